This design comes from an exercise in tuning for small area on the open sky130 flow, not from production work. RTL that was checked went through simulation tests only; none was proved equivalent to the original. Order is by start time. A run may have started before the one above it ended, and the first run may already hold edits. Some runs may be left out. An edit can pass the tests and still lose a function that they never use. The RTL of run 1 was laid out without a check of its function.

[flow/design.v]
module encrypt_v3(  input wire [ 80 - 1 : 0 ]   k,
                    input wire [ 64 - 1 : 0 ]   m,
                   output wire [ 64 - 1 : 0 ]   c,
                    input wire                  clk,
                    input wire                  rst,
                    input wire                  in_valid,
                   output wire                  out_valid );
  parameter [ 31 : 0 ] STAGE_MASK = ( 32'd1 << 6 ) | ( 32'd1 << 13 ) | ( 32'd1 << 20 ) | ( 32'd1 << 26 );
  function automatic integer popcount( input [ 31 : 0 ] x );
    integer j;
    begin
      popcount = 0;
      for ( j = 0; j < 32; j = j + 1 ) popcount = popcount + x[ j ];
    end
  endfunction
  localparam integer NS = popcount( STAGE_MASK );
  function automatic [ 3 : 0 ] sb( input [ 3 : 0 ] x );
    case ( x )
      4'h0: sb = 4'hC; 4'h1: sb = 4'h5; 4'h2: sb = 4'h6; 4'h3: sb = 4'hB;
      4'h4: sb = 4'h9; 4'h5: sb = 4'h0; 4'h6: sb = 4'hA; 4'h7: sb = 4'hD;
      4'h8: sb = 4'h3; 4'h9: sb = 4'hE; 4'hA: sb = 4'hF; 4'hB: sb = 4'h8;
      4'hC: sb = 4'h4; 4'hD: sb = 4'h7; 4'hE: sb = 4'h1; default: sb = 4'h2;
    endcase
  endfunction
  function automatic [ 63 : 0 ] rnd( input [ 63 : 0 ] x, input [ 79 : 0 ] kk );
    reg [ 63 : 0 ] t;
    integer j;
    begin
      t = x ^ kk[ 79 : 16 ];
      for ( j = 0; j < 16; j = j + 1 ) t[ 4*j +: 4 ] = sb( t[ 4*j +: 4 ] );
      for ( j = 0; j < 63; j = j + 1 ) rnd[ ( 16 * j ) % 63 ] = t[ j ];
      rnd[ 63 ] = t[ 63 ];
    end
  endfunction
  function automatic [ 79 : 0 ] ks( input [ 79 : 0 ] x, input [ 4 : 0 ] i );
    reg [ 79 : 0 ] t;
    begin
      t = { x[ 18 : 0 ], x[ 79 : 19 ] };
      t[ 79 : 76 ] = sb( t[ 79 : 76 ] );
      t[ 19 : 15 ] = t[ 19 : 15 ] ^ i;
      ks = t;
    end
  endfunction
  wire [ 63 : 0 ] s_w [ 0 : 31 ];
  wire [ 79 : 0 ] k_w [ 0 : 31 ];
  wire [ 63 : 0 ] s_n [ 0 : 31 ];
  wire [ 79 : 0 ] k_n [ 0 : 31 ];
  assign s_n[ 0 ] = m;
  assign k_n[ 0 ] = k;
  genvar r;
  generate
    for ( r = 0; r < 32; r = r + 1 ) begin : rounds
      if ( r > 0 ) begin : logic_r
        assign s_n[ r ] = rnd( s_w[ r-1 ], k_w[ r-1 ] );
        assign k_n[ r ] = ks( k_w[ r-1 ], r );
      end
      if ( STAGE_MASK[ r ] ) begin : stage
        reg [ 63 : 0 ] s_q;
        reg [ 79 : 0 ] k_q;
        always @( posedge clk ) begin
          s_q <= s_n[ r ];
          k_q <= k_n[ r ];
        end
        assign s_w[ r ] = s_q;
        assign k_w[ r ] = k_q;
      end else begin : wire_r
        assign s_w[ r ] = s_n[ r ];
        assign k_w[ r ] = k_n[ r ];
      end
    end
  endgenerate
  assign c = s_w[ 31 ] ^ k_w[ 31 ][ 79 : 16 ];
  reg [ NS - 1 : 0 ] v_q;
  integer vi;
  always @( posedge clk ) begin
    for ( vi = NS - 1; vi > 0; vi = vi - 1 ) v_q[ vi ] <= rst ? 1'b0 : v_q[ vi-1 ];
    v_q[ 0 ] <= rst ? 1'b0 : in_valid;
  end
  assign out_valid = v_q[ NS - 1 ];
endmodule
[flow/run.sh]
#!/bin/bash
# synth_recipe.tcl (not shown) runs the flow's synth.tcl, then flattens the netlist and writes it again
# the make line also repeats each setting of config.mk as NAME=value (left out here)
make -C /OpenROAD-flow-scripts/flow DESIGN_CONFIG=/design/flow/config.mk WORK_HOME=/design/flow/orfs CLKGATE_MAP_FILE= SYNTH_SCRIPT=/design/flow/synth_recipe.tcl finish
[flow/config.mk]
export PLATFORM = sky130hd
export DESIGN_NAME = encrypt_v3
export DESIGN_NICKNAME = encrypt_v3
export VERILOG_FILES = /design/flow/design.v
export SDC_FILE = /design/flow/constraint.sdc
export NUM_CORES = 4
export LEC_CHECK = 0
export ABC_AREA = 1
export ABC_CLOCK_PERIOD_IN_PS = 5000
export CAP_MARGIN = 20
export CORE_MARGIN = 2
export CORE_UTILIZATION = 50
export PLACE_DENSITY = 0.65
export SLEW_MARGIN = 20
[flow/constraint.sdc]
create_clock -name core_clock -period 5.0 [get_ports {clk}]
set_input_delay 1.0000 -clock core_clock [delete_from_list [all_inputs] [get_ports {clk}]]
set_output_delay 1.0000 -clock core_clock [all_outputs]
set_load 0.01 [all_outputs]
==> results.cfg, run 1 <==
[run_status]
status = did not finish
error_line = [ERROR GRT-0116] Global routing finished with congestion. Check the congestion regions in the DRC Viewer.
haltStage = 5_1_grt

[floorplan]
fp.dieH_um = 544
pin_count = 212
core.rowCount = 198
die_w_um = 544
initial_utilization_pct = 50.2

[logic_synthesis]
yosysTopAreaCell = nand2_1
synth_area_per_cell_um2 = 5.87
synth_flop_cell = dfxtp_1
syn_area_mm2 = 0.146
synth-simple-area-share_pct = 42.4
synth_compound_area_share_pct = 10.0
synthTopCellsByArea = nand2_1 26%, ha_1 23%, nand3_1 11%
async_reset_ff_share_pct = 0
synth_xor_area_share_pct = 7.69
synth_top_family_by_area = simple AND/OR/NAND/NOR gates
ys_seq_area_share_pct = 8.19
synth.distinct_cells = 72
synth-adder-area-share_pct = 23.0
yosysTopAreaCellShare_pct = 25.9
synth_edf_count = 0
synth_nets = 27600
synth_seq_cells = 596
synthMuxAreaShare_pct = 0.0137
yosysWarnings = 1
syn_inst = 24800

[global_routing]
grt_usage_pct = 61.1
grt_max_degree = 18
grt_pass1_wl_mm = 1320
grt.overflow.total = 167
first_global_vias = 189000

[cts]
cts_sinks = 596
postCtsHoldBufs = 0
cts-buffers-inserted = 92
cts-root-buf = clkbuf_16
clockBufferDepth = 4
cts_max_level = 3

[placement]
hpwl_mm = 739
portBuffers = 211
place_area_mm2 = 0.209
dp.cells = 34700
finalWeightedCongestion = 1.19
-- worst min-delay path by stage --
stage | startpoint | to | slack, ps
CTS | v_q[2]$_SDFF_PP0_ | v_q[3]$_SDFF_PP0_ | 410
detailed placement | v_q[1]$_SDFF_PP0_ | v_q[2]$_SDFF_PP0_ | 400
global placement | v_q[2]$_SDFF_PP0_ | v_q[3]$_SDFF_PP0_ | 390
floorplan | rounds[6].stage.k_q[22]$_DFF_P_ | rounds[13].stage.k_q[49]$_DFF_P_ | 330
-- logic make-up after synthesis --
group | count (synthesis)
AO/OA/AOI/OAI | 2522
XOR/XNOR | 1089
adder cells (fa/ha/maj) | 2680
buffers and inverters | 3217
flip-flops | 596
multiplexers | 2
AND/OR/NAND/NOR | 14700
-- metal layers --
layer  GRT usage [%]  overflow
met1            65.5         2
met2            83.0        96
met3            34.6         3
met4            58.7        66
met5            1.61         0
-- per-stage QoR --
step | setup TNS, ps | util (%) | setup slack, ps | hold WS (ps)
4_1_cts | -496920 | 74.9 | -2530 | 413
3_5_place_dp | -622420 | 72.0 | -2460 | 397
3_3_place_gp | -590020 | 72.0 | -2420 | 390
2_1_floorplan | -198580 | - | -1710 | 326
-- cells in the mapped netlist (55+ instances only) --
master / instances
a21oi_1: 226
buf_2: 114
buf_4: 69
dfxtp_1: 596
ha_1: 2680
inv_1: 2547
inv_2: 373
nand2_1: 10100
nand2_2: 439
nand3_1: 3284
nand3b_1: 61
nor2_1: 531
o211ai_1: 465
o21ai_0: 1140
o21ai_1: 468
o21ai_2: 55
o31ai_1: 56
or2_1: 94
or2_2: 96
xnor2_1: 134
xor2_1: 760
xor2_2: 153
-- timing repair --
action	4_1_cts
pin swaps	513
gates resized for setup	1429
endpoints found under the setup margin	320
cloned	1
setup buffers	125
==> inputs of run 2 (changes only) <==
==> flow/design.v (replaced) <==
module sbox( output reg [ 3 : 0 ] r,
              input wire [ 3 : 0 ] x );
  always @* begin
    case ( x )
      4'h0: r = 4'hC; 4'h1: r = 4'h5; 4'h2: r = 4'h6; 4'h3: r = 4'hB;
      4'h4: r = 4'h9; 4'h5: r = 4'h0; 4'h6: r = 4'hA; 4'h7: r = 4'hD;
      4'h8: r = 4'h3; 4'h9: r = 4'hE; 4'hA: r = 4'hF; 4'hB: r = 4'h8;
      4'hC: r = 4'h4; 4'hD: r = 4'h7; 4'hE: r = 4'h1; default: r = 4'h2;
    endcase
  end
endmodule
module sbox_d( output reg [ 3 : 0 ] r,
                input wire [ 3 : 0 ] x );
  reg [ 3 : 0 ] t;
  always @* begin
    case ( x ^ 4'h7 )
      4'h0: t = 4'hC; 4'h1: t = 4'h5; 4'h2: t = 4'h6; 4'h3: t = 4'hB;
      4'h4: t = 4'h9; 4'h5: t = 4'h0; 4'h6: t = 4'hA; 4'h7: t = 4'hD;
      4'h8: t = 4'h3; 4'h9: t = 4'hE; 4'hA: t = 4'hF; 4'hB: t = 4'h8;
      4'hC: t = 4'h4; 4'hD: t = 4'h7; 4'hE: t = 4'h1; default: t = 4'h2;
    endcase
    r = t ^ 4'hE;
  end
endmodule
module encrypt_v3(  input wire [ 80 - 1 : 0 ]   k,
                    input wire [ 64 - 1 : 0 ]   m,
                   output wire [ 64 - 1 : 0 ]   c,
                    input wire                  clk,
                    input wire                  rst,
                    input wire                  in_valid,
                   output wire                  out_valid );
  parameter [ 31 : 0 ] STAGE_MASK = 32'h49249248;
  localparam [ 3 : 0 ] SA = 4'h7;   
  localparam [ 3 : 0 ] SB = 4'hE;
  function automatic integer popcount( input [ 31 : 0 ] x );
    integer j;
    begin
      popcount = 0;
      for ( j = 0; j < 32; j = j + 1 ) popcount = popcount + x[ j ];
    end
  endfunction
  function automatic [ 63 : 0 ] perm( input [ 63 : 0 ] x );
    integer j;
    begin
      for ( j = 0; j < 63; j = j + 1 ) perm[ ( 16 * j ) % 63 ] = x[ j ];
      perm[ 63 ] = x[ 63 ];
    end
  endfunction
  localparam integer      NS   = popcount( STAGE_MASK );
  localparam [ 63 : 0 ]   SA16 = { 16{ SA } };
  localparam [ 63 : 0 ]   CP   = perm( { 16{ SB } } );
  wire [ 63 : 0 ] u_w [ 0 : 31 ];
  wire [ 79 : 0 ] k_w [ 0 : 31 ];
  wire [ 63 : 0 ] u_n [ 0 : 31 ];
  wire [ 79 : 0 ] k_n [ 0 : 31 ];
  assign u_n[ 0 ] = m ^ CP;
  assign k_n[ 0 ] = k;
  genvar r, j;
  generate
    for ( r = 0; r < 32; r = r + 1 ) begin : rounds
      if ( r > 0 ) begin : logic_r
        wire [ 63 : 0 ] z = u_w[ r-1 ] ^ k_w[ r-1 ][ 79 : 16 ] ^ CP ^ SA16;
        wire [ 63 : 0 ] y;
        for ( j = 0; j < 16; j = j + 1 ) begin : sb
          sbox_d s( .r( y[ 4*j +: 4 ] ), .x( z[ 4*j +: 4 ] ) );
        end
        assign u_n[ r ] = perm( y );
        wire [ 79 : 0 ] t = { k_w[ r-1 ][ 18 : 0 ], k_w[ r-1 ][ 79 : 19 ] };
        wire [  3 : 0 ] ks;
        sbox sk( .r( ks ), .x( t[ 79 : 76 ] ) );
        assign k_n[ r ] = { ks, t[ 75 : 20 ], t[ 19 : 15 ] ^ r[ 4 : 0 ], t[ 14 : 0 ] };
      end
      if ( STAGE_MASK[ r ] ) begin : stage
        reg [ 63 : 0 ] u_q;
        reg [ 79 : 0 ] k_q;
        always @( posedge clk ) begin
          u_q <= u_n[ r ];
          k_q <= k_n[ r ];
        end
        assign u_w[ r ] = u_q;
        assign k_w[ r ] = k_q;
      end else begin : wire_r
        assign u_w[ r ] = u_n[ r ];
        assign k_w[ r ] = k_n[ r ];
      end
    end
  endgenerate
  assign c = u_w[ 31 ] ^ CP ^ k_w[ 31 ][ 79 : 16 ];
  reg [ NS - 1 : 0 ] v_q;
  integer vi;
  always @( posedge clk ) begin
    for ( vi = NS - 1; vi > 0; vi = vi - 1 ) v_q[ vi ] <= rst ? 1'b0 : v_q[ vi-1 ];
    v_q[ 0 ] <= rst ? 1'b0 : in_valid;
  end
  assign out_valid = v_q[ NS - 1 ];
endmodule
==> flow/flow/run.sh (new file) <==
#!/bin/bash
# Own layout flow: the standard flow (standard.sh, ORFS make) with these
# changes; floorplan, placement, routing and the rest are ORFS's and the standard flow's.
#  1. ABC maps with an area-oriented script (flow/abc_own.script) in place of
#     ORFS's speed script, from a copy of ORFS's scripts folder.
#  2. No half/full adder extraction (ADDER_MAP_FILE empty): it maps the key
#     additions' XORs into slow adder cells.
#  3. After ORFS's synthesis (hierarchical, so each S-box module is mapped on
#     its own), the S-box modules sbox_d and sbox are replaced by the netlists
#     in flow/sbox_cells.v, then the design is flattened as synth_recipe.tcl does.
#  4. The weakest (_0) variants of cells that have a _1 variant of the same
#     area are added to the don't-use list.
#  5. Ports are buffered with buf_2 cells (ORFS's buffer_ports picks a slow
#     delay cell otherwise).
#  6. CTS with config.mk's buffer and clustering settings, without dummy loads.
# Each tool's output goes to flow_make.log and ORFS's logs under orfs/logs.
set -euo pipefail
W=$(pwd)
rm -rf "$W/scripts_own"
cp -r "$FLOW_HOME/scripts" "$W/scripts_own"
cp "$W/flow/abc_own.script" "$W/scripts_own/abc_speed.script"
cp "$W/flow/abc_own.script" "$W/scripts_own/abc_area.script"
# synth_recipe.tcl with the S-box netlists read in right after ORFS's synthesis
awk -v f="$W/flow/sbox_cells.v" '{print} /^source .*synth\.tcl/ {print "read_verilog -overwrite " f; print "hierarchy -check -top encrypt_v3"}' synth_recipe.tcl > synth_own.tcl
grep -q "sbox_cells.v" synth_own.tcl
sed -e "s|^make -C |make SCRIPTS_DIR=$W/scripts_own ADDER_MAP_FILE= -C |" \
    -e "s|SYNTH_SCRIPT=[^ ]*synth_recipe.tcl|SYNTH_SCRIPT=$W/synth_own.tcl|" standard.sh > standard_own.sh
grep -q "SYNTH_SCRIPT=$W/synth_own.tcl" standard_own.sh
# don't-use list: the platform's, plus the _0 cells above; on the make command
# line, since ORFS runs synthesis in a sub-make that drops environment variables
PLAT_DU=$(make -s -C "$FLOW_HOME" DESIGN_CONFIG="$W/config.mk" WORK_HOME="$W/orfs" print-DONT_USE_CELLS | sed -n 's/^DONT_USE_CELLS: *//p')
test -n "$PLAT_DU"
DU="$PLAT_DU sky130_fd_sc_hd__o21ai_0 sky130_fd_sc_hd__a21boi_0 sky130_fd_sc_hd__or2_0 sky130_fd_sc_hd__and2_0 sky130_fd_sc_hd__o311ai_0"
sed -i -e "s|^make SCRIPTS_DIR=|make DONT_USE_CELLS='$DU' SCRIPTS_DIR=|" standard_own.sh
grep -q "sky130_fd_sc_hd__o311ai_0' SCRIPTS_DIR=" standard_own.sh
export BUFFER_PORTS_ARGS="-buffer_cell sky130_fd_sc_hd__buf_2"
export CTS_ARGS="-sink_clustering_enable -repair_clock_nets -buf_list {sky130_fd_sc_hd__clkbuf_16} -sink_clustering_size 24 -sink_clustering_max_diameter 80 -dont_use_dummy_load"
bash standard_own.sh "$@" > "$W/flow_make.log" 2>&1
if [[ $# -eq 0 ]]; then test -f out/final.def; fi
==> flow/flow/abc_own.script (new file) <==
strash
dch -f
amap
topo
==> flow/flow/sbox_cells.v (new file) <==
// S-box netlists in sky130_fd_sc_hd cells, spliced in place of the RTL
// modules of the same name by flow/run.sh (see flow/synth_own.tcl).

module sbox_d(r, x);
  input [3:0] x;
  wire [3:0] x;
  output [3:0] r;
  wire [3:0] r;
  wire _00_;
  wire _01_;
  wire _02_;
  wire _03_;
  wire _04_;
  wire _05_;
  wire _06_;
  wire _07_;
  wire _08_;
  wire _09_;
  wire _10_;
  wire _11_;
  sky130_fd_sc_hd__clkinv_1 _12_ (
    .A(x[3]),
    .Y(_11_)
  );
  sky130_fd_sc_hd__a21oi_1 _13_ (
    .A1(x[0]),
    .A2(_11_),
    .B1(x[1]),
    .Y(_00_)
  );
  sky130_fd_sc_hd__clkinv_1 _14_ (
    .A(x[2]),
    .Y(_01_)
  );
  sky130_fd_sc_hd__nor2_1 _15_ (
    .A(x[0]),
    .B(_11_),
    .Y(_02_)
  );
  sky130_fd_sc_hd__nor2_1 _16_ (
    .A(_01_),
    .B(_02_),
    .Y(_03_)
  );
  sky130_fd_sc_hd__o22ai_1 _17_ (
    .A1(_01_),
    .A2(x[3]),
    .B1(_11_),
    .B2(_03_),
    .Y(_04_)
  );
  sky130_fd_sc_hd__nand2_1 _18_ (
    .A(_00_),
    .B(_04_),
    .Y(_05_)
  );
  sky130_fd_sc_hd__o21ai_1 _19_ (
    .A1(_00_),
    .A2(_04_),
    .B1(_05_),
    .Y(r[2])
  );
  sky130_fd_sc_hd__clkinv_1 _20_ (
    .A(x[1]),
    .Y(_06_)
  );
  sky130_fd_sc_hd__a21oi_1 _21_ (
    .A1(x[0]),
    .A2(_11_),
    .B1(_02_),
    .Y(_07_)
  );
  sky130_fd_sc_hd__a21oi_1 _22_ (
    .A1(x[2]),
    .A2(_06_),
    .B1(_07_),
    .Y(_08_)
  );
  sky130_fd_sc_hd__o22ai_1 _23_ (
    .A1(_06_),
    .A2(x[3]),
    .B1(_03_),
    .B2(_08_),
    .Y(r[1])
  );
  sky130_fd_sc_hd__nor2_1 _24_ (
    .A(x[2]),
    .B(_06_),
    .Y(_09_)
  );
  sky130_fd_sc_hd__nor2_1 _25_ (
    .A(_07_),
    .B(_09_),
    .Y(_10_)
  );
  sky130_fd_sc_hd__a21oi_1 _26_ (
    .A1(_07_),
    .A2(_09_),
    .B1(_10_),
    .Y(r[0])
  );
  sky130_fd_sc_hd__o22ai_1 _27_ (
    .A1(x[2]),
    .A2(_11_),
    .B1(_00_),
    .B2(_08_),
    .Y(r[3])
  );
endmodule

module sbox(r, x);
  input [3:0] x;
  wire [3:0] x;
  output [3:0] r;
  wire [3:0] r;
  wire _00_;
  wire _01_;
  wire _02_;
  wire _03_;
  wire _04_;
  wire _05_;
  wire _06_;
  wire _07_;
  wire _08_;
  wire _09_;
  wire _10_;
  wire _11_;
  wire _12_;
  wire _13_;
  wire _14_;
  sky130_fd_sc_hd__clkinv_1 _15_ (
    .A(x[1]),
    .Y(_14_)
  );
  sky130_fd_sc_hd__clkinv_1 _16_ (
    .A(x[2]),
    .Y(_00_)
  );
  sky130_fd_sc_hd__o22ai_1 _17_ (
    .A1(_14_),
    .A2(x[2]),
    .B1(x[1]),
    .B2(_00_),
    .Y(_01_)
  );
  sky130_fd_sc_hd__nor2_1 _18_ (
    .A(x[1]),
    .B(x[3]),
    .Y(_02_)
  );
  sky130_fd_sc_hd__nand2_1 _19_ (
    .A(x[2]),
    .B(x[3]),
    .Y(_03_)
  );
  sky130_fd_sc_hd__o21ai_1 _20_ (
    .A1(x[0]),
    .A2(_02_),
    .B1(_03_),
    .Y(_04_)
  );
  sky130_fd_sc_hd__nand2_1 _21_ (
    .A(_01_),
    .B(_04_),
    .Y(_05_)
  );
  sky130_fd_sc_hd__o21ai_1 _22_ (
    .A1(_01_),
    .A2(_04_),
    .B1(_05_),
    .Y(r[2])
  );
  sky130_fd_sc_hd__nand2_1 _23_ (
    .A(x[0]),
    .B(x[3]),
    .Y(_06_)
  );
  sky130_fd_sc_hd__nor2_1 _24_ (
    .A(x[0]),
    .B(x[3]),
    .Y(_07_)
  );
  sky130_fd_sc_hd__a21oi_1 _25_ (
    .A1(x[0]),
    .A2(x[3]),
    .B1(_07_),
    .Y(_08_)
  );
  sky130_fd_sc_hd__a21oi_1 _26_ (
    .A1(x[1]),
    .A2(_00_),
    .B1(_08_),
    .Y(_09_)
  );
  sky130_fd_sc_hd__a21oi_1 _27_ (
    .A1(_00_),
    .A2(_06_),
    .B1(_09_),
    .Y(_10_)
  );
  sky130_fd_sc_hd__nor2_1 _28_ (
    .A(_02_),
    .B(_10_),
    .Y(r[1])
  );
  sky130_fd_sc_hd__nor2_1 _29_ (
    .A(x[1]),
    .B(_00_),
    .Y(_11_)
  );
  sky130_fd_sc_hd__nor2_1 _30_ (
    .A(_11_),
    .B(_08_),
    .Y(_12_)
  );
  sky130_fd_sc_hd__a21oi_1 _31_ (
    .A1(_11_),
    .A2(_08_),
    .B1(_12_),
    .Y(r[0])
  );
  sky130_fd_sc_hd__nor2_1 _32_ (
    .A(_14_),
    .B(_07_),
    .Y(_13_)
  );
  sky130_fd_sc_hd__o21a_1 _33_ (
    .A1(_09_),
    .A2(_13_),
    .B1(_03_),
    .X(r[3])
  );
endmodule

==> flow/standard.sh (new file) <==
#!/bin/bash
# synth_recipe.tcl (not shown) runs the flow's synth.tcl, then flattens the netlist and writes it again
# the make line also repeats each setting of config.mk as NAME=value (left out here)
make -C /OpenROAD-flow-scripts/flow DESIGN_CONFIG=/design/flow/config.mk WORK_HOME=/design/flow/orfs CLKGATE_MAP_FILE= SYNTH_SCRIPT=/design/flow/synth_recipe.tcl "${@:-finish}"
==> flow/config.mk (replaced) <==
export PLATFORM = sky130hd
export DESIGN_NAME = encrypt_v3
export DESIGN_NICKNAME = encrypt_v3
export VERILOG_FILES = /design/flow/design.v
export SDC_FILE = /design/flow/constraint.sdc
export NUM_CORES = 4
export LEC_CHECK = 0
export CAP_MARGIN = 20
export CORE_MARGIN = 2
export CORE_UTILIZATION = 40
export CTS_BUF_LIST = sky130_fd_sc_hd__clkbuf_16
export CTS_CLUSTER_DIAMETER = 80
export CTS_CLUSTER_SIZE = 24
export GPL_TIMING_DRIVEN = 0
export PLACE_DENSITY = 0.6
export SETUP_SLACK_MARGIN = 0.1
export SLEW_MARGIN = 20
export SYNTH_HIERARCHICAL = 1
export SYNTH_MINIMUM_KEEP_SIZE = 0
removed: flow/run.sh
==> run 2 against run 1 <==
Now clean on timing, DRC and antenna. Synthesized cell count down 42%. Area after synthesis down 40%.
==> results.cfg, run 2 <==
[critical_path]
arrival_ps = 5200
crit_fanout = 5
worstSetupStartpointType = flip-flop
critPathKind = flip-flop to flip-flop
worstRegToRegCells = 18
worst_ep_required_time_ps = 5540
endpoint_kind = flip-flop

[timing]
tns_ps = 0
worstMarginPinSlew_ps = 910
fmax_ghz = 0.215
worst_clock_skew_ps = 118
holdWs_ps = 322
rsz0062_at_grt = yes
fin_crit_sh_pct = 93.2
slew_viol_final = 0
finalSetupViolations = 0
setup_slack_ps = 341
final-hold-violation-count = 0
slew_headroom_pct = 39.3
period_minus_slack_ps = 4660

[placement]
finalWeightedCongestion = 1.01
portBuffers = 211
hpwl_mm = 317
place_ws_ps = 67.0

[layout]
largest_reg_flops = 800
syn2layout_area_growth_pct = 8.37
layout_commonest_cell = nor2_1
reg_top3 = rounds.stage.k_q x800, rounds.stage.u_q x640, v_q x10
layout_common_cells = 3772 x nor2_1, 3703 x a21oi_1, 1779 x clkinv_1
regMostFlops = rounds.stage.k_q
nets = 14800
layout-drive-gt1-share_pct = 2.24

[cts]
cts_tree = built
postCtsHoldBufs = 0
cts_sinks = 1450
cts_setup_buffers = 0
cts-root-buf = clkbuf_16
post_cts_resized = 0
clockBufferDepth = 3
cts_max_level = 3
cts-buffers-inserted = 104
clk_latency_ps = 800
clk_pin_slew_ps = 90

[global_routing]
antenna_found_initial = 14
grt_max_degree = 25
first_global_vias = 79000
grt_usage_pct = 32.0
grt_pass1_wl_mm = 523
grt.overflow.total = 0

[routing]
viasPerCell = 5.35
wl_mm = 369
vias = 93600
first_pass_iters = 9
wire_per_inst_um = 21.1
ant_nets = 0
drcViolationCount = 0
drt_iter0_drc = 8725

[floorplan]
initial_utilization_pct = 40.2
pin_count = 212
core.rowCount = 171
core_mm2 = 0.217
die_w_um = 471
dieArea_mm2 = 0.222
fp.dieH_um = 471

[flow_run]
maxCapViolations = 0

[logic_synthesis]
yosysWarnings = 9
synth_area_per_cell_um2 = 6.09
syn_inst = 14300
syn_area_mm2 = 0.0871
synth_nets = 14500

[worst_hold_path]
hold_depth = 0
hold_path.class = flip-flop to flip-flop

[run_status]
status = finished clean
## run 2: per-stage QoR
stage / util, % / area [um^2] / instances
2_1_floorplan: - / 87100 / 14300
3_3_place_gp: 42.3 / 91800 / 17400
3_5_place_dp: 42.3 / 91800 / 17400
4_1_cts: 43.5 / 94400 / 17500
5_1_grt: 43.5 / 94400 / 17500
6_report: 43.5 / 94400 / 17500
## run 2: cell type report
class	count	area [um^2]
clock buffer	104	2600
antenna	6	15.0
inverter	1779	6680
sequential	1450	29000
multi-input combinational	11100	51500
tap	2854	3570
timing repair buffer	211	1060
fill	22900	123000
## run 2: layer usage
| layer | global-route usage (%) | vias up | wire length (um) |
|---|---|---|---|
| met5 | 0 | - | 60 |
| met4 | 20.3 | 8 | 28100 |
| met3 | 3.77 | 857 | 21300 |
| met2 | 55.3 | 3202 | 172000 |
| met1 | 37.6 | 38600 | 147000 |
| li1 | - | 50900 | - |
## run 2: final timing paths
| check | slack [ps] | to | start |
|---|---|---|---|
| setup / recovery | 340 | rounds[18].stage.u_q[63]$_DFF_P_ | rounds[15].stage.k_q[67]$_DFF_P_ |
| hold / removal | 320 | rounds[9].stage.k_q[44]$_DFF_P_ | rounds[6].stage.k_q[21]$_DFF_P_ |
| setup reg to reg | 340 | rounds[18].stage.u_q[63]$_DFF_P_ | rounds[15].stage.k_q[67]$_DFF_P_ |
| hold reg to reg | 320 | rounds[9].stage.k_q[44]$_DFF_P_ | rounds[6].stage.k_q[21]$_DFF_P_ |
## run 2: critical path: stages (launching register included)
cell and delay [ps]:
dfxtp_1 530, clkinv_1 220, a21oi_1 310, clkinv_1 210, a21oi_1 260, a21oi_1 90
o22ai_1 200, nor2_1 60, a21oi_1 240, nor2_1 100, a21oi_1 230, a21oi_1 90
o22ai_1 350, nand2_1 90, o21ai_1 170, clkinv_1 200, a21oi_1 290, a21oi_1 90
o22ai_1 680
Power of run 2 is left out: the tool's default activity adds up to more than one toggle a clock period on the data nets, which glitch-free logic cannot reach.
==> inputs of run 3 (changes only) <==
--- a/flow/flow/run.sh
+++ b/flow/flow/run.sh
@@ -10,7 +10,7 @@
 #     in flow/sbox_cells.v, then the design is flattened as synth_recipe.tcl does.
 #  4. The weakest (_0) variants of cells that have a _1 variant of the same
 #     area are added to the don't-use list.
-#  5. Ports are buffered with buf_2 cells (ORFS's buffer_ports picks a slow
+#  5. Ports are buffered with buf_1 cells (ORFS's buffer_ports picks a slow
 #     delay cell otherwise).
 #  6. CTS with config.mk's buffer and clustering settings, without dummy loads.
 # Each tool's output goes to flow_make.log and ORFS's logs under orfs/logs.
@@ -33,7 +33,7 @@
 DU="$PLAT_DU sky130_fd_sc_hd__o21ai_0 sky130_fd_sc_hd__a21boi_0 sky130_fd_sc_hd__or2_0 sky130_fd_sc_hd__and2_0 sky130_fd_sc_hd__o311ai_0"
 sed -i -e "s|^make SCRIPTS_DIR=|make DONT_USE_CELLS='$DU' SCRIPTS_DIR=|" standard_own.sh
 grep -q "sky130_fd_sc_hd__o311ai_0' SCRIPTS_DIR=" standard_own.sh
-export BUFFER_PORTS_ARGS="-buffer_cell sky130_fd_sc_hd__buf_2"
-export CTS_ARGS="-sink_clustering_enable -repair_clock_nets -buf_list {sky130_fd_sc_hd__clkbuf_16} -sink_clustering_size 24 -sink_clustering_max_diameter 80 -dont_use_dummy_load"
+export BUFFER_PORTS_ARGS="-buffer_cell sky130_fd_sc_hd__buf_1"
+export CTS_ARGS="-sink_clustering_enable -repair_clock_nets -buf_list {sky130_fd_sc_hd__clkbuf_16} -sink_clustering_size 30 -sink_clustering_max_diameter 100 -dont_use_dummy_load"
 bash standard_own.sh "$@" > "$W/flow_make.log" 2>&1
 if [[ $# -eq 0 ]]; then test -f out/final.def; fi
--- a/flow/config.mk
+++ b/flow/config.mk
@@ -9,8 +9,8 @@
 export CORE_MARGIN = 2
 export CORE_UTILIZATION = 40
 export CTS_BUF_LIST = sky130_fd_sc_hd__clkbuf_16
-export CTS_CLUSTER_DIAMETER = 80
-export CTS_CLUSTER_SIZE = 24
+export CTS_CLUSTER_DIAMETER = 100
+export CTS_CLUSTER_SIZE = 30
 export GPL_TIMING_DRIVEN = 0
 export PLACE_DENSITY = 0.6
 export SETUP_SLACK_MARGIN = 0.1
==> run 3 against run 2 <==
First-iteration DRC count is 3.1% lower. Sequential cell count stayed put. Maximum frequency is 1.7% lower. Still clean. Utilization is 0.46 points lower. Final cell count is 0.18% lower. Synthesized cell count stayed put. Sequential share of layout area is 0.33 points higher.
==> results.cfg, run 3 <==
[run_status]
status = finished clean

[global_routing]
grt_usage_pct = 31.5
grt_max_degree = 31
antenna_found_initial = 14
grt.overflow.total = 0
grt_pass1_wl_mm = 515
first_global_vias = 78800

[floorplan]
core.rowCount = 171
fp.dieH_um = 471
pin_count = 212
die_w_um = 471
initial_utilization_pct = 40.2
core_mm2 = 0.217
dieArea_mm2 = 0.222

[routing]
ant_nets = 0
drt_iter0_drc = 8456
viasPerCell = 5.35
drcViolationCount = 0
wl_mm = 364
wire_per_inst_um = 20.8
first_pass_iters = 8
vias = 93300

[timing]
tns_ps = 0
fmax_ghz = 0.211
slew_headroom_pct = 35.3
final-hold-violation-count = 0
finalSetupViolations = 0
slew_viol_final = 0
worst_clock_skew_ps = 128
worstMarginPinSlew_ps = 970
rsz0062_at_grt = yes
fin_crit_sh_pct = 94.8
period_minus_slack_ps = 4740

[cts]
clk_latency_ps = 780
cts_sinks = 1450
cts-root-buf = clkbuf_16
cts_max_level = 3
cts_setup_buffers = 0
cts-buffers-inserted = 73
clk_pin_slew_ps = 120
cts_tree = built
clockBufferDepth = 3

[critical_path]
worst_ep_required_time_ps = 5620
endpoint_kind = flip-flop
arrival_ps = 5360
critPathKind = flip-flop to flip-flop
crit_fanout = 7
worstSetupStartpointType = flip-flop

[layout]
syn2layout_area_growth_pct = 7.22
reg_top3 = rounds.stage.k_q x800, rounds.stage.u_q x640, v_q x10
layout_common_cells = 3772 x nor2_1, 3703 x a21oi_1, 1779 x clkinv_1
layout_commonest_cell = nor2_1
multi_input_area_mm2 = 0.0515
largest_reg_flops = 800
seqCellArea_mm2 = 0.0290
regMostFlops = rounds.stage.k_q
nets = 14700
layout-drive-gt1-share_pct = 0.658
n_fill_cell = 22900

[placement]
hpwl_mm = 313
portBuffers = 211
finalWeightedCongestion = 1.00

[logic_synthesis]
synth_area_per_cell_um2 = 6.09
yosysWarnings = 9
syn_inst = 14300
synth_nets = 14500
syn_area_mm2 = 0.0871

[worst_hold_path]
hold_path.class = flip-flop to flip-flop

[flow_run]
maxCapViolations = 0
run 3: what timing repair did:
item	in CTS	in global routing
setup endpoints to repair	0	49
hold buffers	0	0
gates resized for setup	0	23
run 3: layout make-up:
cell class	count	area share, %
repair buffers	211	0.848
well taps	2854	3.82
clock buffers	73	1.96
inverters	1779	7.15
multi-input cells	11100	55.1
flip-flops and latches	1450	31.1
diodes	6	0.0161
run 3: final timing paths:
| check | start | to | slack (ps) | cells past startpoint |
|---|---|---|---|---|
| max | rounds[27].stage.k_q[65]$_DFF_P_ | rounds[30].stage.u_q[28]$_DFF_P_ | 260 | 19 |
| max reg2reg | rounds[27].stage.k_q[65]$_DFF_P_ | rounds[30].stage.u_q[28]$_DFF_P_ | 260 | 19 |
| min | rounds[18].stage.k_q[1]$_DFF_P_ | rounds[21].stage.k_q[24]$_DFF_P_ | 300 | 0 |
| min reg2reg | rounds[18].stage.k_q[1]$_DFF_P_ | rounds[21].stage.k_q[24]$_DFF_P_ | 300 | 0 |
run 3: per-stage QoR:
| stage | utilization, % | hold slack (ps) | cell area [um^2] | worst slack, ps | std cells |
|---|---|---|---|---|---|
| 5_1_grt | 43.1 | 323 | 93400 | 52.3 | 17400 |
| 6_report | 43.1 | 305 | 93400 | 262 | 17500 |
| 4_1_cts | 43.0 | 313 | 93300 | 334 | 17400 |
| 3_3_place_gp | 42.2 | 344 | 91500 | 38.8 | 17400 |
| 3_5_place_dp | 42.2 | 343 | 91500 | 36.9 | 17400 |
| 2_1_floorplan | - | 338 | 87100 | 1370 | 14300 |
run 3: routing by layer:
layer / track usage [%] / vias up / wire, um / part of all wire [%]
li1: - / 50800 / - / -
met1: 36.7 / 38700 / 145000 / 40
met2: 54.3 / 2974 / 170000 / 47
met3: 3.41 / 785 / 20100 / 5.5
met4: 21.1 / 6 / 28900 / 7.9
met5: 0 / - / 41 / 0.011
run 3: worst max-delay path, stage by stage (launching register included):
cell      delay [ps]
dfxtp_1          760
nor2_1           110
a21oi_1          620
clkinv_1         250
nor2_1           190
nor2_1            50
a21oi_1          160
nor2_1            60
a21oi_1          290
nor2_1           110
a21oi_1          230
a21oi_1           90
o22ai_1          240
nor2_1            70
a21oi_1          490
clkinv_1         290
nor2_1           180
a21oi_1           90
a21oi_1          200
o22ai_1          120
Power of run 3 is left out for the same reason.
==> inputs of run 4 (changes only) <==
--- a/flow/flow/run.sh
+++ b/flow/flow/run.sh
@@ -1,7 +1,7 @@
 #!/bin/bash
 # Own layout flow: the standard flow (standard.sh, ORFS make) with these
 # changes; floorplan, placement, routing and the rest are ORFS's and the standard flow's.
-#  1. ABC maps with an area-oriented script (flow/abc_own.script) in place of
+#  1. ABC maps with an area-recovering script (flow/abc_own.script) in place of
 #     ORFS's speed script, from a copy of ORFS's scripts folder.
 #  2. No half/full adder extraction (ADDER_MAP_FILE empty): it maps the key
 #     additions' XORs into slow adder cells.
@@ -10,7 +10,7 @@
 #     in flow/sbox_cells.v, then the design is flattened as synth_recipe.tcl does.
 #  4. The weakest (_0) variants of cells that have a _1 variant of the same
 #     area are added to the don't-use list.
-#  5. Ports are buffered with buf_1 cells (ORFS's buffer_ports picks a slow
+#  5. Ports are buffered with buf_2 cells (ORFS's buffer_ports picks a slow
 #     delay cell otherwise).
 #  6. CTS with config.mk's buffer and clustering settings, without dummy loads.
 # Each tool's output goes to flow_make.log and ORFS's logs under orfs/logs.
@@ -33,7 +33,7 @@
 DU="$PLAT_DU sky130_fd_sc_hd__o21ai_0 sky130_fd_sc_hd__a21boi_0 sky130_fd_sc_hd__or2_0 sky130_fd_sc_hd__and2_0 sky130_fd_sc_hd__o311ai_0"
 sed -i -e "s|^make SCRIPTS_DIR=|make DONT_USE_CELLS='$DU' SCRIPTS_DIR=|" standard_own.sh
 grep -q "sky130_fd_sc_hd__o311ai_0' SCRIPTS_DIR=" standard_own.sh
-export BUFFER_PORTS_ARGS="-buffer_cell sky130_fd_sc_hd__buf_1"
-export CTS_ARGS="-sink_clustering_enable -repair_clock_nets -buf_list {sky130_fd_sc_hd__clkbuf_16} -sink_clustering_size 30 -sink_clustering_max_diameter 100 -dont_use_dummy_load"
+export BUFFER_PORTS_ARGS="-buffer_cell sky130_fd_sc_hd__buf_2"
+export CTS_ARGS="-sink_clustering_enable -repair_clock_nets -buf_list {sky130_fd_sc_hd__clkbuf_16} -sink_clustering_size 24 -sink_clustering_max_diameter 80 -dont_use_dummy_load"
 bash standard_own.sh "$@" > "$W/flow_make.log" 2>&1
 if [[ $# -eq 0 ]]; then test -f out/final.def; fi
==> flow/flow/abc_own.script (replaced) <==
strash
&get -n
&dch -f
&nf -R 1000
&put
topo
--- a/flow/config.mk
+++ b/flow/config.mk
@@ -9,8 +9,8 @@
 export CORE_MARGIN = 2
 export CORE_UTILIZATION = 40
 export CTS_BUF_LIST = sky130_fd_sc_hd__clkbuf_16
-export CTS_CLUSTER_DIAMETER = 100
-export CTS_CLUSTER_SIZE = 30
+export CTS_CLUSTER_DIAMETER = 80
+export CTS_CLUSTER_SIZE = 24
 export GPL_TIMING_DRIVEN = 0
 export PLACE_DENSITY = 0.6
 export SETUP_SLACK_MARGIN = 0.1
==> run 4 against run 3 <==
Utilization is 0.61 points higher. Register-to-register slack lost 70 ps. Die area down 0.66%. Via count decreased by 8.1%. Synthesized cell count down 15%. Highest routed layer unchanged. Worst setup slack worse by 69 ps. Maximum frequency is 1.4% lower. Sequential cell count unchanged. Wire length grew 3.3%. Critical path type unchanged. Clock skew shrank 13 ps.
==> results.cfg, run 4 <==
[critical_path]
endpoint_kind = flip-flop
worst_ep_required_time_ps = 5560
critPathKind = flip-flop to flip-flop
critPathTopFamily = compound AO/OA/AOI/OAI gates
critPathBufInv = 2
timing.rr.end = rounds[6].stage.u_q[37]$_DFF_P_
slowest_delay_ps = 730
crit_fanout = 5
r2r-start = rounds[3].stage.k_q[31]$_DFF_P_
cp_common_cell = a21oi_1
critPathSlowestCell = o21ai_1
r2r_slack_ps = 190
crit_cells = 16
arrival_ps = 5370
worstRegToRegCells = 16
worstSetupStartpointType = flip-flop
path_cells = xor2_1, clkinv_1, nor2_1, a21oi_1, a21oi_1, o22ai_1, xnor2_1, clkinv_1, a21oi_1, a21oi_1, o22ai_1, xor2_1, nor2_1, nor2_1, o22ai_1, o21ai_1

[timing]
rsz0062_at_grt = no
worstMarginPinSlew_ps = 1030
worst_clock_skew_ps = 115
finalSetupViolations = 0
tns_ps = 0
setup_slack_ps = 192
slew_headroom_pct = 31.3
fmax_ghz = 0.208
slew_viol_final = 0
period_minus_slack_ps = 4810
fin_crit_sh_pct = 96.2
final-hold-violation-count = 0

[floorplan]
pin_count = 212
initial_utilization_pct = 40.3
die_w_um = 469
core_mm2 = 0.215
fp.dieH_um = 469
dieArea_mm2 = 0.220
core.rowCount = 170

[cts]
clk_latency_ps = 800
cts_tree = built
cts-root-buf = clkbuf_16
cts_setup_buffers = 0
postCtsHoldBufs = 0
cts-buffers-inserted = 104
cts_max_level = 3
clk_pin_slew_ps = 100
clockBufferDepth = 3
cts_sinks = 1450

[logic_synthesis]
syn_inst = 12100
yosysWarnings = 9
synth_nets = 12300
synth_area_per_cell_um2 = 7.15
syn_area_mm2 = 0.0866

[global_routing]
grt_usage_pct = 32.8
grt_pass1_wl_mm = 520
grt_max_degree = 25
grt.overflow.total = 0
antenna_found_initial = 22
first_global_vias = 77300

[layout]
layout_commonest_cell = nor2_1
syn2layout_area_growth_pct = 8.40
n_fill_cell = 21500
layout_common_cells = 2170 x nor2_1, 2108 x a21oi_1, 1625 x clkinv_1
fin_cells = 15300
largest_reg_flops = 800
reg_top3 = rounds.stage.k_q x800, rounds.stage.u_q x640, v_q x10
layout-drive-gt1-share_pct = 2.58
nets = 12600
regMostFlops = rounds.stage.k_q

[routing]
drt_iter0_drc = 8032
ant_nets = 0
viasPerCell = 5.61
drcViolationCount = 0
vias = 85700
first_pass_iters = 8
wl_mm = 376
wire_per_inst_um = 24.6

[worst_hold_path]
hold_path.startpoint = rounds[21].stage.k_q[11]$_DFF_P_
hold_path.class = flip-flop to flip-flop
whs_endpoint = rounds[24].stage.k_q[34]$_DFF_P_
hold_depth = 0

[placement]
finalWeightedCongestion = 1.02
dp.cells = 15200
portBuffers = 211
hpwl_mm = 319
place_ws_ps = 177

[flow_run]
maxCapViolations = 0

[run_status]
status = finished clean
## run 4: changes by cell type in the layout (fill, tap and decap cells not counted), moves of 154 or more
| cell | delta |
|---|---|
| nor2_1 | -1602 |
| a21oi_1 | -1595 |
| xor2_1 | +1245 |
| xnor2_1 | +799 |
| nand2_1 | -446 |
| o21ai_1 | -442 |
| buf_1 | -211 |
| buf_2 | +211 |
| clkinv_1 | -154 |
## run 4: area by class of cell
| cell class | instances | area [um^2] | area share (%) |
|---|---|---|---|
| well taps | 2838 | 3550 | 3.78 |
| diodes | 9 | 22.5 | 0.0240 |
| flip-flops and latches | 1450 | 29000 | 30.9 |
| repair buffers | 211 | 1060 | 1.13 |
| inverters | 1625 | 6100 | 6.50 |
| clock buffers | 104 | 2600 | 2.77 |
| multi-input cells | 9033 | 51500 | 54.9 |
## run 4: routing by layer
| layer | GRT usage (%) | up-vias | wire [um] |
|---|---|---|---|
| met2 | 56.7 | 3500 | 178000 |
| met1 | 38.1 | 39400 | 147000 |
| met5 | 0 | - | 13 |
| met4 | 21.1 | 2 | 27900 |
| met3 | 4.05 | 837 | 23600 |
| li1 | - | 41900 | - |
## run 4: worst reg2reg max path: cells and delay by family, from the launching register on
| family | cells | cell delay, ps |
|---|---|---|
| compound gates | 8 | 1920 |
| buf+inv | 2 | 480 |
| simple gates | 3 | 410 |
| flops | 1 | 720 |
| xor+xnor | 3 | 1050 |
## run 4: metrics by stage
step                area, um^2  hold slack [ps]  utilization (%)
CTS                      93800              338             43.6
global route             93800              343             43.7
global placement         91200              382             42.4
finish                   93800              347             43.7
floorplan                86600              373                -
detailed placement       91200              384             42.4
## run 4: worst max path at each step
stage,from,end,slack [ps]
global route,rounds[3].stage.k_q[31]$_DFF_P_,rounds[6].stage.u_q[37]$_DFF_P_,110
floorplan,k[79],rounds[3].stage.u_q[63]$_DFF_P_,1360
global placement,k[79],rounds[3].stage.u_q[0]$_DFF_P_,380
detailed placement,rounds[3].stage.k_q[68]$_DFF_P_,rounds[6].stage.u_q[61]$_DFF_P_,180
CTS,rounds[3].stage.k_q[68]$_DFF_P_,rounds[6].stage.u_q[61]$_DFF_P_,130
finish,rounds[3].stage.k_q[31]$_DFF_P_,rounds[6].stage.u_q[37]$_DFF_P_,190
## run 4: timing repair
item	4_1_cts	5_1_grt
endpoints found under the setup margin	0	19
endpoints found under the hold margin	0	0
gates resized for setup	0	5
Power of run 4 is left out for the same reason.
==> inputs of run 5 (changes only) <==
--- a/flow/flow/run.sh
+++ b/flow/flow/run.sh
@@ -10,7 +10,7 @@
 #     in flow/sbox_cells.v, then the design is flattened as synth_recipe.tcl does.
 #  4. The weakest (_0) variants of cells that have a _1 variant of the same
 #     area are added to the don't-use list.
-#  5. Ports are buffered with buf_2 cells (ORFS's buffer_ports picks a slow
+#  5. Ports are buffered with buf_1 cells (ORFS's buffer_ports picks a slow
 #     delay cell otherwise).
 #  6. CTS with config.mk's buffer and clustering settings, without dummy loads.
 # Each tool's output goes to flow_make.log and ORFS's logs under orfs/logs.
@@ -33,7 +33,7 @@
 DU="$PLAT_DU sky130_fd_sc_hd__o21ai_0 sky130_fd_sc_hd__a21boi_0 sky130_fd_sc_hd__or2_0 sky130_fd_sc_hd__and2_0 sky130_fd_sc_hd__o311ai_0"
 sed -i -e "s|^make SCRIPTS_DIR=|make DONT_USE_CELLS='$DU' SCRIPTS_DIR=|" standard_own.sh
 grep -q "sky130_fd_sc_hd__o311ai_0' SCRIPTS_DIR=" standard_own.sh
-export BUFFER_PORTS_ARGS="-buffer_cell sky130_fd_sc_hd__buf_2"
-export CTS_ARGS="-sink_clustering_enable -repair_clock_nets -buf_list {sky130_fd_sc_hd__clkbuf_16} -sink_clustering_size 24 -sink_clustering_max_diameter 80 -dont_use_dummy_load"
+export BUFFER_PORTS_ARGS="-buffer_cell sky130_fd_sc_hd__buf_1"
+export CTS_ARGS="-sink_clustering_enable -repair_clock_nets -buf_list {sky130_fd_sc_hd__clkbuf_16} -sink_clustering_size 30 -sink_clustering_max_diameter 100 -dont_use_dummy_load"
 bash standard_own.sh "$@" > "$W/flow_make.log" 2>&1
 if [[ $# -eq 0 ]]; then test -f out/final.def; fi
--- a/flow/config.mk
+++ b/flow/config.mk
@@ -9,8 +9,8 @@
 export CORE_MARGIN = 2
 export CORE_UTILIZATION = 40
 export CTS_BUF_LIST = sky130_fd_sc_hd__clkbuf_16
-export CTS_CLUSTER_DIAMETER = 80
-export CTS_CLUSTER_SIZE = 24
+export CTS_CLUSTER_DIAMETER = 100
+export CTS_CLUSTER_SIZE = 30
 export GPL_TIMING_DRIVEN = 0
 export PLACE_DENSITY = 0.6
 export SETUP_SLACK_MARGIN = 0.1
==> run 5 against run 4 <==
Worst hold slack gained 8.7 ps. Still clean. Maximum frequency is 1.9% higher. Global-route usage is 1.5 points lower. First-iteration DRC count grew 1.7%. Cell area down 1.1%.
==> results.cfg, run 5 <==
[run_status]
status = finished clean

[logic_synthesis]
synth_area_per_cell_um2 = 7.15
synth_nets = 12300
syn_area_mm2 = 0.0866
yosysWarnings = 9
syn_inst = 12100

[cts]
clk_latency_ps = 770
postCtsHoldBufs = 0
cts-root-buf = clkbuf_16
clockBufferDepth = 3
clk_pin_slew_ps = 100
cts_setup_buffers = 0
cts_tree = built
cts-buffers-inserted = 74
cts_sinks = 1450
cts_max_level = 3

[layout]
layout_common_cells = 2170 x nor2_1, 2108 x a21oi_1, 1625 x clkinv_1
layout_commonest_cell = nor2_1
reg_top3 = rounds.stage.k_q x800, rounds.stage.u_q x640, v_q x10
syn2layout_area_growth_pct = 7.21
postLayoutCoreUtil_pct = 43.2
layout-drive-gt1-share_pct = 0.629
regMostFlops = rounds.stage.k_q
nets = 12500
n_fill_cell = 21700
largest_reg_flops = 800

[timing]
slew_viol_final = 0
worstMarginPinSlew_ps = 1150
finalSetupViolations = 0
period_minus_slack_ps = 4720
final-hold-violation-count = 0
fin_crit_sh_pct = 94.4
slew_headroom_pct = 23.0
rsz0062_at_grt = no
worst_clock_skew_ps = 94.6
tns_ps = 0
fmax_ghz = 0.212
holdWs_ps = 355
setup_slack_ps = 281

[global_routing]
grt_usage_pct = 31.3
grt.overflow.total = 0
grt_pass1_wl_mm = 502
grt_max_degree = 31
first_global_vias = 77600
antenna_found_initial = 19

[floorplan]
core_mm2 = 0.215
pin_count = 212
initial_utilization_pct = 40.3
core.rowCount = 170
dieArea_mm2 = 0.220
fp.dieH_um = 469
die_w_um = 469

[flow_run]
maxCapViolations = 0

[critical_path]
slowest_delay_ps = 900
crit_fanout = 5
endpoint_kind = flip-flop
worstSetupStartpointType = flip-flop
path_cells = xnor2_1, clkinv_1, nor2_1, nor2_1, o22ai_1, nand2_1, o21ai_1, xor2_1, clkinv_1, a21oi_1, o22ai_1, xnor2_1, clkinv_1, nor2_1, a21oi_1, a21oi_1, o22ai_1
critPathKind = flip-flop to flip-flop
arrival_ps = 5310
critPathSlowestCell = xnor2_1
worst_ep_required_time_ps = 5590

[routing]
first_pass_iters = 9
ant_nets = 0
wire_per_inst_um = 23.6
vias = 85600
viasPerCell = 5.62
drcViolationCount = 0
wl_mm = 360
drt_iter0_drc = 8172

[placement]
finalWeightedCongestion = 0.994
place_ws_ps = 117
portBuffers = 211
hpwl_mm = 303

[worst_hold_path]
hold_path.class = flip-flop to flip-flop
[run 5: critical path: cells and delay by family, from the launching register on]
family / cells / cell delay, ps
XOR/XNOR: 3 / 1710
AO/OA/AOI/OAI: 7 / 990
buffers and inverters: 3 / 790
AND/OR/NAND/NOR: 4 / 580
flip-flops: 1 / 520
[run 5: worst paths after layout]
path	to	slack, ps	cells past startpoint	from
min reg2reg	rounds[18].stage.k_q[65]$_DFF_P_	360	0	rounds[15].stage.k_q[42]$_DFF_P_
max	rounds[18].stage.u_q[62]$_DFF_P_	280	17	rounds[15].stage.k_q[71]$_DFF_P_
min	rounds[18].stage.k_q[65]$_DFF_P_	360	0	rounds[15].stage.k_q[42]$_DFF_P_
max reg2reg	rounds[18].stage.u_q[62]$_DFF_P_	280	17	rounds[15].stage.k_q[71]$_DFF_P_
[run 5: metal layers]
metal	global-route usage, %	vias up	part of all wire [%]
met3	3.87	952	6.8
li1	-	41900	-
met2	52.3	3733	45
met1	36.7	39100	39
met5	0	-	0.013
met4	23.1	6	8.7
[run 5: area by class of cell]
type | count | area, um^2 | share of cell area [%]
multi-input combinational | 9033 | 51500 | 55.5
sequential | 1450 | 29000 | 31.3
inverter | 1625 | 6100 | 6.57
tap | 2838 | 3550 | 3.83
clock buffer | 74 | 1850 | 2.00
timing repair buffer | 211 | 792 | 0.853
antenna | 6 | 15.0 | 0.0162
[run 5: stage by stage]
stage               instance area [um^2]  instances
floorplan                          86600      12100
global placement                   90900      15200
detailed placement                 90900      15200
CTS                                92800      15200
global route                       92800      15200
finish                             92800      15200
[run 5: what timing repair did]
action,CTS,global route
hold endpoints to repair,0,0
endpoints found under the setup margin,0,9
gates resized for setup,0,4
Power of run 5 is left out for the same reason.
==> inputs of run 6 (changes only) <==
--- a/flow/design.v
+++ b/flow/design.v
@@ -13,13 +13,13 @@
                 input wire [ 3 : 0 ] x );
   reg [ 3 : 0 ] t;
   always @* begin
-    case ( x ^ 4'h7 )
+    case ( x ^ 4'h5 )
       4'h0: t = 4'hC; 4'h1: t = 4'h5; 4'h2: t = 4'h6; 4'h3: t = 4'hB;
       4'h4: t = 4'h9; 4'h5: t = 4'h0; 4'h6: t = 4'hA; 4'h7: t = 4'hD;
       4'h8: t = 4'h3; 4'h9: t = 4'hE; 4'hA: t = 4'hF; 4'hB: t = 4'h8;
       4'hC: t = 4'h4; 4'hD: t = 4'h7; 4'hE: t = 4'h1; default: t = 4'h2;
     endcase
-    r = t ^ 4'hE;
+    r = t ^ 4'hA;
   end
 endmodule
 module encrypt_v3(  input wire [ 80 - 1 : 0 ]   k,
@@ -30,8 +30,8 @@
                     input wire                  in_valid,
                    output wire                  out_valid );
   parameter [ 31 : 0 ] STAGE_MASK = 32'h49249248;
-  localparam [ 3 : 0 ] SA = 4'h7;   
-  localparam [ 3 : 0 ] SB = 4'hE;
+  localparam [ 3 : 0 ] SA = 4'h5;   
+  localparam [ 3 : 0 ] SB = 4'hA;
   function automatic integer popcount( input [ 31 : 0 ] x );
     integer j;
     begin
--- a/flow/flow/sbox_cells.v
+++ b/flow/flow/sbox_cells.v
@@ -17,93 +17,88 @@
   wire _08_;
   wire _09_;
   wire _10_;
-  wire _11_;
-  sky130_fd_sc_hd__clkinv_1 _12_ (
+  sky130_fd_sc_hd__clkinv_1 _11_ (
     .A(x[3]),
-    .Y(_11_)
-  );
-  sky130_fd_sc_hd__a21oi_1 _13_ (
-    .A1(x[0]),
-    .A2(_11_),
-    .B1(x[1]),
+    .Y(_10_)
+  );
+  sky130_fd_sc_hd__a21boi_1 _12_ (
+    .A1(x[0]),
+    .A2(_10_),
+    .B1_N(x[1]),
     .Y(_00_)
   );
-  sky130_fd_sc_hd__clkinv_1 _14_ (
+  sky130_fd_sc_hd__clkinv_1 _13_ (
     .A(x[2]),
     .Y(_01_)
   );
+  sky130_fd_sc_hd__nor2_1 _14_ (
+    .A(x[0]),
+    .B(_10_),
+    .Y(_02_)
+  );
   sky130_fd_sc_hd__nor2_1 _15_ (
-    .A(x[0]),
-    .B(_11_),
-    .Y(_02_)
-  );
-  sky130_fd_sc_hd__nor2_1 _16_ (
     .A(_01_),
     .B(_02_),
     .Y(_03_)
   );
-  sky130_fd_sc_hd__o22ai_1 _17_ (
+  sky130_fd_sc_hd__o22ai_1 _16_ (
     .A1(_01_),
     .A2(x[3]),
-    .B1(_11_),
+    .B1(_10_),
     .B2(_03_),
     .Y(_04_)
   );
-  sky130_fd_sc_hd__nand2_1 _18_ (
+  sky130_fd_sc_hd__nor2_1 _17_ (
     .A(_00_),
     .B(_04_),
     .Y(_05_)
   );
-  sky130_fd_sc_hd__o21ai_1 _19_ (
+  sky130_fd_sc_hd__a21oi_1 _18_ (
     .A1(_00_),
     .A2(_04_),
     .B1(_05_),
     .Y(r[2])
   );
-  sky130_fd_sc_hd__clkinv_1 _20_ (
-    .A(x[1]),
+  sky130_fd_sc_hd__a21oi_1 _19_ (
+    .A1(x[0]),
+    .A2(_10_),
+    .B1(_02_),
     .Y(_06_)
   );
-  sky130_fd_sc_hd__a21oi_1 _21_ (
-    .A1(x[0]),
-    .A2(_11_),
-    .B1(_02_),
+  sky130_fd_sc_hd__a21oi_1 _20_ (
+    .A1(x[2]),
+    .A2(x[1]),
+    .B1(_06_),
     .Y(_07_)
   );
-  sky130_fd_sc_hd__a21oi_1 _22_ (
-    .A1(x[2]),
-    .A2(_06_),
-    .B1(_07_),
-    .Y(_08_)
-  );
-  sky130_fd_sc_hd__o22ai_1 _23_ (
-    .A1(_06_),
+  sky130_fd_sc_hd__o22ai_1 _21_ (
+    .A1(x[1]),
     .A2(x[3]),
     .B1(_03_),
-    .B2(_08_),
+    .B2(_07_),
     .Y(r[1])
   );
-  sky130_fd_sc_hd__nor2_1 _24_ (
-    .A(x[2]),
-    .B(_06_),
+  sky130_fd_sc_hd__nor2_1 _22_ (
+    .A(x[2]),
+    .B(x[1]),
+    .Y(_08_)
+  );
+  sky130_fd_sc_hd__nor2_1 _23_ (
+    .A(_06_),
+    .B(_08_),
     .Y(_09_)
   );
-  sky130_fd_sc_hd__nor2_1 _25_ (
-    .A(_07_),
-    .B(_09_),
-    .Y(_10_)
-  );
-  sky130_fd_sc_hd__a21oi_1 _26_ (
-    .A1(_07_),
-    .A2(_09_),
-    .B1(_10_),
+  sky130_fd_sc_hd__a21oi_1 _24_ (
+    .A1(_06_),
+    .A2(_08_),
+    .B1(_09_),
     .Y(r[0])
   );
-  sky130_fd_sc_hd__o22ai_1 _27_ (
+  sky130_fd_sc_hd__o22ai_1 _25_ (
     .A1(x[2]),
-    .A2(_11_),
+    .A2(_10_),
     .B1(_00_),
-    .B2(_08_),
+    .B2(_07_),
     .Y(r[3])
   );
 endmodule
==> run 6 against run 5 <==
Maximum frequency grew 1.7%. Cell area down 0.64%. Global-route usage rose by 0.28 points. Sequential cell count unchanged. Highest routed layer unchanged. Register-to-register slack gained 80 ps. Critical path depth rose by 1. Still clean on timing, DRC and antenna. Wire length is 0.57% higher. Clock skew up 23 ps. Die area down 0.71%. Sequential share of layout area up 0.20 points.
==> results.cfg, run 6 <==
[run_status]
status = finished clean

[timing]
fin_crit_sh_pct = 92.8
worstMarginPinSlew_ps = 1050
rsz0062_at_grt = yes
slew_headroom_pct = 30.0
tns_ps = 0
fmax_ghz = 0.216
worst_clock_skew_ps = 117
final-hold-violation-count = 0
slew_viol_final = 0
period_minus_slack_ps = 4640
finalSetupViolations = 0

[routing]
highest_layer = met5
drt_iter0_drc = 8643
m1WireLength_mm = 142
viasPerCell = 5.74
wire_per_inst_um = 24.5
route.met2.wl_mm = 169
first_pass_iters = 7
vias = 84600
wl_mm = 362
ant_nets = 0
drcViolationCount = 0
wl_met3_mm = 23.9

[critical_path]
timing.rr.end = rounds[6].stage.u_q[46]$_DFF_P_
crit_fanout = 5
arrival_ps = 5230
worst_ep_required_time_ps = 5590
r2r_slack_ps = 360
crit_path_end = rounds[6].stage.u_q[46]$_DFF_P_
worstSetupStartpointType = flip-flop
r2r-start = rounds[3].stage.k_q[78]$_DFF_P_
endpoint_kind = flip-flop
critPathKind = flip-flop to flip-flop
worstRegToRegCells = 18
startpoint = rounds[3].stage.k_q[78]$_DFF_P_

[floorplan]
core.rowCount = 170
dieArea_mm2 = 0.219
core_mm2 = 0.214
initial_utilization_pct = 40.1
die_w_um = 468
fp.dieH_um = 468
pin_count = 212

[layout]
reg_top3 = rounds.stage.k_q x800, rounds.stage.u_q x640, v_q x10
largest_reg_flops = 800
n_fill_cell = 21300
seqCellArea_mm2 = 0.0290
layout_common_cells = 2666 x nor2_1, 2107 x a21oi_1, 1517 x o22ai_1
regMostFlops = rounds.stage.k_q
layout_commonest_cell = nor2_1
layout-drive-gt1-share_pct = 0.715
nets = 12000
syn2layout_area_growth_pct = 7.29
multi_input_area_mm2 = 0.0528

[cts]
cts_max_level = 3
clockBufferDepth = 3
cts_sinks = 1450
cts_tree = built
cts_setup_buffers = 0
clk_pin_slew_ps = 110
clk_latency_ps = 780
cts-buffers-inserted = 73
cts-root-buf = clkbuf_16

[flow_run]
maxCapViolations = 0

[global_routing]
grt_usage_pct = 31.5
grt_max_degree = 31
grt_pass1_wl_mm = 502
grt.overflow.total = 0
first_global_vias = 75700
antenna_found_initial = 20

[logic_synthesis]
synth_nets = 11800
syn_inst = 11600
syn_area_mm2 = 0.0859
yosysWarnings = 9
synth_area_per_cell_um2 = 7.40

[placement]
finalWeightedCongestion = 0.967
hpwl_mm = 304
portBuffers = 211

[worst_hold_path]
hold_path.startpoint = rounds[24].stage.k_q[5]$_DFF_P_
hold_path.class = flip-flop to flip-flop
## run 6: layout make-up
class,instances,share of cell area [%]
multi-input combinational,9033,57.2
sequential,1450,31.5
inverter,1129,4.60
tap,2838,3.85
clock buffer,73,1.98
timing repair buffer,211,0.859
antenna,8,0.0217
## run 6: repair_timing
action	4_1_cts	5_1_grt
resized for setup	0	12
hold buffers	0	0
setup endpoints to repair	0	19
## run 6: stage by stage
stage / worst slack (ps) / util [%] / cells / instance area, um^2 / hold slack, ps
after floorplan: 1260 / - / 11600 / 85900 / 373
after global placement: 220 / 42.2 / 14700 / 90300 / 385
after detailed placement: 49.5 / 42.2 / 14700 / 90300 / 389
after CTS: 283 / 43.0 / 14700 / 92100 / 351
after global routing: 74.1 / 43.0 / 14700 / 92200 / 345
final: 361 / 43.0 / 14700 / 92200 / 354
## run 6: worst max-delay path, cell delays in order, from the launching register on
cell and delay [ps]:
dfxtp_1 610, xor2_1 490, clkinv_1 170, nor2_1 180, o22ai_1 110, a21oi_1 270, xor2_1 300, clkinv_1 200
nor2_1 160, a21oi_1 90, a21oi_1 190, o22ai_1 110, xnor2_1 480, clkinv_1 290, nor2_1 180, nor2_1 70
o22ai_1 150, nor2_1 60, a21oi_1 360
## run 6: how the worst min path moves through the flow
stage / to / cells after the start
finish: rounds[27].stage.k_q[28]$_DFF_P_ / 0
global route: rounds[27].stage.k_q[28]$_DFF_P_ / 0
CTS: rounds[27].stage.k_q[28]$_DFF_P_ / 0
detailed placement: rounds[15].stage.k_q[74]$_DFF_P_ / 0
global placement: rounds[9].stage.k_q[63]$_DFF_P_ / 0
floorplan: rounds[12].stage.k_q[23]$_DFF_P_ / 0
## run 6: routing by layer
| layer | vias up | GRT usage, % |
|---|---|---|
| li1 | 40700 | - |
| met1 | 39100 | 37.5 |
| met2 | 3854 | 53.7 |
| met3 | 909 | 3.62 |
| met4 | 2 | 20.7 |
| met5 | - | 0 |
Power of run 6 is left out for the same reason.
==> inputs of run 7 (changes only) <==
--- a/flow/design.v
+++ b/flow/design.v
@@ -13,13 +13,13 @@
                 input wire [ 3 : 0 ] x );
   reg [ 3 : 0 ] t;
   always @* begin
-    case ( x ^ 4'h5 )
+    case ( x ^ 4'h7 )
       4'h0: t = 4'hC; 4'h1: t = 4'h5; 4'h2: t = 4'h6; 4'h3: t = 4'hB;
       4'h4: t = 4'h9; 4'h5: t = 4'h0; 4'h6: t = 4'hA; 4'h7: t = 4'hD;
       4'h8: t = 4'h3; 4'h9: t = 4'hE; 4'hA: t = 4'hF; 4'hB: t = 4'h8;
       4'hC: t = 4'h4; 4'hD: t = 4'h7; 4'hE: t = 4'h1; default: t = 4'h2;
     endcase
-    r = t ^ 4'hA;
+    r = t ^ 4'hE;
   end
 endmodule
 module encrypt_v3(  input wire [ 80 - 1 : 0 ]   k,
@@ -30,8 +30,8 @@
                     input wire                  in_valid,
                    output wire                  out_valid );
   parameter [ 31 : 0 ] STAGE_MASK = 32'h49249248;
-  localparam [ 3 : 0 ] SA = 4'h5;   
-  localparam [ 3 : 0 ] SB = 4'hA;
+  localparam [ 3 : 0 ] SA = 4'h7;   
+  localparam [ 3 : 0 ] SB = 4'hE;
   function automatic integer popcount( input [ 31 : 0 ] x );
     integer j;
     begin
==> flow/flow/sbox_cells.v: back to that of run 2 <==
--- a/flow/config.mk
+++ b/flow/config.mk
@@ -7,12 +7,12 @@
 export LEC_CHECK = 0
 export CAP_MARGIN = 20
 export CORE_MARGIN = 2
-export CORE_UTILIZATION = 40
+export CORE_UTILIZATION = 45
 export CTS_BUF_LIST = sky130_fd_sc_hd__clkbuf_16
 export CTS_CLUSTER_DIAMETER = 100
 export CTS_CLUSTER_SIZE = 30
 export GPL_TIMING_DRIVEN = 0
-export PLACE_DENSITY = 0.6
+export PLACE_DENSITY = 0.65
 export SETUP_SLACK_MARGIN = 0.1
 export SLEW_MARGIN = 20
 export SYNTH_HIERARCHICAL = 1
==> run 7 against run 6 <==
Worst hold slack worse by 43 ps. Sequential cell count unchanged. Synthesized cell count rose by 4.3%. Area after synthesis grew 0.72%. Critical path depth fell by 2. Utilization up 5.4 points. First-iteration DRC count increased by 1.6%. Register-to-register slack lost 130 ps. Wire length up 4.1%. Critical endpoint is now rounds[6].stage.u_q[39]$_DFF_P_. Highest routed layer unchanged.
==> results.cfg, run 7 <==
[run_status]
status = finished clean

[global_routing]
grt_max_degree = 31
grt_pass1_wl_mm = 519
first_global_vias = 76800
antenna_found_initial = 22
grt.overflow.total = 0
grt_usage_pct = 36.6

[floorplan]
pin_count = 212
initial_utilization_pct = 45.4
die_w_um = 443
core_mm2 = 0.191
core.rowCount = 160
fp.dieH_um = 443
dieArea_mm2 = 0.196

[timing]
slew_viol_final = 0
fmax_ghz = 0.210
fin_crit_sh_pct = 95.4
final-hold-violation-count = 0
finalSetupViolations = 0
period_minus_slack_ps = 4770
rsz0062_at_grt = no
worst_clock_skew_ps = 97.5
tns_ps = 0
slew_headroom_pct = 21.0
worstMarginPinSlew_ps = 1180

[layout]
syn2layout_area_growth_pct = 6.70
regMostFlops = rounds.stage.k_q
layout-drive-gt1-share_pct = 0.670
nets = 12500
layout_commonest_cell = nor2_1
layout_common_cells = 2170 x nor2_1, 2107 x a21oi_1, 1625 x clkinv_1
largest_reg_flops = 800
reg_top3 = rounds.stage.k_q x800, rounds.stage.u_q x640, v_q x10

[placement]
hpwl_mm = 320
portBuffers = 211
finalWeightedCongestion = 1.02

[routing]
wire_per_inst_um = 25.3
first_pass_iters = 8
wl_met3_mm = 28.3
m1WireLength_mm = 144
highest_layer = met5
route.met2.wl_mm = 173
drcViolationCount = 0
ant_nets = 0
viasPerCell = 5.75
wl_mm = 376
vias = 85800
drt_iter0_drc = 8778

[flow_run]
maxCapViolations = 0

[cts]
postCtsHoldBufs = 0
cts_sinks = 1450
clockBufferDepth = 3
cts_tree = built
cts_setup_buffers = 0
cts_max_level = 3
cts-root-buf = clkbuf_16
cts-buffers-inserted = 71
clk_pin_slew_ps = 110
clk_latency_ps = 770

[logic_synthesis]
synth_area_per_cell_um2 = 7.15
syn_area_mm2 = 0.0866
yosysWarnings = 9
syn_inst = 12100
synth_nets = 12300

[critical_path]
critPathKind = flip-flop to flip-flop
worstSetupStartpointType = flip-flop
arrival_ps = 5410
endpoint_kind = flip-flop
crit_fanout = 5
worst_ep_required_time_ps = 5650

[worst_hold_path]
hold_path.class = flip-flop to flip-flop
==> run 7: layout make-up <==
| type | instances | area (um^2) |
|---|---|---|
| Sequential cell | 1450 | 29000 |
| Tap cell | 2511 | 3140 |
| Fill cell | 18900 | 98200 |
| Clock buffer | 71 | 1780 |
| Timing Repair Buffer | 211 | 792 |
| Antenna cell | 7 | 17.5 |
| Multi-Input combinational cell | 9033 | 51500 |
| Inverter | 1625 | 6100 |
==> run 7: timing repair <==
action | in CTS | in global routing
endpoints found under the setup margin | 0 | 24
gates resized for setup | 0 | 12
endpoints found under the hold margin | 0 | 0
==> run 7: worst paths after layout <==
path	slack, ps	cells after the start	start	endpoint
setup / recovery	230	16	rounds[3].stage.k_q[63]$_DFF_P_	rounds[6].stage.u_q[39]$_DFF_P_
hold / removal	310	0	rounds[18].stage.k_q[5]$_DFF_P_	rounds[21].stage.k_q[28]$_DFF_P_
hold reg to reg	310	0	rounds[18].stage.k_q[5]$_DFF_P_	rounds[21].stage.k_q[28]$_DFF_P_
setup reg to reg	230	16	rounds[3].stage.k_q[63]$_DFF_P_	rounds[6].stage.u_q[39]$_DFF_P_
==> run 7: worst max-delay path, stage by stage, from the launching register on <==
cell and delay (ps):
dfxtp_1 710, xnor2_1 280, clkinv_1 230, nor2_1 170, a21oi_1 90, a21oi_1 190
o22ai_1 170, xnor2_1 720, clkinv_1 330, a21oi_1 310, a21oi_1 90, o22ai_1 310
xor2_1 370, clkinv_1 160, nor2_1 170, o22ai_1 100, o21ai_1 270
==> run 7: per-layer routing <==
metal / up-vias / global-route usage [%]
li1: 41800 / -
met5: - / 0
met4: 6 / 25.5
met3: 941 / 5.07
met2: 3764 / 61.4
met1: 39300 / 43.2
==> run 7: stage by stage <==
stage	cells	setup slack (ps)	area [um^2]	hold slack (ps)	util, %
6_report	14900	231	92400	311	48.5
3_5_place_dp	14800	212	90500	381	47.5
4_1_cts	14900	218	92300	314	48.4
5_1_grt	14900	119	92300	312	48.5
3_3_place_gp	14800	134	90500	378	47.5
2_1_floorplan	12100	1360	86600	373	-
Power of run 7 is left out for the same reason.
==> inputs of run 8 (changes only) <==
--- a/flow/design.v
+++ b/flow/design.v
@@ -13,13 +13,13 @@
                 input wire [ 3 : 0 ] x );
   reg [ 3 : 0 ] t;
   always @* begin
-    case ( x ^ 4'h7 )
+    case ( x ^ 4'h5 )
       4'h0: t = 4'hC; 4'h1: t = 4'h5; 4'h2: t = 4'h6; 4'h3: t = 4'hB;
       4'h4: t = 4'h9; 4'h5: t = 4'h0; 4'h6: t = 4'hA; 4'h7: t = 4'hD;
       4'h8: t = 4'h3; 4'h9: t = 4'hE; 4'hA: t = 4'hF; 4'hB: t = 4'h8;
       4'hC: t = 4'h4; 4'hD: t = 4'h7; 4'hE: t = 4'h1; default: t = 4'h2;
     endcase
-    r = t ^ 4'hE;
+    r = t ^ 4'hA;
   end
 endmodule
 module encrypt_v3(  input wire [ 80 - 1 : 0 ]   k,
@@ -30,8 +30,8 @@
                     input wire                  in_valid,
                    output wire                  out_valid );
   parameter [ 31 : 0 ] STAGE_MASK = 32'h49249248;
-  localparam [ 3 : 0 ] SA = 4'h7;   
-  localparam [ 3 : 0 ] SB = 4'hE;
+  localparam [ 3 : 0 ] SA = 4'h5;   
+  localparam [ 3 : 0 ] SB = 4'hA;
   function automatic integer popcount( input [ 31 : 0 ] x );
     integer j;
     begin
==> flow/flow/sbox_cells.v: back to that of run 6 <==
==> run 8 against run 7 <==
Maximum frequency is essentially flat. Die area decreased by 0.71%. Clock skew down 11 ps. Synthesized cell count decreased by 4.1%. Worst setup slack better by 2.1 ps. Sequential cell count unchanged. Critical path type unchanged. Final cell count decreased by 3.3%. First-iteration DRC count grew 3.1%. Highest routed layer unchanged. Count of clock-buffer cells in the layout unchanged. Wire length down 0.30%. Non-clock buffer count did not move. Still clean on timing, DRC and antenna.
==> results.cfg, run 8 <==
[timing]
slew_headroom_pct = 18.9
finalSetupViolations = 0
worstMarginPinSlew_ps = 1210
slew_viol_final = 0
fin_crit_sh_pct = 95.3
setup_slack_ps = 233
final-hold-violation-count = 0
rsz0062_at_grt = yes
tns_ps = 0
period_minus_slack_ps = 4770
worst_clock_skew_ps = 86.9
fmax_ghz = 0.210

[global_routing]
grt.overflow.total = 0
grt_max_degree = 31
first_global_vias = 75300
grt_usage_pct = 37.0
antenna_found_initial = 22
grt_pass1_wl_mm = 515

[worst_hold_path]
hold_path.class = flip-flop to flip-flop

[run_status]
status = finished clean

[cts]
cts-buffers-inserted = 71
clk_pin_slew_ps = 110
cts_setup_buffers = 0
postCtsHoldBufs = 0
clk_latency_ps = 770
cts_sinks = 1450
cts_tree = built
post_cts_resized = 0
cts_max_level = 3
cts-root-buf = clkbuf_16
clockBufferDepth = 3

[routing]
drt_iter0_drc = 9050
ant_nets = 0
vias = 84700
wl_mm = 375
viasPerCell = 5.88
drcViolationCount = 0
first_pass_iters = 7
wire_per_inst_um = 26.0

[layout]
regMostFlops = rounds.stage.k_q
layout_commonest_cell = nor2_1
stdcell_area_mm2 = 0.0917
largest_reg_flops = 800
reg_top3 = rounds.stage.k_q x800, rounds.stage.u_q x640, v_q x10
n_fill_cell = 18700
multi_input_area_mm2 = 0.0527
fin_cells = 14400
seqCellArea_mm2 = 0.0290
nets = 12000
layout_common_cells = 2666 x nor2_1, 2107 x a21oi_1, 1517 x o22ai_1
syn2layout_area_growth_pct = 6.72
layout-drive-gt1-share_pct = 0.681

[floorplan]
core_mm2 = 0.190
core.rowCount = 160
pin_count = 212
dieArea_mm2 = 0.194
die_w_um = 441
initial_utilization_pct = 45.2
fp.dieH_um = 441

[critical_path]
crit_fanout = 5
worst_ep_required_time_ps = 5610
arrival_ps = 5370
worstSetupStartpointType = flip-flop
endpoint_kind = flip-flop
critPathKind = flip-flop to flip-flop

[placement]
place_ws_ps = 187
finalWeightedCongestion = 1.01
dp.cells = 14300
portBuffers = 211
hpwl_mm = 318
place_area_mm2 = 0.0899

[logic_synthesis]
yosysWarnings = 9
synth_nets = 11800
syn_area_mm2 = 0.0859
syn_inst = 11600
synth_area_per_cell_um2 = 7.40

[flow_run]
maxCapViolations = 0
-- run 8: final timing paths --
check | from | endpoint | slack (ps) | depth (start not counted)
min reg2reg | rounds[9].stage.k_q[1]$_DFF_P_ | rounds[12].stage.k_q[24]$_DFF_P_ | 350 | 0
min | rounds[9].stage.k_q[1]$_DFF_P_ | rounds[12].stage.k_q[24]$_DFF_P_ | 350 | 0
max | rounds[27].stage.k_q[63]$_DFF_P_ | rounds[30].stage.u_q[46]$_DFF_P_ | 230 | 19
max reg2reg | rounds[27].stage.k_q[63]$_DFF_P_ | rounds[30].stage.u_q[46]$_DFF_P_ | 230 | 19
-- run 8: metal layers --
layer / global-route usage [%] / routed length (um)
met3: 5.23 / 28100
met4: 26.5 / 32500
met5: 0 / 41
met1: 43.9 / 145000
met2: 61.1 / 170000
-- run 8: layout make-up --
class,count,share of cell area (%)
Antenna cell,5,0.0136
Sequential cell,1450,31.7
Multi-Input combinational cell,9033,57.5
Clock buffer,71,1.94
Inverter,1129,4.62
Timing Repair Buffer,211,0.864
Tap cell,2511,3.43
-- run 8: critical path, cell delays in order (launching register included) --
cell,delay (ps)
dfxtp_1,700
xor2_1,340
clkinv_1,210
nor2_1,160
nor2_1,80
o22ai_1,160
nor2_1,60
a21oi_1,300
xor2_1,330
clkinv_1,220
nor2_1,180
a21oi_1,90
a21oi_1,200
o22ai_1,110
xor2_1,790
clkinv_1,220
nor2_1,200
o22ai_1,100
nor2_1,110
a21oi_1,50
-- run 8: through the flow --
step	util (%)	hold WS (ps)
floorplan	-	373
global placement	47.3	378
detailed placement	47.3	380
CTS	48.2	343
global route	48.3	353
finish	48.3	350
Power of run 8 is left out for the same reason.

==> port drivers added, routing unchanged <==
No port has a modelled driver above. Below, the same layouts with a new extraction and two added sets of constraints. Step 1 (the two cells are an assumption about what drives the block):
set clk [get_ports {clk}]
set_driving_cell -lib_cell sky130_fd_sc_hd__clkbuf_16 $clk
set_driving_cell -lib_cell sky130_fd_sc_hd__buf_2 [delete_from_list [all_inputs] $clk]
Step 2 adds t to the input delays and takes it off the output delays; t is the mean of the earliest and latest rising clock arrival at the registers after step 1. Input paths then give back, and output paths get back, about the clock's delay inside the block. Three values: ideal, step 1, step 2; two values: the first two.
| run | t (ns) | slack for setup (ns) | worst setup path after step 2 | worst data-port slew with drivers (ns) | cell pins on the clock port's net |
|---|---|---|---|---|---|
| run 2 | 0.839 | 0.341 / 0.341 / -0.081 | input to register | 0.05 | 1 |
| run 3 | 0.810 | 0.262 / 0.262 / -0.146 | input to register | 0.07 | 1 |
| run 4 | 0.839 | 0.192 / 0.192 / 0.165 | input to register | 0.09 | 1 |
| run 5 | 0.817 | 0.281 / 0.281 / -0.109 | input to register | 0.04 | 1 |
| run 6 | 0.817 | 0.361 / 0.361 / -0.147 | input to register | 0.05 | 1 |
| run 7 | 0.812 | 0.231 / 0.231 / 0.081 | input to register | 0.06 | 1 |
| run 8 | 0.820 | 0.233 / 0.233 / -0.055 | input to register | 0.11 | 1 |
Met with ideal ports but missed after step 2: setup timing in 5 of these runs. For run 6, which loses most, drivers alone change the setup slack by 0.000 ns; drivers and shift together by -0.508 ns.
